This design comes from an exercise in tuning for small area on the open sky130 flow, not from production work.
RTL that was checked went through simulation tests only; none was proved equivalent to the original.
The runs stand in the order in which they began. Some may have run side by side, so a run need not build on the results above it, and the first need not be the original design.
Not every run is shown, and edits may drop behaviour that the tests do not exercise.
The RTL of runs 3 and 6 was laid out without a check of its function.
No activity file was given, so power comes from the tool's default toggle rates.

File: design.v
module mtx_arb #(
    parameter int N = 32
) (
    input wire clk,
    input wire rstn,
    input wire upd,
    input  wire [N-1:0] req,
    output wire [N-1:0] gnt
);
    localparam int W = 5;   
    reg  [W-1:0] rank [N];
    wire [N-1:0] cand [W+1];
    wire [W-1:0] gr;       
    assign cand[W] = req;
    genvar b, k;
    generate
        for (b = W - 1; b >= 0; --b) begin : gen_elim
            wire [N-1:0] zero_here;
            for (k = 0; k < N; ++k) begin : gen_z
                assign zero_here[k] = cand[b+1][k] & ~rank[k][b];
            end
            assign gr[b] = ~(|zero_here);
            for (k = 0; k < N; ++k) begin : gen_c
                assign cand[b][k] = cand[b+1][k] & (~rank[k][b] | gr[b]);
            end
        end
    endgenerate
    assign gnt = cand[0];
    wire any = |req;
    generate
        for (k = 0; k < N; ++k) begin : gen_rank
            wire behind = rank[k] > gr;
            always @(posedge clk or negedge rstn) begin
                if (~rstn) begin
                    rank[k] <= W'(k);
                end else if (upd & any) begin
                    if (gnt[k]) rank[k] <= W'(N - 1);
                    else if (behind) rank[k] <= rank[k] - 1'b1;
                end
            end
        end
    endgenerate
endmodule
File: run.sh
#!/bin/bash
# synth_recipe.tcl (not shown) runs the flow's synth.tcl, then flattens the netlist and writes it again
# the make line also repeats each setting of config.mk as NAME=value (left out here)
make -C /OpenROAD-flow-scripts/flow DESIGN_CONFIG=/design/flow/config.mk WORK_HOME=/design/flow/orfs CLKGATE_MAP_FILE= SYNTH_SCRIPT=/design/flow/synth_recipe.tcl finish
File: config.mk
export PLATFORM = sky130hd
export DESIGN_NAME = mtx_arb
export DESIGN_NICKNAME = mtx_arb
export VERILOG_FILES = /design/flow/design.v
export SDC_FILE = /design/flow/constraint.sdc
export NUM_CORES = 4
export LEC_CHECK = 0
export CAP_MARGIN = 20
export CORE_MARGIN = 2
export CORE_UTILIZATION = 35
export SLEW_MARGIN = 20
File: constraint.sdc
create_clock -name core_clock -period 6.0 [get_ports {clk}]
set_input_delay 1.2000 -clock core_clock [delete_from_list [all_inputs] [get_ports {clk}]]
set_output_delay 1.2000 -clock core_clock [all_outputs]
set_load 0.01 [all_outputs]
==> notes.md, run 1 <==
Synthesis
The number of distinct library cells after synthesis is 49. In this run the mean area of a mapped cell was 9.01 um2. Counting flops with a built-in enable in the synthesized netlist gives 0. The count of state elements after synthesis is 160.

The flip-flop cell with the highest count after synthesis is dfstp_2. The largest area contributor in the synthesized netlist is ha_1. The post-synthesis sequential area ratio is 27.6%. After synthesis, the largest area contributor takes up 18.9% of total cell area.

The net count after synthesis is 1906. During synthesis, Yosys emitted a total of 2 warnings. The cell area that synthesis handed to floorplanning was 0.0148 mm2. The cell count after synthesis came out at 1647. The proportion of register bits with asynchronous set or reset after synthesis is 100%. In the post-synthesis netlist, the biggest area contributors are ha_1, dfstp_2, dfrtp_1.

STA
Setup repair after global routing could not meet its margin everywhere. The part of the cycle the worst path needs is 167%. The headroom to the max-slew limit is 40.1%.

Across the routed clock network, the largest skew measured is 0.0179 ns. The setup slack after layout is -3.99 ns. Timing would allow up to 100 MHz. The count of pins over their slew limit was 0. The number of setup violations in the final report is 192. The worst path in the final design needs a cycle of 9.99 ns, including I/O delays and setup. The count of final hold-check violations is 0.

At the pin with the least slew margin, the transition time is 0.898 ns.

Finish
Summing all non-filler instances in the final layout gives an area of 0.0229 mm2. The largest registers in the layout are rank x160. The register with the most flip-flops in the layout has 160 of them. Counting flops per register, the top entry is rank. At the end of the flow, the number of nets in the layout was 2485. Relative to the synthesized area, the layout overhead comes to 53.9%. For this run, the share of the core covered by cells in the final layout is 54.5%. The count of antenna diodes in the layout is 0. The ratio of cells with drive above 1 in the final layout is 48.5%.

The library cell used most frequently in the layout, excluding fill and tap cells, is buf_4. The library cells used most frequently in the layout, excluding fill and tap cells, are buf_4, inv_1, ha_1.

Floorplanning
The number of rows in the core area is 75. The starting utilization of the core area is 35.4%. The core area is 0.0419 mm2.

During I/O placement, the number of pins put on the boundary was 67. The floorplan step set the die width to 210 um. The vertical extent of the die is 210 um. The floorplan step defined a die boundary enclosing 0.0441 mm2.

CTS
The worst-case clock buffer depth is 2. The tree built by TritonCTS fans out to 160 sinks. The clock tree from TritonCTS is done. The root buffer cell is clkbuf_16.

The clock insertion delay at the later pin of the skew report is 0.46 ns. After clock tree synthesis, the clock-pin slew on the worst setup and hold paths is 0.06 ns. The H-tree depth is 4. Counting the buffers created by CTS gives 17.

Worst setup path
The endpoint required time on the critical path is 4.80 ns. The worst setup path is captured at an output pin. The largest driver fanout on the critical path is 10. The maximum cell stage delay along the critical path is 0.55 ns.

In this design, the largest share of critical-path delay is due to simple AND/OR/NAND/NOR gates. The worst endpoint data arrival time is 8.79 ns. The number of buffers and inverters on the critical path is 15.

The worst setup path is of the primary input to output pin kind. The highest-delay cell along the critical path is or4_4. The element type at the critical path start is a primary input.

Global routing
The via count of the first global-routing pass came to 16800. The global route total overflow is 0. Across every metal layer, demand over resource in global routing totals 28.1%.

The initial antenna violation count is 0. Entering global routing, the biggest net connects 85 pins. The first-pass GRT wire length is 96000 um.

Detailed routing
The wire length on met3 is 4430 um. Before antenna repair, the detailed router went through 5 iterations. The detailed router finished its first iteration with 1475 violations. The average wire per standard cell is 22.4 um. In the routed layout, each cell is associated on average with a via count of 6.03. The detailed-route wire length on metal 1 is 25400 um.

The routed design uses 29300 um of met2 wire. Once detail routing completed, the nets flagged for antenna violations numbered 0. The number of design rule violations left after detail routing is 0. The highest metal layer with signal wires is met4. Summing over every cut layer, the via total after detailed routing is 16800. The routed wire length is 62100 um.

Outcome
The run finished, with violations left. The reasons given for failing layout checks are negative setup slack.

Placement
The weighted congestion at the end of routability-driven global placement is 0.971. The HPWL after detailed placement is 45900 um. During placement, the flow inserted port buffers numbering 66. Before CTS, the worst setup slack after placement is -5.81 ns. The placed instances occupy a cell area of 0.0200 mm2.

Hold path
The tightest min-delay check is of the flop to flop type.

Job
The total of max-cap violations is 0.
==> metal layers <==
| layer | up-vias | track usage (%) |
|---|---|---|
| met5 | - | 0 |
| met4 | 0 | 12.7 |
| met3 | 185 | 5.21 |
| met2 | 687 | 46.7 |
| met1 | 8265 | 35.5 |
| li1 | 7626 | - |
==> final timing paths <==
check                       startpoint           to  slack, ns  cells past startpoint
setup / recovery               req[22]      gnt[27]      -3.99                     41
hold / removal              rank[6][1]   rank[6][1]       0.54                      2
setup reg to reg           rank[22][4]   rank[2][4]      -2.79                     42
hold reg to reg             rank[6][1]   rank[6][1]       0.54                      2
max in group asynchronous         rstn  rank[18][3]       3.97                      2
min in group asynchronous         rstn   rank[2][3]       0.85                      1
==> through the flow <==
step | hold slack, ns | setup TNS [ns] | std cells
6_report | 0.544 | -615.57 | 2778
5_1_grt | 0.568 | -666.02 | 2778
4_1_cts | 0.543 | -620.06 | 2773
3_5_place_dp | 0.528 | -1023.02 | 2712
3_3_place_gp | 0.519 | -982.76 | 2712
2_1_floorplan | 0.491 | -918.54 | 1647
==> what timing repair did <==
| action | 4_1_cts | 5_1_grt |
|---|---|---|
| hold buffers | 0 | 0 |
| endpoints found under the setup margin | 192 | 192 |
| pin swaps | 117 | 37 |
| buffers inserted | 29 | 8 |
| gates resized for setup | 503 | 90 |
| gates cloned | 4 | 0 |
==> worst min-delay path: stages, from the launching register on <==
cell	delay [ns]
dfstp_2	0.39
inv_1	0.08
a22oi_1	0.06
==> logic make-up after synthesis <==
logic type	synth area share, %
buffers and inverters	5.53
multiplexers	2.16
flip-flops	27.6
AO/OA/AOI/OAI	22.4
adder cells (fa/ha/maj)	18.9
AND/OR/NAND/NOR	23.4
==> cells in the mapped netlist, types with 32 or more instances <==
master and count:
a21oi_1 82, o221ai_1 32, or2_2 32, o21ai_0 34, ha_1 224, o22ai_1 33, nor4_1 88, a31oi_1 48
mux2i_1 32, nand2b_1 45, nand2_1 35, a22oi_1 32, a31o_2 47, dfstp_2 80, dfrtp_1 80, a211oi_1 32
inv_1 189, nand4_1 40, nor3_1 108, a311oi_1 43, nor2_1 132, o41a_1 43
==> cell type report <==
class                           count  area, um2
Inverter                          189        717
Multi-Input combinational cell   1277      12000
Clock inverter                     11        233
Clock buffer                       21        460
Tap cell                          539        674
Fill cell                        3588      19100
Timing Repair Buffer              581       4650
Sequential cell                   160       4100
Power of run 1 is not shown: the default activity estimate is doubtful for this run.
==> inputs of run 2 (changes only) <==
==> design.v (replaced) <==
module mtx_arb #(
    parameter int N = 32
) (
    input wire clk,
    input wire rstn,
    input wire upd,
    input  wire [N-1:0] req,
    output wire [N-1:0] gnt
);
    reg  [N-1:0] bhd [N];      
    wire [N-1:0] ahd [N];      
    wire [N-1:0] mv;           
    genvar i, j;
    generate
        for (i = 0; i < N; ++i) begin : gen_row
            for (j = 0; j < N; ++j) begin : gen_col
                if (j > i) begin : g_hi
                    assign ahd[i][j] = bhd[i][j];
                end else if (j < i) begin : g_lo
                    assign ahd[i][j] = ~bhd[j][i];
                end else begin : g_dg
                    assign ahd[i][j] = 1'b0;
                end
            end
            assign gnt[i] = req[i] & ~(|(req & ahd[i]));
            assign mv[i]  = upd & gnt[i];
        end
        for (i = 0; i < N; ++i) begin : gen_ff_row
            for (j = i + 1; j < N; ++j) begin : gen_ff
                always @(posedge clk or negedge rstn) begin
                    if (~rstn) bhd[i][j] <= 1'b0;
                    else bhd[i][j] <= mv[i] | (bhd[i][j] & ~mv[j]);
                end
            end
        end
    endgenerate
endmodule
==> notes.md, run 2 <==
Worst setup path
The capturing element type of the critical path is an output pin. The highest-delay cell along the critical path is a211oi_1. In this run the critical register-to-register path is launched from bhd[1][7]. The path depth of the worst reg2reg path is 6 (-86%). The number of stages on the worst setup path is 7 (-83%). The endpoint identified for the worst register-to-register timing path is bhd[1][3]. The maximum cell stage delay along the critical path came to 0.81 ns (+0.26 ns). The timing startpoint of the critical path is req[6]. The register-to-register path setup slack is 3.07 ns (+5.86 ns).

The most frequent cell on the critical path is clkdlybuf4s50_1. The largest driver fanout on the critical path is 20 (+10). The worst endpoint data arrival time is 4.58 ns (-4.21 ns). The signal on the critical path passes through clkdlybuf4s50_1 > buf_4 > inv_2 > a211oi_1 > and4_1 > and2_1 > clkdlybuf4s50_1. The number of buffers and inverters on the critical path is 4 (-11). In this design, the largest share of critical-path delay is due to buffers and inverters.

The endpoint required time on the critical path is 4.80 ns (about the same). The type of the worst setup path is primary input to output pin. The worst setup path is launched from a primary input.

STA
The hold slack was 0.499 ns (-0.0450 ns). The accumulated negative setup slack is 0 ns (+615.57 ns). The minimum clock period after layout is 5.78 ns (-4.22 ns).

The slew at the pin with the worst max-slew slack came to 1.08 ns (+0.183 ns). The number of setup violations in the final report was 0 (-100%). The maximum clock frequency is 173 MHz (+73%).

The post-route clock skew was 0.0426 ns (+0.0247 ns). The count of final hold-check violations was 0 (unchanged). The part of the cycle the worst path needs is 96.3% (-70 points). The count of pins over their slew limit came to 0 (unchanged). Setup repair after global routing left no endpoint under its margin. The headroom to the max-slew limit was 27.9% (-12 points).

Synthesis
The post-synthesis instance area came to 0.0242 mm2 (+63%). By area, the combinational part of the netlist is dominated by compound AO/OA/AOI/OAI gates. The synthesis warning total is 2 (unchanged).

The multiplexer area fraction after synthesis came to 0% (-2.2 points). The count of state elements after synthesis came to 496 (+210%). The compound-cell area share of the yosys netlist is 28.4% (+6.1 points).

By area the synthesized netlist is led by dfrtp_1, a21o_1, nand2b_1. The post-synthesis area per instance came to 10.8 um2 (+19%). The proportion of register bits with asynchronous set or reset after synthesis is 100% (unchanged).

In the synthesized netlist the dominant register cell turns out to be dfrtp_1. The xor-xnor portion of the synthesized cell area came to 0% (unchanged). The library cell with the highest instance count after synthesis is dfrtp_1. By count the netlist is led by dfrtp_1, a21o_1, nand2b_1. The net count after synthesis is 2284 (+20%). The area share of the leading cell type in the synthesized netlist is 51.3% (+32 points). The post-synthesis adder-cell area fraction came to 0% (-19 points). The post-synthesis sequential area ratio is 51.3% (+24 points). The count of flip-flops with a built-in enable after synthesis is 0 (unchanged).

The number of distinct library cells after synthesis was 48 (-2.0%). The synthesized netlist cell count came to 2249 (+37%). Summed over all instances, the cell type with the most area after synthesis is dfrtp_1. The simple-gate share of the synthesized area was 14.7% (-8.7 points).

Floorplanning
The core area was 0.0685 mm2 (+63%). The die area is 0.0712 mm2 (+62%). The top-level I/O count was 67 (unchanged).

The vertical extent of the die is 267 um (+27%). The starting utilization of the core area is 35.3% (-0.056 points). The number of rows in the core area came to 96 (+28%).

The overall die width is 267 um (+27%).

Finish
Counting flops per register, the top entry is bhd. The library cell used most frequently in the layout, excluding fill and tap cells, is dfrtp_1. From synthesis to final layout, the design area changed by 14.7%. In the layout the commonest cells are dfrtp_1, a21o_1, nand2b_1.

The number of nets at the end of the flow is 2321 (-6.6%). The number of flip-flops under the largest register name is 496 (+210%). The largest registers in the layout are bhd x496. The ratio of cells with drive above 1 in the final layout was 10.7% (-38 points). The count of placed standard cells in the final layout, fillers left out came to 3216 (+16%). The final design area excluding fillers is 0.0278 mm2 (+21%).

CTS
The clock sink count is 496 (+210%). The worst-case clock buffer depth is 3 (+1). The total clock buffers created by CTS was 56 (+39).

The clock-pin slew on the worst setup and hold paths was 0.06 ns (about the same). The count of cells resized by post-cts repair was 0 (-100%). The clock insertion delay at the later pin of the skew report is 0.66 ns (+0.20 ns). The H-tree depth is 2 (-2). The post-CTS setup buffer count is 0 (-100%). The clock tree from TritonCTS is done. The number of hold-repair buffers added at the cts stage was 0 (unchanged). The root buffer cell is clkbuf_16.

Placement
The placed cell area is 0.0258 mm2 (+29%). The weighted congestion at the end of routability-driven global placement is 1.04 (+7.3%). The number of placed cells counting well taps came to 3110 (+15%). The total of buffers placed on input and output ports came to 66 (unchanged).

The total half-perimeter wirelength after legalization and detailed placement is 81700 um (+78%).

Detailed routing
The detailed router's first-iteration violation count is 3675 (+150%). The via total after detailed routing is 21700 (+29%). The routed length on met2 is 48900 um (+67%). The via density per instance is 6.74 (+12%). The first-pass iteration count of the detailed router is 6 (+1). The antenna violation net count after detailed routing was 0 (unchanged). The wire length on met3 was 13600 um (+210%). The number of design rule violations left after detail routing is 0 (unchanged). The average wire per standard cell was 36.3 um (+62%). The highest metal layer with signal wires is met5. The routed wire length is 117000 um (+88%). The detailed-route wire length on metal 1 came to 46500 um (+83%).

Power
The worst-case IR drop observed on VDD is 0.255 mV. The design draws 10.3 mW. Summed over all cells, the static leakage comes to 14.5 nW.

Dividing total power by cell area gives a power density of 372 mW/mm2.

Hold path
In this run the most critical hold path is launched from bhd[13][15]. The depth of the worst hold-timing path came to 1 (-1). The worst min-delay path category is flop to flop. The path with the worst hold slack has its endpoint at bhd[13][15].

Global routing
The maximum number of pins on one net before global-route repair is 129 (+52%). The via count of the first global-routing pass is 20900 (+24%). The first-pass GRT wire length is 165000 um (+72%). The total routing usage reported by global routing came to 32.7% (+4.6 points). The initial antenna violation count is 5 (+5). The global route total overflow is 0 (unchanged).

Job
The total of max-cap violations was 0 (unchanged).

Outcome
The run finished with no timing, DRC or antenna violations.
## run 2: cell count changes in the layout (fill, tap and decap cells not counted), sizes merged, moves of 108 or more
cell     change
buf        -429
dfrtp      +416
a21o       +322
nand2b     +234
ha         -224
a22o       +162
nor3       -130
inv        -129
nor2       -121
nand2      +116
o2111ai    +108
## run 2: metrics by stage
step                      utilization (%)  worst slack, ns
after CTS                            40.5            0.390
after detailed placement             37.8            0.402
after global routing                 40.5            0.259
final                                40.6            0.223
after floorplan                         -             2.23
after global placement               37.8            0.416
## run 2: cell type report
type,instances,area [um2]
fillers,6630,40700
multi-input cells,1486,10500
inverters,60,230
well taps,882,1100
flip-flops and latches,496,12400
repair buffers,186,1650
clock inverters,23,267
diodes,3,7.51
clock buffers,80,1640
## run 2: worst max path at each step
| stage | to | slack (ns) |
|---|---|---|
| detailed placement | gnt[2] | 0.40 |
| CTS | gnt[2] | 0.39 |
| global route | gnt[2] | 0.26 |
| floorplan | gnt[2] | 2.23 |
| global placement | gnt[2] | 0.42 |
| finish | gnt[6] | 0.22 |
## run 2: logic make-up (layout without fill, tap and decap cells)
kind of cell / Yosys count / after routing
AO/OA/AOI/OAI: 860 / 860
flip-flops: 496 / 496
other: 0 / 3
AND/OR/NAND/NOR: 626 / 626
buffers and inverters: 267 / 349
## run 2: routing by layer
| metal | global-route usage (%) | vias to the layer above |
|---|---|---|
| li1 | - | 8474 |
| met1 | 44.3 | 11200 |
| met2 | 47.3 | 1616 |
| met3 | 9.02 | 350 |
| met4 | 17.8 | 6 |
| met5 | 0 | - |
## run 2: where the power goes
| group | internal (mW) | total [mW] | switching, mW |
|---|---|---|---|
| combinational | 0.859 | 1.94 | 1.09 |
| sequential | 3.98 | 4.76 | 0.781 |
| clock | 2.11 | 3.62 | 1.51 |
==> inputs of run 3 (changes only) <==
==> design.v (replaced) <==
module mtx_arb #(
    parameter int N = 32
) (
    input wire clk,
    input wire rstn,
    input wire upd,
    input  wire [N-1:0] req,
    output wire [N-1:0] gnt
);
    localparam int W  = 5;    
    localparam int S  = 8;    
    localparam int G  = 4;    
    reg  [W-1:0] rank [N];
    reg  [S-1:0] bhd  [N];    
    wire [N-1:0] gw;          
    wire [G-1:0] gany;        
    wire [W-1:0] wr [G];      
    wire [G-1:0] cand [W+1];
    wire [W-1:0] gr;          
    wire [N-1:0] mv;
    genvar k, b, g;
    generate
        for (k = 0; k < N; ++k) begin : gen_gw
            localparam int KG = k / S;
            localparam int KS = k % S;
            wire [S-1:0] ahd;
            for (b = 0; b < S; ++b) begin : gen_a
                if (b > KS) begin : g_hi
                    assign ahd[b] = bhd[k][b];
                end else if (b < KS) begin : g_lo
                    assign ahd[b] = ~bhd[KG*S+b][KS];
                end else begin : g_dg
                    assign ahd[b] = 1'b0;
                end
            end
            assign gw[k] = req[k] & ~(|(req[KG*S +: S] & ahd));
        end
        for (g = 0; g < G; ++g) begin : gen_grp
            assign gany[g] = |req[g*S +: S];
            for (b = 0; b < W; ++b) begin : gen_wr
                wire [S-1:0] t;
                for (k = 0; k < S; ++k) begin : gen_t
                    assign t[k] = gw[g*S+k] & rank[g*S+k][b];
                end
                assign wr[g][b] = |t;
            end
        end
        assign cand[W] = gany;
        for (b = W - 1; b >= 0; --b) begin : gen_elim
            wire [G-1:0] z;
            for (g = 0; g < G; ++g) begin : gen_z
                assign z[g] = cand[b+1][g] & ~wr[g][b];
            end
            assign gr[b] = ~(|z);
            for (g = 0; g < G; ++g) begin : gen_c
                assign cand[b][g] = cand[b+1][g] & (~wr[g][b] | gr[b]);
            end
        end
        for (k = 0; k < N; ++k) begin : gen_gnt
            assign gnt[k] = gw[k] & cand[0][k/S];
            assign mv[k]  = upd & gnt[k];
        end
    endgenerate
    wire step = upd & (|req);
    generate
        for (k = 0; k < N; ++k) begin : gen_rank
            wire [W:0] cy;
            assign cy[0] = 1'b0;
            for (b = 0; b < W; ++b) begin : gen_cmp
                assign cy[b+1] = (rank[k][b] & ~gr[b]) | (rank[k][b] & cy[b]) | (~gr[b] & cy[b]);
            end
            wire dec = step & cy[W];
            wire [W:0] bw;
            wire [W-1:0] nxt;
            assign bw[0] = dec;
            for (b = 0; b < W; ++b) begin : gen_b
                assign bw[b+1] = bw[b] & ~rank[k][b];
                assign nxt[b] = mv[k] | (rank[k][b] ^ bw[b]);
            end
            always @(posedge clk or negedge rstn) begin
                if (~rstn) rank[k] <= W'(k);
                else rank[k] <= nxt;
            end
            for (b = k % S + 1; b < S; ++b) begin : gen_m
                always @(posedge clk or negedge rstn) begin
                    if (~rstn) bhd[k][b] <= 1'b0;
                    else bhd[k][b] <= mv[k] | (bhd[k][b] & ~mv[(k/S)*S+b]);
                end
            end
        end
    endgenerate
endmodule
==> notes.md, run 3 <==
Outcome
The run finished, with violations left. The violated checks flagged are negative setup slack.

STA
The count of final hold-check violations is 0 (unchanged). The maximum clock frequency is 148 MHz (-15%). The headroom to the max-slew limit is 29.1% (+1.2 points).

Setup repair after global routing could not meet its margin everywhere. The hold slack was 0.507 ns (+0.00713 ns). The count of pins over their slew limit is 0 (unchanged). The post-route clock skew is 0.0259 ns (-0.0168 ns). The setup slack after layout is -0.768 ns (-0.990 ns). The number of setup violations in the final report is 52 (+52).

The minimum clock period after layout was 6.77 ns (+0.990 ns). The slew at the pin with the worst max-slew slack came to 1.06 ns (-0.0185 ns). The accumulated negative setup slack is -24.54 ns (-24.54 ns).

The part of the cycle the worst path needs came to 113% (+17 points).

Detailed routing
The detailed router's first-iteration violation count is 1087 (-70%). The first-pass iteration count of the detailed router came to 5 (-1). The routed wire length came to 52200 um (-55%).

The antenna violation net count after detailed routing is 0 (unchanged). The average wire per standard cell came to 19.4 um (-46%). The routed length on met2 is 24900 um (-49%). The wire length on met3 was 2540 um (-81%).

The via total after detailed routing is 15000 (-31%). The highest metal layer carrying signal wires in the routed design is met4. The number of design rule violations left after detail routing was 0 (unchanged). The detailed-route wire length on metal 1 came to 23200 um (-50%). The via density per instance is 5.59 (-17%).

Finish
The combined flip-flop and latch cell area is 0.00691 mm2 (-44%). The area growth from synthesis to layout is 33.8%. The number of nets at the end of the flow is 2214 (-4.6%). The largest registers in the layout are rank x160, bhd x112.

The largest register by flop count is rank. The count of antenna diodes in the layout is 0 (-3). The filler cell count in the final layout was 4359 (-34%). The area used by multi-input combinational logic is 0.00937 mm2 (-10%). Leaving out fill and tap cells, the most frequent cell in the layout is nand2_1.

The ratio of cells with drive above 1 in the final layout is 31.7% (+21 points). The count of placed standard cells in the final layout, fillers left out came to 2686 (-16%). Leaving out fill and tap cells, the most frequent cells in the layout are nand2_1, buf_4, dfrtp_1.

The number of flip-flops under the largest register name is 160 (-68%).

CTS
The total clock buffers created by CTS is 36 (-36%). The H-tree depth is 2 (unchanged). The worst-case clock buffer depth is 3 (unchanged).

The clock insertion delay at the later pin of the skew report came to 0.56 ns (-0.10 ns). The clock-pin slew on the worst setup and hold paths is 0.06 ns (about the same). The number of hold-repair buffers added at the cts stage came to 0 (unchanged). The clock sink count is 272 (-45%).

The clock tree from TritonCTS is done. The root buffer cell is clkbuf_16.

Placement
The number of placed cells counting well taps is 2563 (-18%). The weighted congestion at the end of routability-driven global placement is 0.918 (-12%). The total half-perimeter wirelength after legalization and detailed placement was 36500 um (-55%). The post-placement setup slack is -1.76 ns (-2.16 ns). The total of buffers placed on input and output ports is 66 (unchanged).

Floorplanning
The die area was 0.0484 mm2 (-32%). The number of rows in the core area is 79 (-18%). The vertical extent of the die is 220 um (-18%). The core area was 0.0463 mm2 (-32%).

The overall die width is 220 um (-18%). The starting utilization of the core area came to 35.3% (-0.074 points). The top-level I/O count came to 67 (unchanged).

Synthesis
The post-synthesis area per instance is 9.32 um2 (-13%). nand2_1 is the most common cell in the netlist. The number of distinct library cells after synthesis is 61 (+27%). The area share of the leading cell type in the synthesized netlist is 29.5% (-22 points). The count of state elements after synthesis came to 272 (-45%). The synthesis warning total is 3 (+1). The proportion of register bits with asynchronous set or reset after synthesis is 100% (unchanged). The net count after synthesis came to 1913 (-16%). The post-synthesis instance area is 0.0163 mm2 (-33%). The synthesized netlist cell count is 1750 (-22%). The count of flip-flops with a built-in enable after synthesis is 0 (unchanged). Ranked by total cell area, the synthesized netlist is headed by dfrtp_1, dfstp_2, ha_1. Ranked by instance count, the synthesized netlist is headed by nand2_1, dfrtp_1, inv_1. The post-synthesis sequential area ratio was 42.3% (-9.0 points).

The most used flip-flop cell after synthesis is dfrtp_1. Summed over all instances, the cell type with the most area after synthesis is dfrtp_1.

Hold path
The worst min-delay path category is flop to flop. The hold path startpoint is bhd[25][3].

Worst setup path
The worst endpoint data arrival time came to 5.57 ns (+0.99 ns). Broken down by cell family, the worst path's largest delay share belongs to compound AO/OA/AOI/OAI gates. The worst setup path is captured at an output pin. The highest-delay cell along the critical path is or2_4. The maximum cell stage delay along the critical path is 0.29 ns (-0.52 ns). The signal on the critical path passes through clkdlybuf4s15_1 > buf_4 > a21boi_0 > and4_1 > a22o_1 > a221oi_4 > and3_4 > buf_4 > a41oi_2 > buf_4 > buf_4 > a21oi_1 > a31oi_2 > a211oi_2 > a31oi_2 > a31oi_4 > o22ai_2 > or2_4 > buf_8 > buf_6 > a21oi_4 > buf_6 > and2_4 > buf_6.

The type of the worst setup path is primary input to output pin. The timing startpoint of the critical path is req[16]. The most frequent cell on the critical path is buf_4. The worst register-to-register path begins at bhd[3][6].

The endpoint required time on the critical path came to 4.80 ns (about the same). The largest driver fanout on the critical path is 4 (-80%). The number of buffers and inverters on the critical path is 9 (+5).

STA classifies the critical path startpoint as a primary input.

Global routing
The initial antenna violation count is 0 (-5). The first-pass GRT wire length is 84000 um (-49%). The total routing usage reported by global routing is 22.0% (-11 points).

The maximum number of pins on one net before global-route repair is 135 (+4.7%). The via count of the first global-routing pass came to 15200 (-27%). The global route total overflow came to 0 (unchanged).

Job
The total of max-cap violations is 0 (unchanged).
-- run 3: cell count changes in the layout (fill, tap and decap cells not counted), moves of 130 or more --
| cell | delta |
|---|---|
| dfrtp_1 | -304 |
| buf_4 | +147 |
| nand2b_1 | -270 |
| a21o_1 | -245 |
| nand2_1 | +130 |
| a22o_1 | -149 |
-- run 3: layout make-up --
class                   instances  share of cell area, %
clock buffers                  50                   4.74
clock inverters                16                  0.688
inverters                     163                   2.82
multi-input cells            1222                   42.9
flip-flops and latches        272                   31.6
well taps                     607                   3.48
repair buffers                356                   13.7
-- run 3: through the flow --
stage	utilization, %	area [um2]
6_report	47.2	21800
5_1_grt	47.2	21800
3_3_place_gp	42.2	19500
3_5_place_dp	42.2	19500
2_1_floorplan	-	16700
4_1_cts	46.3	21400
-- run 3: final timing paths --
kind | cells past startpoint | slack [ns] | to
hold / removal | 1 | 0.51 | bhd[25][3]
setup reg to reg | 25 | 0.30 | rank[2][4]
max in group asynchronous | 2 | 4.11 | rank[5][4]
min in group asynchronous | 1 | 0.59 | bhd[18][7]
setup / recovery | 24 | -0.77 | gnt[4]
hold reg to reg | 1 | 0.51 | bhd[25][3]
-- run 3: timing repair --
action                                  4_1_cts  5_1_grt
pin swaps                                    77       56
gates resized for setup                     292      126
cloned                                        5        0
endpoints found under the setup margin      290      284
setup buffers                                35       21
-- run 3: cells by family after synthesis --
kind of cell / after synthesis / share of synthesized area [%]
AND/OR/NAND/NOR: 556 / 15.9
AO/OA/AOI/OAI: 505 / 24.2
buffers and inverters: 257 / 6.03
XOR/XNOR: 32 / 1.72
adder cells (fa/ha/maj): 128 / 9.82
flip-flops: 272 / 42.3
-- run 3: worst reg2reg max path: stages (launching register included) --
cell and delay (ns):
dfrtp_1 0.43, a22oi_2 0.22, o221ai_4 0.14, a2111oi_4 0.44, a22oi_2 0.14, and3_4 0.22
o41a_1 0.41, or3_4 0.40, a41o_4 0.26, buf_4 0.14, and2_4 0.13, o41ai_2 0.38
nor2b_4 0.23, o2bb2ai_4 0.13, buf_4 0.13, buf_6 0.33, o2bb2ai_1 0.11, o211ai_1 0.12
o221ai_1 0.14, a31oi_1 0.21, ha_1 0.19, ha_1 0.15, ha_1 0.15, ha_1 0.18
xnor2_1 0.12, nand2_1 0.07
-- run 3: routing by layer --
metal / vias up / track usage (%)
li1: 6992 / -
met1: 7507 / 29.3
met2: 412 / 36.3
met3: 114 / 3.71
met4: 0 / 7.27
met5: - / 0
Power of run 3 is not shown: the default activity estimate is doubtful for this run.
==> inputs of run 4 (changes only) <==
--- a/design.v
+++ b/design.v
@@ -15,10 +15,10 @@
     wire [N-1:0] gw;          
     wire [G-1:0] gany;        
     wire [W-1:0] wr [G];      
-    wire [G-1:0] cand [W+1];
+    wire [G-1:0] gwin;        
     wire [W-1:0] gr;          
     wire [N-1:0] mv;
-    genvar k, b, g;
+    genvar k, b, g, h;
     generate
         for (k = 0; k < N; ++k) begin : gen_gw
             localparam int KG = k / S;
@@ -45,19 +45,31 @@
                 assign wr[g][b] = |t;
             end
         end
-        assign cand[W] = gany;
-        for (b = W - 1; b >= 0; --b) begin : gen_elim
-            wire [G-1:0] z;
-            for (g = 0; g < G; ++g) begin : gen_z
-                assign z[g] = cand[b+1][g] & ~wr[g][b];
+        for (g = 0; g < G; ++g) begin : gen_win
+            wire [G-1:0] beats;
+            for (h = 0; h < G; ++h) begin : gen_h
+                if (h == g) begin : g_same
+                    assign beats[h] = gany[g];
+                end else begin : g_other
+                    wire [W:0] cy;
+                    assign cy[0] = 1'b0;
+                    for (b = 0; b < W; ++b) begin : gen_cmp
+                        assign cy[b+1] = (wr[h][b] & ~wr[g][b]) | (wr[h][b] & cy[b]) | (~wr[g][b] & cy[b]);
+                    end
+                    assign beats[h] = ~gany[h] | cy[W];
+                end
             end
-            assign gr[b] = ~(|z);
-            for (g = 0; g < G; ++g) begin : gen_c
-                assign cand[b][g] = cand[b+1][g] & (~wr[g][b] | gr[b]);
+            assign gwin[g] = &beats;
+        end
+        for (b = 0; b < W; ++b) begin : gen_gr
+            wire [G-1:0] t;
+            for (g = 0; g < G; ++g) begin : gen_t
+                assign t[g] = gwin[g] & wr[g][b];
             end
+            assign gr[b] = |t;
         end
         for (k = 0; k < N; ++k) begin : gen_gnt
-            assign gnt[k] = gw[k] & cand[0][k/S];
+            assign gnt[k] = gw[k] & gwin[k/S];
             assign mv[k]  = upd & gnt[k];
         end
     endgenerate
==> notes.md, run 4 <==
Hold path
The depth of the worst hold-timing path is 2 (+1). The worst hold path begins at bhd[3][5]. The worst min-delay path category is flop to flop. The hold path endpoint is bhd[3][5].

Floorplanning
The starting utilization of the core area is 35.4% (+0.11 points). The number of rows in the core area is 80 (+1.3%). The core area is 0.0476 mm2 (+3.0%). The overall die width was 223 um (+1.6%). The top-level I/O count is 67 (unchanged). The die area is 0.0499 mm2 (+3.3%).

The vertical extent of the die is 223 um (+1.6%).

Global routing
The via count of the first global-routing pass is 16100 (+5.6%). The initial antenna violation count is 0 (unchanged). The maximum number of pins on one net before global-route repair came to 120 (-11%). The global route total overflow is 0 (unchanged). The total routing usage reported by global routing came to 21.7% (-0.35 points). The first-pass GRT wire length is 87500 um (+4.1%).

Finish
The top cell types in the final layout, fill and taps aside, are nand2_1, buf_4, dfrtp_1. The combined flip-flop and latch cell area is 0.00691 mm2 (unchanged). The ratio of cells with drive above 1 in the final layout is 27.6% (-4.1 points). In the final layout, the registers with the most flip-flops are rank x160, bhd x112. The utilization of the core after routing is 47.2% (+0.064 points). The register with the most flip-flops in the final layout is rank. The number of nets at the end of the flow is 2472 (+12%).

The area used by multi-input combinational logic is 0.00976 mm2 (+4.2%). The most common library cell in the layout ignoring fill and taps is nand2_1. From synthesis to final layout, the design area changed by 33.5%.

The filler cell count in the final layout is 4543 (+4.2%). The count of antenna diodes in the layout is 0 (unchanged). The number of flip-flops under the largest register name is 160 (unchanged).

Detailed routing
The detailed router's first-iteration violation count is 1204 (+11%). The routed wire length is 55200 um (+5.7%). The antenna violation net count after detailed routing is 0 (unchanged). The number of design rule violations left after detail routing was 0 (unchanged). The via density per instance is 5.55 (-0.70%). The average wire per standard cell is 18.7 um (-3.7%). The via total after detailed routing is 16400 (+9.0%).

The first-pass iteration count of the detailed router is 6 (+1).

Worst setup path
The endpoint required time on the critical path came to 4.80 ns (about the same). The worst endpoint data arrival time came to 4.64 ns (-0.93 ns). The type of the worst setup path is primary input to output pin. The end of the worst register-to-register path is rank[2][4]. The path depth of the worst reg2reg path came to 22 (-12%).

The register-to-register path setup slack is 0.68 ns (+0.38 ns). The capturing element type of the critical path is an output pin. The worst register-to-register path begins at bhd[17][5]. The element type at the critical path start is a primary input. The largest driver fanout on the critical path is 8 (+4).

CTS
The clock insertion delay at the later pin of the skew report is 0.59 ns (+0.03 ns). The worst-case clock buffer depth came to 3 (unchanged). The number of hold-repair buffers added at the cts stage is 0 (unchanged). The clock sink count is 272 (unchanged). The root buffer cell is clkbuf_16.

The H-tree depth was 1 (-1). The clock-pin slew on the worst setup and hold paths is 0.06 ns (about the same). The total clock buffers created by CTS came to 31 (-14%). TritonCTS built the clock tree.

Synthesis
The net count after synthesis was 2139 (+12%). The count of state elements after synthesis is 272 (unchanged). The area share of the leading cell type in the synthesized netlist is 28.5% (-0.94 points). The post-synthesis instance area came to 0.0169 mm2 (+3.3%). The flip-flop cell with the highest count after synthesis is dfrtp_1. The proportion of register bits with asynchronous set or reset after synthesis was 100% (unchanged). In the post-synthesis netlist, the biggest area contributors are dfrtp_1, dfstp_2, nand2_1. The library cell with the highest instance count after synthesis is nand2_1. The number of distinct library cells after synthesis was 72 (+18%). The post-synthesis sequential area ratio is 41.0% (-1.4 points). dfrtp_1 takes more of the synthesized area than any other cell. The post-synthesis area per instance came to 8.53 um2 (-8.5%). The synthesis warning total came to 3 (unchanged). By count the netlist is led by nand2_1, dfrtp_1, inv_1. The count of flip-flops with a built-in enable after synthesis was 0 (unchanged). The synthesized netlist cell count is 1976 (+13%).

STA
The count of pins over their slew limit came to 0 (unchanged). The headroom to the max-slew limit is 44.9% (+16 points). The slew at the pin with the worst max-slew slack came to 0.826 ns (-0.237 ns). The number of setup violations in the final report is 0 (-100%). The minimum clock period after layout is 5.84 ns (-0.928 ns). The part of the cycle the worst path needs came to 97.3% (-15 points). The count of final hold-check violations is 0 (unchanged). The maximum clock frequency is 171 MHz (+16%).

The post-route clock skew is 0.0238 ns (-0.00210 ns).

Placement
The total half-perimeter wirelength after legalization and detailed placement is 39400 um (+7.8%). The weighted congestion at the end of routability-driven global placement came to 0.944 (+2.8%). The total of buffers placed on input and output ports came to 66 (unchanged).

Outcome
The run finished with no timing, DRC or antenna violations.

Job
The total of max-cap violations is 0 (unchanged).
## run 4: cell types whose count changed in the layout (fill, tap and decap cells not counted), sizes merged, moves of 21 or more
cell	before	now
nand2	285	523
nand3	135	49
a21o	77	1
nor2	10	61
nor3	10	53
a21oi	6	44
a21bo	36	0
o221ai	35	2
o2bb2ai	31	1
a22oi	79	51
a211oi	6	33
o211ai	63	40
o21ai	46	69
o22ai	25	46
## run 4: what timing repair did
action / 4_1_cts / 5_1_grt
gates cloned: 0 / 5
setup endpoints to repair: 122 / 110
resized for setup: 133 / 198
endpoints found under the hold margin: 0 / 0
pin swaps: 21 / 66
setup buffers: 16 / 26
## run 4: worst max-delay path by stage
stage | from | end | slack, ns | cells after the start
4_1_cts | req[13] | gnt[10] | 0.001 | 16
5_1_grt | req[11] | rank[0][4] | -0.04 | 24
3_5_place_dp | req[12] | gnt[12] | -1.08 | 15
2_1_floorplan | req[23] | rank[7][4] | 0.19 | 24
6_report | req[5] | gnt[19] | 0.16 | 18
3_3_place_gp | req[12] | gnt[12] | -1.06 | 14
## run 4: through the flow
stage | cells | hold slack (ns) | cell area, um2 | worst slack, ns | setup TNS (ns)
CTS | 2916 | 0.495 | 21600 | 0.00137 | 0
global route | 2947 | 0.512 | 22500 | -0.0395 | -0.0771
finish | 2947 | 0.494 | 22500 | 0.160 | 0
global placement | 2844 | 0.478 | 20100 | -1.06 | -102.70
detailed placement | 2844 | 0.482 | 20100 | -1.08 | -119.83
floorplan | 1976 | 0.458 | 16900 | 0.192 | 0
## run 4: critical path, stage by stage
cell and delay (ns):
dlygate4sd2_1 0.33, buf_4 0.18, a22o_1 0.20, a211oi_2 0.22, buf_4 0.15, and3_1 0.20
a2111oi_4 0.04, buf_4 0.16, buf_4 0.12, and4_4 0.18, o211ai_1 0.20, and2_0 0.18
o211ai_1 0.12, buf_4 0.18, nor3_4 0.16, buf_6 0.16, and2_1 0.13, clkdlybuf4s50_1 0.53
## run 4: area by class of cell
class | instances | area share (%)
tap | 615 | 3.42
sequential | 272 | 30.7
clock inverter | 8 | 0.428
timing repair buffer | 400 | 15.3
inverter | 168 | 2.83
multi-input combinational | 1436 | 43.4
clock buffer | 48 | 4.00
## run 4: cell families (layout without fill, tap and decap cells)
kind of cell,after synthesis,after routing,share of synthesized area [%]
XOR/XNOR,32,32,1.66
buffers and inverters,268,624,6.41
flip-flops,272,272,41.0
AND/OR/NAND/NOR,843,843,22.8
AO/OA/AOI/OAI,430,430,18.5
adder cells (fa/ha/maj),131,131,9.69
## run 4: routing by layer
metal	track usage (%)	part of all wire, %
met1	29.7	44
met2	35.5	47
met3	2.66	5.3
met4	7.10	3.1
met5	0	0
Power of run 4 is not shown: the default activity estimate is doubtful for this run.
==> inputs of run 5 (changes only) <==
--- a/config.mk
+++ b/config.mk
@@ -8,4 +8,5 @@
 export CAP_MARGIN = 20
 export CORE_MARGIN = 2
 export CORE_UTILIZATION = 35
+export GPL_TIMING_DRIVEN = 0
 export SLEW_MARGIN = 20
==> notes.md, run 5 <==
Detailed routing
The detailed router's first-iteration violation count is 1471 (+22%). The average wire per standard cell was 21.9 um (+17%). The antenna violation net count after detailed routing is 0 (unchanged). The number of design rule violations left after detail routing came to 0 (unchanged). The via density per instance was 5.90 (+6.3%). The via total after detailed routing is 16400 (+0.037%). The first-pass iteration count of the detailed router is 7 (+1). The routed wire length is 60700 um (+10%).

STA
The part of the cycle the worst path needs came to 98.5% (+1.1 points). The count of final hold-check violations was 0 (unchanged). The accumulated negative setup slack is 0 ns (unchanged). Setup repair after global routing could not meet its margin everywhere.

The slew at the pin with the worst max-slew slack is 0.937 ns (+0.110 ns). The post-route clock skew was 0.0220 ns (-0.00177 ns). The count of pins over their slew limit is 0 (unchanged). The headroom to the max-slew limit is 37.0% (-7.9 points). The hold slack was 0.499 ns (+0.00460 ns).

The minimum clock period after layout came to 5.91 ns (+0.0676 ns). The number of setup violations in the final report is 0 (unchanged). The maximum clock frequency is 169 MHz (-1.1%).

CTS
The total clock buffers created by CTS came to 34 (+9.7%). The worst-case clock buffer depth is 3 (unchanged). The root buffer cell is clkbuf_16. The clock sink count came to 272 (unchanged). The H-tree depth is 2 (+1). The number of hold-repair buffers added at the cts stage came to 0 (unchanged). TritonCTS built the clock tree. The clock insertion delay at the later pin of the skew report is 0.55 ns (-0.04 ns). The clock-pin slew on the worst setup and hold paths is 0.05 ns (about the same).

Outcome
The flow ran to the end and the layout has no timing, DRC or antenna violations.

Placement
The placed cell area is 0.0183 mm2 (-9.3%). The total half-perimeter wirelength after legalization and detailed placement is 41800 um (+6.2%). The total of buffers placed on input and output ports is 52 (-21%).

The number of placed cells counting well taps is 2648 (-6.9%). The weighted congestion at the end of routability-driven global placement is 0.946 (+0.23%).

Worst setup path
The path depth of the worst reg2reg path is 22 (unchanged). The element type at the critical path start is a primary input. The largest driver fanout on the critical path was 7 (-1).

The critical path ends at gnt[10]. The register-to-register path setup slack came to 0.61 ns (-0.07 ns). The origin of the critical flop-to-flop path is bhd[19][5]. The capturing element type of the critical path is an output pin. The endpoint required time on the critical path was 4.80 ns (about the same).

The timing startpoint of the critical path is req[16]. In this run the critical register-to-register path is captured at rank[31][4]. The worst endpoint data arrival time was 4.71 ns (+0.07 ns). The worst setup path is of the primary input to output pin kind.

Floorplanning
The starting utilization of the core area is 35.4% (unchanged). The core area was 0.0476 mm2 (unchanged). The die area is 0.0499 mm2 (unchanged). The top-level I/O count is 67 (unchanged).

The number of rows in the core area is 80 (unchanged). The vertical extent of the die is 223 um (unchanged). The overall die width is 223 um (unchanged).

Synthesis
The post-synthesis sequential area ratio is 41.0% (unchanged). Among all flip-flop cells after synthesis, the most frequent one is dfrtp_1. The number of distinct library cells after synthesis is 72 (unchanged). By count the netlist is led by nand2_1, dfrtp_1, inv_1. The net count after synthesis came to 2139 (unchanged). The post-synthesis area per instance is 8.53 um2 (unchanged). The synthesized netlist cell count is 1976 (unchanged). The synthesis warning total is 3 (unchanged). Ranked by total cell area, the synthesized netlist is headed by dfrtp_1, dfstp_2, nand2_1.

The count of flip-flops with a built-in enable after synthesis is 0 (unchanged). Summed over all instances, the cell type with the most area after synthesis is dfrtp_1. The area share of the leading cell type in the synthesized netlist is 28.5% (unchanged).

The proportion of register bits with asynchronous set or reset after synthesis is 100% (unchanged). The post-synthesis instance area came to 0.0169 mm2 (unchanged). Among all cell types in the netlist, the one instantiated most often is nand2_1. The count of state elements after synthesis is 272 (unchanged).

Finish
Leaving out fill and tap cells, the most frequent cell in the layout is nand2_1. The largest register by flop count is rank. In the layout the commonest cells are nand2_1, dfrtp_1, inv_1. The number of nets at the end of the flow is 2296 (-7.1%). The count of placed standard cells in the final layout, fillers left out is 2774 (-5.9%).

The largest registers in the layout are rank x160, bhd x112. The synthesis-to-layout area growth is 24.3%. The final design area excluding fillers is 0.0210 mm2 (-6.9%).

The number of flip-flops under the largest register name is 160 (unchanged). The ratio of cells with drive above 1 in the final layout is 20.4% (-7.2 points).

Hold path
The worst min-delay path category is flop to flop. The depth of the worst hold-timing path is 2 (unchanged).

Global routing
The total routing usage reported by global routing is 24.2% (+2.5 points). The via count of the first global-routing pass was 16000 (-0.48%). The initial antenna violation count was 1 (+1). The global route total overflow is 0 (unchanged). The first-pass GRT wire length came to 93600 um (+7.1%).

The maximum number of pins on one net before global-route repair is 94 (-22%).

Job
The total of max-cap violations was 0 (unchanged).
-- run 5: cell types whose count changed in the layout (fill, tap and decap cells not counted), sizes merged, moves of 5 or more --
cell / delta
buf: -216
clkbuf: +47
dlymetal6s2s: -13
clkdlybuf4s15: +7
dlygate4sd2: -7
clkdlybuf4s50: +5
-- run 5: worst max-delay path, cell delays in order --
cell             delay (ns)
dlygate4sd2_1          0.28
inv_2                  0.15
buf_4                  0.13
o21ai_1                0.10
nor4_4                 0.22
buf_4                  0.18
a221oi_1               0.12
and3_4                 0.20
or3_1                  0.37
maj3_2                 0.32
a221o_2                0.43
buf_4                  0.17
or3_2                  0.47
nor2_2                 0.11
clkdlybuf4s15_2        0.23
-- run 5: per-stage QoR --
step	utilization (%)	setup WS, ns
finish	44.0	0.0928
floorplan	-	0.192
CTS	43.1	0.00683
global route	44.0	-0.0517
detailed placement	38.3	-1.97
global placement	38.1	-8.10
-- run 5: cell type report --
type                    count  area [um2]
inverters                 168         643
repair buffers            127        1120
clock inverters             9         124
plain buffers              92         601
well taps                 615         769
clock buffers              52        1040
fillers                  4625       26700
flip-flops and latches    272        6910
multi-input cells        1438        9750
diodes                      1        2.50
-- run 5: metal layers --
layer	part of all wire (%)	global-route usage (%)
met4	4.3	10.0
met5	0.040	0
met2	45	37.6
met1	42	33.2
met3	8.8	4.28
-- run 5: logic make-up after synthesis --
kind of cell / count (synthesis) / share of synthesized area (%)
and+or+nand+nor: 843 / 22.8
AOI/OAI and AO/OA: 430 / 18.5
DFF: 272 / 41.0
buffers and inverters: 268 / 6.41
adders and majority gates: 131 / 9.69
xor gates and xnor gates: 32 / 1.66
-- run 5: worst min path at each step --
| stage | from | endpoint | slack, ns |
|---|---|---|---|
| 2_1_floorplan | bhd[16][3] | bhd[16][3] | 0.46 |
| 3_3_place_gp | bhd[10][7] | bhd[10][7] | 0.48 |
| 3_5_place_dp | bhd[10][7] | bhd[10][7] | 0.48 |
| 4_1_cts | bhd[10][7] | bhd[10][7] | 0.50 |
| 5_1_grt | bhd[26][5] | bhd[26][5] | 0.53 |
| 6_report | bhd[26][5] | bhd[26][5] | 0.50 |
-- run 5: what timing repair did --
action	4_1_cts	5_1_grt
gates resized for setup	231	126
gates cloned	2	0
buffers inserted	54	16
setup endpoints to repair	216	119
pin swaps	44	24
Power of run 5 is not shown: the default activity estimate is doubtful for this run.
==> inputs of run 6 (changes only) <==
--- a/design.v
+++ b/design.v
@@ -8,17 +8,22 @@
     output wire [N-1:0] gnt
 );
     localparam int W  = 5;    
-    localparam int S  = 8;    
-    localparam int G  = 4;    
+    localparam int S  = 4;    
+    localparam int G  = 8;    
     reg  [W-1:0] rank [N];
     reg  [S-1:0] bhd  [N];    
     wire [N-1:0] gw;          
     wire [G-1:0] gany;        
     wire [W-1:0] wr [G];      
     wire [G-1:0] gwin;        
+    localparam int P = G / 2;   
+    wire [P-1:0] podd;        
+    wire [P-1:0] pany;        
+    wire [W-1:0] pr [P];      
+    wire [P-1:0] pwin;        
     wire [W-1:0] gr;          
     wire [N-1:0] mv;
-    genvar k, b, g, h;
+    genvar k, b, g, h, p;
     generate
         for (k = 0; k < N; ++k) begin : gen_gw
             localparam int KG = k / S;
@@ -45,21 +50,33 @@
                 assign wr[g][b] = |t;
             end
         end
-        for (g = 0; g < G; ++g) begin : gen_win
-            wire [G-1:0] beats;
-            for (h = 0; h < G; ++h) begin : gen_h
-                if (h == g) begin : g_same
-                    assign beats[h] = gany[g];
+        for (p = 0; p < P; ++p) begin : gen_pair
+            wire [W:0] cy;
+            assign cy[0] = 1'b0;
+            for (b = 0; b < W; ++b) begin : gen_cmp
+                assign cy[b+1] = (wr[2*p][b] & ~wr[2*p+1][b]) | (wr[2*p][b] & cy[b]) | (~wr[2*p+1][b] & cy[b]);
+            end
+            assign podd[p] = gany[2*p+1] & (~gany[2*p] | cy[W]);
+            assign pany[p] = gany[2*p] | gany[2*p+1];
+            assign pr[p] = podd[p] ? wr[2*p+1] : wr[2*p];
+        end
+        for (p = 0; p < P; ++p) begin : gen_win
+            wire [P-1:0] beats;
+            for (h = 0; h < P; ++h) begin : gen_h
+                if (h == p) begin : g_same
+                    assign beats[h] = pany[p];
                 end else begin : g_other
                     wire [W:0] cy;
                     assign cy[0] = 1'b0;
                     for (b = 0; b < W; ++b) begin : gen_cmp
-                        assign cy[b+1] = (wr[h][b] & ~wr[g][b]) | (wr[h][b] & cy[b]) | (~wr[g][b] & cy[b]);
+                        assign cy[b+1] = (pr[h][b] & ~pr[p][b]) | (pr[h][b] & cy[b]) | (~pr[p][b] & cy[b]);
                     end
-                    assign beats[h] = ~gany[h] | cy[W];
+                    assign beats[h] = ~pany[h] | cy[W];
                 end
             end
-            assign gwin[g] = &beats;
+            assign pwin[p] = &beats;
+            assign gwin[2*p]   = pwin[p] & ~podd[p];
+            assign gwin[2*p+1] = pwin[p] & podd[p];
         end
         for (b = 0; b < W; ++b) begin : gen_gr
             wire [G-1:0] t;
==> notes.md, run 6 <==
Outcome
The run finished, with violations left. The layout checks failed on negative setup slack.

Detailed routing
The via density per instance came to 6.16 (+4.4%). The via total after detailed routing was 17400 (+6.1%). The detailed router's first-iteration violation count came to 1540 (+4.7%).

The routed wire length was 65100 um (+7.2%). The first-pass iteration count of the detailed router is 7 (unchanged). The antenna violation net count after detailed routing is 0 (unchanged). The number of design rule violations left after detail routing is 0 (unchanged).

The average wire per standard cell is 23.1 um (+5.5%).

Worst setup path
The highest-delay cell along the critical path is or4_4. The capturing element type of the critical path is a flop. The register-to-register path setup slack came to -0.26 ns (-0.87 ns). The element type at the critical path start is a primary input. The most frequent cell on the critical path is ha_4. The largest driver fanout on the critical path is 10 (+3). The maximum cell stage delay along the critical path was 0.54 ns (+0.07 ns). The endpoint required time on the critical path is 6.43 ns (+1.63 ns). The path depth of the worst reg2reg path came to 27 (+23%).

The type of the worst setup path is primary input to flop. The worst endpoint data arrival time came to 6.99 ns (+2.28 ns).

Synthesis
Among all flip-flop cells after synthesis, the most frequent one is dfrtp_1. The count of flip-flops with a built-in enable after synthesis is 0 (unchanged). The count of state elements after synthesis is 208 (-24%). The post-synthesis area per instance is 8.44 um2 (-1.1%). Yosys attributes the largest share of cell area to dfrtp_1, dfstp_2, ha_1.

The post-synthesis sequential area ratio is 32.9% (-8.1 points). By count the netlist is led by nand2_1, inv_1, dfrtp_1, ha_1, nand4_1. The largest area contributor in the synthesized netlist is dfrtp_1. The proportion of register bits with asynchronous set or reset after synthesis is 100% (unchanged).

The net count after synthesis is 2074 (-3.0%). The library cell with the highest instance count after synthesis is nand2_1. The number of distinct library cells after synthesis is 95 (+32%). The synthesized netlist cell count is 1911 (-3.3%).

The area share of the leading cell type in the synthesized netlist was 19.9% (-8.6 points). The post-synthesis instance area is 0.0161 mm2 (-4.4%). The synthesis warning total is 3 (unchanged).

Finish
The largest registers in the layout are rank x160, bhd x48. Leaving out fill and tap cells, the most frequent cells in the layout are nand2_1, buf_4, inv_1. The most common library cell in the layout ignoring fill and taps is nand2_1. The register with the most flip-flops in the final layout is rank. The count of antenna diodes in the layout is 0 (-1). The final design area excluding fillers came to 0.0241 mm2 (+15%).

The number of nets at the end of the flow came to 2363 (+2.9%). The filler cell count in the final layout was 3972 (-14%). The number of flip-flops under the largest register name was 160 (unchanged). The ratio of cells with drive above 1 in the final layout came to 41.8% (+21 points). The synthesis-to-layout area growth is 49.4%.

STA
The minimum clock period after layout came to 6.56 ns (+0.654 ns). The setup slack after layout is -0.561 ns (-0.654 ns). Setup repair after global routing could not meet its margin everywhere. The part of the cycle the worst path needs is 109% (+11 points).

The post-route clock skew was 0.0120 ns (-0.0100 ns). The number of setup violations in the final report is 169 (+169). The maximum clock frequency was 152 MHz (-10%).

The headroom to the max-slew limit is 22.5% (-14 points). The slew at the pin with the worst max-slew slack is 1.16 ns (+0.225 ns). The hold slack is 0.500 ns (+0.00185 ns).

The count of final hold-check violations is 0 (unchanged). The count of pins over their slew limit is 0 (unchanged).

Job
The total of max-cap violations is 0 (unchanged).

Global routing
The global route total overflow is 0 (unchanged). The total routing usage reported by global routing is 26.7% (+2.6 points). The first-pass GRT wire length is 99400 um (+6.1%). The via count of the first global-routing pass is 17300 (+8.5%). The maximum number of pins on one net before global-route repair was 91 (-3.2%). The initial antenna violation count was 0 (-1).

Floorplanning
The number of rows in the core area was 78 (-2.5%). The die area is 0.0478 mm2 (-4.3%). The starting utilization of the core area is 35.5% (+0.15 points). The overall die width is 219 um (-2.2%). The vertical extent of the die came to 219 um (-2.2%). The top-level I/O count is 67 (unchanged).

The core area is 0.0454 mm2 (-4.8%).

Hold path
The worst min-delay path category is flop to flop. The depth of the worst hold-timing path is 2 (unchanged).

CTS
The number of hold-repair buffers added at the cts stage is 0 (unchanged). TritonCTS built the clock tree. The clock-pin slew on the worst setup and hold paths came to 0.06 ns (about the same). The worst-case clock buffer depth is 3 (unchanged). The total clock buffers created by CTS is 26 (-24%). The cell sitting at the root of the clock tree is a clkbuf_16. The clock sink count is 208 (-24%). The H-tree depth is 1 (-1). The clock insertion delay at the later pin of the skew report is 0.56 ns (about the same).

Placement
The total half-perimeter wirelength after legalization and detailed placement is 41500 um (-0.67%). The weighted congestion at the end of routability-driven global placement was 0.954 (+0.84%). The total of buffers placed on input and output ports came to 60 (+15%). The placed cell area is 0.0182 mm2 (-0.47%).
run 6: kinds of logic after synthesis:
| logic type | after synthesis | synth area share, % |
|---|---|---|
| AO/OA/AOI/OAI | 407 | 19.2 |
| XOR/XNOR | 32 | 1.74 |
| adder cells (fa/ha/maj) | 172 | 12.9 |
| buffers and inverters | 229 | 5.95 |
| flip-flops | 208 | 32.9 |
| AND/OR/NAND/NOR | 861 | 27.2 |
| multiplexers | 2 | 0.132 |
run 6: per-layer routing:
| layer | global-route usage (%) | vias up | share of wire (%) |
|---|---|---|---|
| met5 | 0 | - | 0 |
| met4 | 14.9 | 0 | 6.0 |
| met3 | 4.38 | 234 | 8.2 |
| met2 | 42.7 | 933 | 46 |
| met1 | 34.3 | 8556 | 40 |
| li1 | - | 7648 | - |
run 6: metrics by stage:
step | utilization (%) | worst slack, ns | setup TNS [ns] | instances
floorplan | - | -0.371 | -15.98 | 1911
global placement | 39.9 | -5.33 | -1262.13 | 2571
detailed placement | 40.1 | -2.18 | -360.67 | 2574
CTS | 51.3 | -0.366 | -17.67 | 2785
global route | 53.1 | -0.747 | -68.53 | 2818
finish | 53.1 | -0.561 | -43.61 | 2818
run 6: worst paths after layout:
kind / startpoint / end
min: bhd[25][2] / bhd[25][2]
max in group asynchronous: rstn / rank[7][2]
max: req[5] / rank[11][4]
max reg2reg: rank[7][2] / rank[11][4]
min in group asynchronous: rstn / rank[29][1]
min reg2reg: bhd[25][2] / bhd[25][2]
run 6: final cells by class:
class	count	area, um2	area share, %
Sequential cell	208	5310	22.0
Clock buffer	42	812	3.37
Multi-Input combinational cell	1474	13200	54.7
Tap cell	600	751	3.12
Timing Repair Buffer	267	2580	10.7
Clock inverter	4	45.0	0.187
Inverter	138	520	2.16
Buffer	85	897	3.73
run 6: worst max-delay path: cells and delay by family:
kind	cells	cell delay (ns)
compound gates	11	2.48
simple gates	6	1.36
buf+inv	7	1.06
fa+ha+maj	4	0.71
xor+xnor	1	0.14
run 6: what timing repair did:
| item | CTS | global route |
|---|---|---|
| pin swaps | 190 | 131 |
| gates resized for setup | 674 | 154 |
| buffers inserted | 156 | 39 |
| cloned | 14 | 0 |
| setup endpoints to repair | 205 | 191 |
Power of run 6 is left out: the tool's default activity adds up to more than one toggle a clock period on the data nets, which glitch-free logic cannot reach.
==> inputs of run 7 (changes only) <==
==> design.v: back to that of run 4 <==
--- a/config.mk
+++ b/config.mk
@@ -8,5 +8,8 @@
 export CAP_MARGIN = 20
 export CORE_MARGIN = 2
 export CORE_UTILIZATION = 35
+export CTS_BUF_LIST = sky130_fd_sc_hd__clkbuf_4 sky130_fd_sc_hd__clkbuf_8
+export CTS_CLUSTER_SIZE = 30
 export GPL_TIMING_DRIVEN = 0
+export SETUP_SLACK_MARGIN = 0.1
 export SLEW_MARGIN = 20
==> notes.md, run 7 <==
Finish
The final design area excluding fillers is 0.0213 mm2 (-12%). The count of placed standard cells in the final layout, fillers left out was 2832 (+0.50%). The utilization of the core after routing was 44.7% (-8.4 points). The number of nets at the end of the flow came to 2337 (-1.1%). The library cells used most frequently in the layout, excluding fill and tap cells, are nand2_1, dfrtp_1, inv_1.

The area growth from synthesis to layout is 26.4%. The number of flip-flops under the largest register name was 160 (unchanged). The largest register by flop count is rank. The ratio of cells with drive above 1 in the final layout is 24.1% (-18 points). In the final layout, the registers with the most flip-flops are rank x160, bhd x112. Leaving out fill and tap cells, the most frequent cell in the layout is nand2_1.

Hold path
The min-delay analysis places its worst path in the category primary input to async pin.

Synthesis
The area share of the leading cell type in the synthesized netlist is 28.5% (+8.6 points). The synthesis warning total is 3 (unchanged). The net count after synthesis is 2139 (+3.1%). The synthesized design spends more area on one cell type than any other, namely dfrtp_1. The flip-flop cell with the highest count after synthesis is dfrtp_1. The library cell with the highest instance count after synthesis is nand2_1. The count of state elements after synthesis is 272 (+31%).

The number of distinct library cells after synthesis is 72 (-24%). The post-synthesis sequential area ratio is 41.0% (+8.1 points). By count the netlist is led by nand2_1, dfrtp_1, inv_1. The post-synthesis area per instance is 8.53 um2 (+1.1%).

The proportion of register bits with asynchronous set or reset after synthesis was 100% (unchanged). The post-synthesis instance area is 0.0169 mm2 (+4.5%). The synthesized netlist cell count is 1976 (+3.4%). The count of flip-flops with a built-in enable after synthesis is 0 (unchanged).

Ranked by total cell area, the synthesized netlist is headed by dfrtp_1, dfstp_2, nand2_1.

Worst setup path
For this design, the slowest cell found on the critical path is or3_4. The worst endpoint data arrival time was 4.62 ns (-2.37 ns). STA classifies the critical path startpoint as a primary input. The type of the worst setup path is primary input to output pin. The endpoint required time on the critical path is 4.80 ns (-1.63 ns). The capturing element type of the critical path is an output pin. The register-to-register path setup slack was 0.48 ns (+0.74 ns). The largest driver fanout on the critical path was 10 (unchanged).

The maximum cell stage delay along the critical path was 0.43 ns (-0.11 ns). The number of buffers and inverters on the critical path came to 5 (-2). The critical path goes through buf_2 > a22oi_1 > nand2_1 > a2111oi_4 > buf_4 > buf_4 > a22oi_2 > nand3_4 > or3_4 > maj3_2 > a221o_1 > or3_4 > clkbuf_16 > nor4_4 > buf_2.

The cell family contributing the most delay on the critical path is simple AND/OR/NAND/NOR gates.

STA
The headroom to the max-slew limit was 36.7% (+14 points). The count of pins over their slew limit is 0 (unchanged). The minimum clock period after layout was 5.82 ns (-0.741 ns). The hold slack is 0.472 ns (-0.0286 ns).

The part of the cycle the worst path needs is 97.0% (-12 points). The slew at the pin with the worst max-slew slack is 0.940 ns (-0.222 ns). The number of setup violations in the final report is 0 (-100%). The count of final hold-check violations is 0 (unchanged).

Setup repair after global routing could not meet its margin everywhere. The maximum clock frequency is 172 MHz (+13%). The post-route clock skew is 0.0230 ns (+0.0110 ns).

Detailed routing
The antenna violation net count after detailed routing was 0 (unchanged). The first-pass iteration count of the detailed router was 8 (+1). The via density per instance is 5.79 (-6.1%). The via total after detailed routing is 16400 (-5.7%).

The routed wire length was 60800 um (-6.5%). The average wire per standard cell is 21.5 um (-7.0%). The detailed router's first-iteration violation count is 1564 (+1.6%). The number of design rule violations left after detail routing came to 0 (unchanged).

Global routing
The first-pass GRT wire length is 93300 um (-6.2%). The total routing usage reported by global routing came to 24.1% (-2.7 points). The initial antenna violation count was 1 (+1). The via count of the first global-routing pass is 16100 (-7.3%). The global route total overflow is 0 (unchanged). The maximum number of pins on one net before global-route repair is 94 (+3.3%).

Placement
The total of buffers placed on input and output ports is 52 (-13%). The placed cell area is 0.0183 mm2 (+0.47%). The number of placed cells counting well taps is 2648 (+2.9%). The weighted congestion at the end of routability-driven global placement is 0.946 (-0.83%).

The total half-perimeter wirelength after legalization and detailed placement is 41800 um (+0.68%).

CTS
The clock-pin slew on the worst setup and hold paths is 0.06 ns (about the same). The clock insertion delay at the later pin of the skew report is 0.64 ns (+0.08 ns). The worst-case clock buffer depth is 3 (unchanged). The total clock buffers created by CTS is 50 (+92%). The clock tree from TritonCTS is done.

The H-tree depth was 2 (+1). The clock sink count is 272 (+31%). The tree is rooted in a clkbuf_8.

Floorplanning
The starting utilization of the core area is 35.4% (-0.15 points). The top-level I/O count is 67 (unchanged). The overall die width is 223 um (+2.2%). The die area came to 0.0499 mm2 (+4.5%).

The number of rows in the core area was 80 (+2.6%). The vertical extent of the die is 223 um (+2.2%). The core area is 0.0476 mm2 (+5.0%).

Job
The total of max-cap violations is 0 (unchanged).

Outcome
The flow ran to the end and the layout has no timing, DRC or antenna violations.
==> run 7: cell types whose count changed after synthesis, moves of 19 or more <==
cell      before  now
a21o_1        26    1
o21ai_0       25   50
dfrtp_1      128  192
nand4_1       94    8
nand4b_1      23    1
nor2_1        80   61
a22oi_1       13   51
nand2_1      350  522
maj3_2        29    1
o22ai_1        5   46
o221ai_1      27    2
==> run 7: metal layers <==
| layer | global-route usage (%) | wire (um) | part of all wire (%) |
|---|---|---|---|
| met1 | 32.6 | 25600 | 42 |
| met2 | 37.5 | 27300 | 45 |
| met3 | 5.00 | 5650 | 9.3 |
| met4 | 9.72 | 2360 | 3.9 |
| met5 | 0 | 0 | 0 |
==> run 7: timing repair <==
item,in CTS,in global routing
gates cloned,3,1
endpoints found under the setup margin,216,155
gates resized for setup,251,197
setup buffers,47,40
pin swaps,44,61
hold buffers,0,0
==> run 7: kinds of logic after synthesis <==
group,share of synthesized area [%]
buf+inv,6.41
xor+xnor,1.66
compound gates,18.5
flops,41.0
fa+ha+maj,9.69
simple gates,22.8
==> run 7: layout make-up <==
| type | count | area [um2] |
|---|---|---|
| Fill cell | 4634 | 26300 |
| Multi-Input combinational cell | 1437 | 9890 |
| Sequential cell | 272 | 6910 |
| Timing Repair Buffer | 147 | 1310 |
| Clock buffer | 78 | 1010 |
| Tap cell | 615 | 769 |
| Buffer | 98 | 657 |
| Inverter | 168 | 648 |
| Clock inverter | 16 | 108 |
| Antenna cell | 1 | 2.50 |
==> run 7: worst paths after layout <==
kind,from,to,cells past startpoint
max in group asynchronous,rstn,rank[27][4],3
min in group core_clock,bhd[26][5],bhd[26][5],2
hold reg to reg,bhd[26][5],bhd[26][5],2
setup reg to reg,bhd[17][5],rank[9][4],23
hold / removal,rstn,bhd[9][6],1
setup / recovery,req[10],gnt[12],15
==> run 7: stage by stage <==
step / worst slack [ns] / TNS (ns)
final: 0.180 / 0
after detailed placement: -1.97 / -316.03
after floorplan: 0.192 / 0
after CTS: 0.0947 / 0
after global placement: -8.10 / -2333.62
after global routing: 0.0458 / 0
==> run 7: worst register-to-register path, cell delays in order, from the launching register on <==
cell	delay [ns]
dfrtp_1	0.41
a22o_1	0.25
a211oi_2	0.35
and3_1	0.21
a2111o_1	0.14
and4b_2	0.27
or3_4	0.33
maj3_2	0.31
a221o_1	0.40
buf_6	0.16
or4b_4	0.48
o2111a_2	0.25
buf_8	0.20
clkbuf_16	0.17
nand3_1	0.09
o211ai_1	0.08
a211oi_1	0.22
nor2_1	0.09
ha_1	0.19
ha_1	0.18
ha_1	0.18
ha_1	0.20
xnor2_1	0.14
nand2_1	0.07
Power of run 7 is not shown: the default activity estimate is doubtful for this run.
==> inputs of run 8 (changes only) <==
--- a/config.mk
+++ b/config.mk
@@ -8,8 +8,6 @@
 export CAP_MARGIN = 20
 export CORE_MARGIN = 2
 export CORE_UTILIZATION = 35
-export CTS_BUF_LIST = sky130_fd_sc_hd__clkbuf_4 sky130_fd_sc_hd__clkbuf_8
-export CTS_CLUSTER_SIZE = 30
 export GPL_TIMING_DRIVEN = 0
-export SETUP_SLACK_MARGIN = 0.1
+export PLACE_DENSITY = 0.45
 export SLEW_MARGIN = 20
==> notes.md, run 8 <==
STA
The slew at the pin with the worst max-slew slack is 0.944 ns (+0.00359 ns). The headroom to the max-slew limit is 36.8% (+0.11 points). The count of pins over their slew limit is 0 (unchanged). The maximum clock frequency was 169 MHz (-1.8%). The post-route clock skew is 0.0160 ns (-0.00704 ns). The number of setup violations in the final report is 0 (unchanged).

The minimum clock period after layout is 5.93 ns (+0.108 ns). The part of the cycle the worst path needs is 98.8% (+1.8 points). The count of final hold-check violations was 0 (unchanged).

Synthesis
The synthesized netlist cell count is 1976 (unchanged). The area share of the leading cell type in the synthesized netlist was 28.5% (unchanged). The count of flip-flops with a built-in enable after synthesis is 0 (unchanged). By area the synthesized netlist is led by dfrtp_1, dfstp_2, nand2_1. The largest area contributor in the synthesized netlist is dfrtp_1. The proportion of register bits with asynchronous set or reset after synthesis is 100% (unchanged). The net count after synthesis is 2139 (unchanged). The flip-flop cell with the highest count after synthesis is dfrtp_1. The synthesis warning total is 3 (unchanged). By instance count, the leading cell after synthesis is nand2_1. The count of state elements after synthesis is 272 (unchanged).

The post-synthesis area per instance came to 8.53 um2 (unchanged). The post-synthesis sequential area ratio is 41.0% (unchanged). After synthesis, the most frequently instantiated cells are nand2_1, dfrtp_1, inv_1. The post-synthesis instance area is 0.0169 mm2 (unchanged). The number of distinct library cells after synthesis is 72 (unchanged).

Global routing
The global-route met1 utilization was 35.8% (+3.2 points). The global-route layer with the greatest usage is met2. The via count of the first global-routing pass is 15800 (-2.0%). The total routing usage reported by global routing is 25.9% (+1.9 points). The first-pass GRT wire length was 98200 um (+5.3%). The global route total overflow is 0 (unchanged). The initial antenna violation count came to 2 (+1).

The global-route met2 utilization is 42.1% (+4.6 points). The maximum number of pins on one net before global-route repair is 72 (-23%). The met3 track demand over resource is 3.46% (-1.5 points).

Detailed routing
The first-pass iteration count of the detailed router was 8 (unchanged). The antenna violation net count after detailed routing is 0 (unchanged). The number of design rule violations left after detail routing is 0 (unchanged). The via density per instance is 5.71 (-1.3%). The routed wire length is 64800 um (+6.5%). The detailed router's first-iteration violation count is 1477 (-5.6%). The average wire per standard cell is 23.1 um (+7.4%).

The via total after detailed routing is 16000 (-2.1%).

Worst setup path
The endpoint identified for the worst register-to-register timing path is rank[25][4]. The most critical setup path has its endpoint at gnt[14]. The critical path starts at req[23]. For this design, the slowest cell found on the critical path is or3_4. The largest driver fanout on the critical path was 10 (unchanged). The path depth of the worst reg2reg path is 25 (+8.7%). The element type at the critical path start is a primary input. The capturing element type of the critical path is an output pin.

The origin of the critical flop-to-flop path is bhd[17][5]. The worst endpoint data arrival time is 4.73 ns (+0.11 ns). The worst setup path is of the primary input to output pin kind. Walking the worst path, the cells encountered are buf_2 > a22oi_2 > o221a_1 > and4_4 > a22oi_1 > and3_4 > or3_1 > maj3_2 > a221o_2 > buf_4 > or3_4 > buf_6 > nor4_4 > buf_2. The most frequent cell on the critical path is buf_2. The register-to-register path setup slack is 0.52 ns (+0.04 ns). The endpoint required time on the critical path came to 4.80 ns (about the same).

The number of stages on the worst setup path is 14 (-1). The maximum cell stage delay along the critical path was 0.43 ns (about the same). Among cell families on the critical path, the largest total delay comes from simple AND/OR/NAND/NOR gates. The number of buffers and inverters on the critical path came to 4 (-1).

Finish
In the final layout, the registers with the most flip-flops are rank x160, bhd x112. Leaving out fill and tap cells, the most frequent cell in the layout is nand2_1. The number of nets at the end of the flow is 2328 (-0.39%).

The register with the most flip-flops in the final layout is rank. The combined flip-flop and latch cell area is 0.00691 mm2 (unchanged). The filler cell count in the final layout is 4704 (+1.5%).

The synthesis-to-layout area growth is 26.8%. The number of flip-flops under the largest register name is 160 (unchanged). The ratio of cells with drive above 1 in the final layout is 22.5% (-1.6 points). The final design area excluding fillers came to 0.0214 mm2 (+0.35%). The top cell types in the final layout, fill and taps aside, are nand2_1, dfrtp_1, inv_1. The area used by multi-input combinational logic is 0.00995 mm2 (+0.59%).

Hold path
In this run the most critical hold path is launched from bhd[3][7]. In this run the worst hold path is classified as flop to flop.

CTS
The H-tree depth was 2 (unchanged). The worst-case clock buffer depth was 3 (unchanged). The tree is rooted in a clkbuf_16.

The total clock buffers created by CTS is 35 (-30%). The clock-pin slew on the worst setup and hold paths is 0.06 ns (about the same). The clock tree from TritonCTS is done. The clock insertion delay at the later pin of the skew report is 0.56 ns (-0.08 ns). The clock sink count is 272 (unchanged).

The number of hold-repair buffers added at the cts stage is 0 (unchanged).

Floorplanning
The core area is 0.0476 mm2 (unchanged). The overall die width is 223 um (unchanged). The starting utilization of the core area is 35.4% (unchanged). The number of rows in the core area came to 80 (unchanged).

The top-level I/O count is 67 (unchanged). The die area is 0.0499 mm2 (unchanged). The vertical extent of the die is 223 um (unchanged).

Placement
The placed cell area came to 0.0183 mm2 (about the same). The weighted congestion at the end of routability-driven global placement came to 0.917 (-3.1%). The total half-perimeter wirelength after legalization and detailed placement came to 44800 um (+7.2%). The total of buffers placed on input and output ports is 52 (unchanged).

Outcome
The flow ran to the end and the layout has no timing, DRC or antenna violations.

Job
The total of max-cap violations was 0 (unchanged).
run 8: cells by family after synthesis:
kind of cell,synth area share (%)
DFF,41.0
AOI/OAI and AO/OA,18.5
and+or+nand+nor,22.8
buffers and inverters,6.41
adders and majority gates,9.69
xor gates and xnor gates,1.66
run 8: what timing repair did:
item	in CTS	in global routing
cloned	1	1
endpoints found under the hold margin	0	0
gates resized for setup	221	207
pin swaps	40	43
endpoints found under the setup margin	248	136
buffers inserted	56	44
run 8: through the flow:
| step | instances | TNS, ns | utilization, % | setup WS, ns | hold slack [ns] |
|---|---|---|---|---|---|
| 2_1_floorplan | 1976 | 0 | - | 0.192 | 0.458 |
| 3_3_place_gp | 2643 | -2647.91 | 38.1 | -8.82 | 0.480 |
| 3_5_place_dp | 2648 | -360.96 | 38.3 | -2.02 | 0.486 |
| 4_1_cts | 2762 | 0 | 43.0 | 0.000415 | 0.501 |
| 5_1_grt | 2806 | -0.233 | 44.9 | -0.0544 | 0.529 |
| 6_report | 2807 | 0 | 44.9 | 0.0718 | 0.504 |
run 8: cell type report:
| cell class | instances | area share (%) |
|---|---|---|
| Inverter | 168 | 3.01 |
| Clock inverter | 11 | 0.609 |
| Timing Repair Buffer | 158 | 6.26 |
| Antenna cell | 1 | 0.0117 |
| Sequential cell | 272 | 32.3 |
| Clock buffer | 52 | 4.78 |
| Multi-Input combinational cell | 1437 | 46.5 |
| Buffer | 93 | 2.87 |
| Tap cell | 615 | 3.60 |
run 8: how the worst min path moves through the flow:
stage / cells past startpoint / to / slack (ns)
2_1_floorplan: 2 / bhd[16][3] / 0.46
3_3_place_gp: 2 / bhd[11][6] / 0.48
3_5_place_dp: 2 / bhd[3][7] / 0.49
4_1_cts: 2 / bhd[3][7] / 0.50
5_1_grt: 2 / bhd[10][6] / 0.53
6_report: 2 / bhd[3][7] / 0.50
run 8: worst min-delay path, delay by kind of cell (launching register included):
family        cells  cell delay [ns]
simple gates      2             0.12
flops             1             0.36
run 8: metal layers:
metal | part of all wire (%) | wire length [um] | up-vias
li1 | - | - | 7382
met1 | 45 | 29500 | 8008
met2 | 46 | 29900 | 506
met3 | 5.3 | 3430 | 142
met4 | 3.1 | 1980 | 0
met5 | 0 | 0 | -
Power of run 8 is not shown: the default activity estimate is doubtful for this run.
==> inputs of run 9 (changes only) <==
--- a/config.mk
+++ b/config.mk
@@ -8,6 +8,6 @@
 export CAP_MARGIN = 20
 export CORE_MARGIN = 2
 export CORE_UTILIZATION = 35
+export CTS_BUF_LIST = sky130_fd_sc_hd__clkbuf_8 sky130_fd_sc_hd__clkbuf_16
 export GPL_TIMING_DRIVEN = 0
-export PLACE_DENSITY = 0.45
 export SLEW_MARGIN = 20
==> notes.md, run 9 <==
Outcome
The flow ran to the end and the layout has no timing, DRC or antenna violations.

Placement
The total half-perimeter wirelength after legalization and detailed placement is 41800 um (-6.7%). The total of buffers placed on input and output ports came to 52 (unchanged). The weighted congestion at the end of routability-driven global placement is 0.946 (+3.2%).

Floorplanning
The overall die width came to 223 um (unchanged). The starting utilization of the core area is 35.4% (unchanged). The core area is 0.0476 mm2 (unchanged).

The top-level I/O count came to 67 (unchanged). The die area is 0.0499 mm2 (unchanged). The vertical extent of the die came to 223 um (unchanged). The number of rows in the core area is 80 (unchanged).

Hold path
The depth of the worst hold-timing path was 2 (unchanged). The worst hold path begins at bhd[26][5]. The worst min-delay path category is flop to flop.

For hold timing, the worst endpoint is bhd[26][5].

Synthesis
The post-synthesis sequential area ratio is 41.0% (unchanged). The count of flip-flops with a built-in enable after synthesis came to 0 (unchanged). The synthesized netlist cell count is 1976 (unchanged). The synthesis warning total was 3 (unchanged). The number of distinct library cells after synthesis is 72 (unchanged). Among all flip-flop cells after synthesis, the most frequent one is dfrtp_1. The count of state elements after synthesis is 272 (unchanged). The post-synthesis area per instance is 8.53 um2 (unchanged). Sorting the synthesized cells by area gives the leading types as dfrtp_1, dfstp_2, nand2_1. The commonest cells after synthesis are nand2_1, dfrtp_1, inv_1.

The proportion of register bits with asynchronous set or reset after synthesis was 100% (unchanged). In the post-synthesis netlist, the cell with the most instances is nand2_1. The largest area contributor in the synthesized netlist is dfrtp_1. The net count after synthesis was 2139 (unchanged). The area share of the leading cell type in the synthesized netlist is 28.5% (unchanged).

The post-synthesis instance area was 0.0169 mm2 (unchanged).

Finish
In the layout the commonest cells are nand2_1, dfrtp_1, inv_1. The number of nets at the end of the flow is 2296 (-1.4%). The filler cell count in the final layout was 4625 (-1.7%).

The number of flip-flops under the largest register name came to 160 (unchanged). Compared with the post-synthesis result, the final layout area differs by 24.3%. The most common library cell in the layout ignoring fill and taps is nand2_1. The utilization of the core after routing is 44.0% (-0.87 points). More flip-flops sit in one register than any other, and that register is rank. The ratio of cells with drive above 1 in the final layout is 20.4% (-2.1 points).

In the final layout, the registers with the most flip-flops are rank x160, bhd x112.

Global routing
The via count of the first global-routing pass was 16000 (+1.5%). The maximum number of pins on one net before global-route repair is 94 (+31%). The total routing usage reported by global routing is 24.2% (-1.8 points). The initial antenna violation count is 1 (-1). The global route total overflow is 0 (unchanged).

The first-pass GRT wire length came to 93600 um (-4.7%).

STA
The post-route clock skew was 0.0209 ns (+0.00492 ns). The number of setup violations in the final report is 0 (unchanged). The minimum clock period after layout came to 5.91 ns (-0.0189 ns). The part of the cycle the worst path needs is 98.5% (-0.31 points). The headroom to the max-slew limit is 36.8% (-0.057 points). Setup repair after global routing could not meet its margin everywhere. The count of pins over their slew limit came to 0 (unchanged).

The maximum clock frequency is 169 MHz (+0.32%). The slew at the pin with the worst max-slew slack came to 0.945 ns (+0.000855 ns). The count of final hold-check violations is 0 (unchanged). The hold slack is 0.498 ns (-0.00540 ns).

Detailed routing
The routed wire length was 60600 um (-6.4%). The detailed router's first-iteration violation count is 1465 (-0.81%). The number of design rule violations left after detail routing is 0 (unchanged).

The antenna violation net count after detailed routing came to 0 (unchanged). The via total after detailed routing is 16300 (+1.6%). The average wire per standard cell is 21.9 um (-5.3%).

The via density per instance came to 5.88 (+2.8%). The first-pass iteration count of the detailed router is 11 (+3).

Worst setup path
The register-to-register path setup slack came to 0.61 ns (+0.09 ns). The largest driver fanout on the critical path is 7 (-3). The worst setup path is of the primary input to output pin kind.

The element type at the critical path start is a primary input. The worst endpoint data arrival time is 4.71 ns (-0.02 ns). The path depth of the worst reg2reg path is 22 (-12%). The endpoint required time on the critical path was 4.80 ns (about the same). The end of the worst register-to-register path is rank[31][4].

The capturing element type of the critical path is an output pin. The origin of the critical flop-to-flop path is bhd[19][5].

CTS
The H-tree depth is 2 (unchanged). The cell sitting at the root of the clock tree is a clkbuf_16. The clock sink count is 272 (unchanged). TritonCTS built the clock tree.

The clock-pin slew on the worst setup and hold paths is 0.05 ns (about the same). The clock insertion delay at the later pin of the skew report came to 0.55 ns (about the same). The worst-case clock buffer depth is 3 (unchanged).

The number of hold-repair buffers added at the cts stage is 0 (unchanged). The total clock buffers created by CTS is 34 (-2.9%).

Job
The total of max-cap violations is 0 (unchanged).
## run 9: cell counts after synthesis
No cell type changed its count.
## run 9: logic make-up (layout without fill, tap and decap cells)
logic type / count (synthesis) / in the layout / share of synthesized area (%)
AOI/OAI and AO/OA: 430 / 430 / 18.5
DFF: 272 / 272 / 41.0
other: 0 / 1 / 0
and+or+nand+nor: 843 / 845 / 22.8
buffers and inverters: 268 / 448 / 6.41
xor gates and xnor gates: 32 / 32 / 1.66
adders and majority gates: 131 / 131 / 9.69
## run 9: final cells by class
| cell class | count | area [um2] | share of cell area, % |
|---|---|---|---|
| Sequential cell | 272 | 6910 | 33.0 |
| Tap cell | 615 | 769 | 3.67 |
| Antenna cell | 1 | 2.50 | 0.0119 |
| Timing Repair Buffer | 127 | 1120 | 5.33 |
| Clock buffer | 45 | 1010 | 4.84 |
| Buffer | 92 | 601 | 2.87 |
| Inverter | 168 | 643 | 3.07 |
| Clock inverter | 16 | 150 | 0.717 |
| Multi-Input combinational cell | 1438 | 9750 | 46.5 |
## run 9: metrics by stage
step / TNS, ns / cell area, um2 / cells / setup slack, ns
2_1_floorplan: 0 / 16900 / 1976 / 0.192
3_3_place_gp: -2333.62 / 18100 / 2643 / -8.10
3_5_place_dp: -316.03 / 18300 / 2648 / -1.97
4_1_cts: 0 / 20500 / 2759 / 0.00683
5_1_grt: -0.203 / 21000 / 2773 / -0.0517
6_report: 0 / 21000 / 2774 / 0.0907
## run 9: how the worst max path moves through the flow
stage / start / to / cells after the start
after floorplan: req[23] / rank[7][4] / 24
after global placement: rstn / bhd[26][4] / 1
after detailed placement: req[6] / rank[9][4] / 22
after CTS: req[2] / gnt[30] / 13
after global routing: req[0] / rank[31][4] / 25
final: req[20] / gnt[10] / 14
## run 9: routing by layer
layer / up-vias / global-route usage, % / part of all wire (%)
met5: - / 0 / 0
met4: 0 / 10.0 / 4.1
met3: 192 / 4.28 / 8.7
met2: 843 / 37.6 / 45
met1: 7949 / 33.2 / 42
li1: 7317 / - / -
## run 9: timing repair
| item | CTS | global route |
|---|---|---|
| gates cloned | 2 | 0 |
| hold endpoints to repair | 0 | 0 |
| pin swaps | 44 | 24 |
| resized for setup | 231 | 126 |
| setup buffers | 54 | 16 |
| setup endpoints to repair | 216 | 119 |
## run 9: worst max-delay path, stage by stage
cell             delay [ns]
dlygate4sd2_1          0.26
buf_6                  0.14
nor2b_1                0.14
a21oi_1                0.20
and3_2                 0.30
a22oi_1                0.13
and3_4                 0.22
or3_1                  0.37
maj3_2                 0.32
a221o_2                0.44
buf_4                  0.17
or3_2                  0.47
nor2_2                 0.11
clkdlybuf4s15_2        0.23
Power of run 9 is not shown: the default activity estimate is doubtful for this run.

what the ideal ports hide:
The flow's constraints put no driver on any port. The routed layouts listed below were extracted and timed again, unchanged, in two steps. Step 1 assumes that a clkbuf_16 drives the clock port and a buf_2 every other input. Step 2 also shifts input and output timing later by t, the mid clock arrival at the registers, as if the neighbouring blocks saw the same clock. Slacks: ideal ports / drivers / drivers and shift; pairs: ideal ports / drivers.
run	shift t [ns]	setup slack, ns	latest minus earliest clock arrival (ns)
run 1	0.511	-3.994 / -4.027 / -4.027	0.018 / 0.018
run 2	0.705	0.223 / 0.198 / 0.198	0.045 / 0.045
run 3	0.606	-0.768 / -0.791 / -0.791	0.026 / 0.026
run 4	0.635	0.160 / 0.136 / -0.384	0.023 / 0.024
run 5	0.598	0.093 / 0.074 / -0.432	0.022 / 0.022
run 6	0.617	-0.561 / -0.534 / -1.151	0.012 / 0.012
run 7	0.678	0.180 / 0.157 / -0.456	0.023 / 0.023
run 8	0.608	0.072 / 0.053 / -0.377	0.016 / 0.016
run 9	0.597	0.091 / 0.072 / -0.430	0.021 / 0.021
With both steps, setup timing fails in 5 of these runs, where it was met with ideal ports. For run 7, which loses most, drivers alone change the setup slack by -0.023 ns; drivers and shift together by -0.636 ns.
